From an optimization exercise on the open Yosys and OpenROAD flow, aimed at small area; shortcuts taken in it are not production practice. RTL that was checked went through simulation tests only; none was proved equivalent to the original. Order is by start time. A run may have started before the one above it ended, and the first run may already hold edits. Not every run is shown, and edits may drop behaviour that the tests do not exercise. For run 8, only the layout was checked, not whether the RTL still works. No driver is modelled on the clock port, so clock power and skew are understated where the tree is cut down; a real chip needs a root buffer or a tree. Power figures rest on the tool's default switching activity, not on a simulated workload.

==> flow/design.v <==
`timescale 1ns/1ps
module Debouncer(in,brk,hids,ign,dd,pd,clk);
 output reg brk,hids,ign,dd,pd;
 input [4:0]in;
 input clk;
 always@(posedge clk)
 begin
   brk<=in[4];
   hids<=in[3];
   ign<=in[2];
   dd<=in[1];
   pd<=in[0];
 end
endmodule
module fuel_pump(ign,hids,brk,clk,power,reset);
 input ign,hids,clk,brk,reset;
 output reg power;
 reg state;
 always@(posedge clk)
 begin
   if(reset==1'b1)
   begin
     power<=1'b0;
     state<=1'b0;
   end
   else if(state == 1'b0)
   begin
     if((ign & hids & brk) == 1'b1)
     begin
       power<=1'b1;
       state<=1'b1;
     end
   end
   else if (state== 1'b1)
   begin
     if(ign==1'b0)
     begin
       power<=1'b0;
       state<=1'b0;
     end
   end
 end
endmodule
module anti_theft_fsm(ign,dd,pd,st,exp,stat,siren,clk,start,ck,reset);
 input ign,dd,pd,exp,clk,ck,reset;
 output reg siren,stat,start;
 output reg [1:0]st;
 reg [2:0]p_state;
 reg star;
 reg [1:0] k;
 reg [1:0] k_v;
 reg start_v;
 always@(negedge clk)
 begin
  if(reset==1'b1)
  begin
    k<=2'd0;
    start<=1'b0;
    star<=1'b0;
    p_state<=3'd0;
    st<=2'd0;
    siren<=1'b0;
    stat<=1'b0;
  end
  else
  begin
   k_v=k;
   start_v=start;
   if(star==1'b1)
   begin
     k_v=k_v+2'd1;
     if(k_v==2'd2)
     begin
       k_v=2'd0;
       start_v=1'b1;
     end
   end
   else
   begin
     k_v=2'd0;
     start_v=1'b0;
   end
   k<=k_v;
   start<=start_v;
   if(p_state==3'd0)
   begin
    stat<=ck;
   end
   if(p_state==3'd0)
    begin
     if((dd==1'b1 | pd==1'b1) & ign==1'b0)
     begin
       star<=1'b1;
       siren<=1'b0;
       if(dd==1'b1 & pd==1'b0)
       st<=2'd1;
       else if(pd==1'b1)
       st<=2'd2;
       p_state<= 3'd4;
     end
     else if(ign==1'b1)
     begin
       star<=1'b0;
       st<=2'd0;
       stat<=1'b0;
       siren<=1'b0;
       p_state<=3'd2;
     end
    end
    else if(p_state==3'd1)
    begin
      if(dd==1'b0 & pd==1'b0 & ign==1'b0 & siren==1'b1 & exp==1'b1)
      begin
       star<=1'b0;
       st<=2'd0;
       siren<=1'b0;
       stat<=ck;
       p_state<=3'd0;
      end
      else if(ign==1'b1)
      begin
       star<=1'b0;
       st<=2'd0;
       stat<=1'b0;
       siren<=1'b0;
       p_state<=3'd2;
      end
      else if((dd==1'b1 | pd==1'b1) & ign==1'b0 & siren==1'b1)
      begin
       star<=1'b0;
       st<=2'd0;
       stat<=1'b1;
       siren<=1'b1;
       p_state<=3'd5;
      end
    end
    else if(p_state==3'd2)
    begin
      if(dd==1'b0 & pd==1'b0 & ign==1'b0 & siren==1'b0)
      begin
       star<=1'b1;
       st<=2'd0;
       stat<=1'b1;
       siren<=1'b0;
       p_state<=3'd7;
      end
      else if((dd==1'b1 | pd==1'b1) & ign==1'b0 & siren==1'b0)
      begin
       star<=1'b0;
       st<=2'd0;
       stat<=1'b0;
       siren<=1'b0;
       p_state<=3'd4;
     end
    end
    else if(p_state==3'd4)
    begin
      if(ign==1'b1)
      begin
       star<=1'b0;
       st<=2'd0;
       stat<=1'b0;
       siren<=1'b0;
       p_state<=3'd2;
      end
      else if((dd==1'b1 | pd==1'b1) & ign==1'b0 & siren==1'b0 & exp==1'b1)
      begin
       star<=1'b0;
       st<=2'd0;
       stat<=1'b1;
       siren<=1'b1;
       p_state<=3'd5;
      end
      else if(dd==1'b0 & pd==1'b0 & ign==1'b0 & siren==1'b0  & start_v==1'b0)
      begin
       star<=1'b1;
       st<=2'd0;
       stat<=1'b1;
       siren<=1'b0;
       p_state<=3'd7;
      end
      else if(dd==1'b0 & pd==1'b0 & ign==1'b0 & siren==1'b0 & start_v==1'b1)
      begin
        star<=1'b0;
        siren<=1'b0;
        st<=2'd0;
        stat<=ck;
        p_state<=3'd0;
      end
    end
    else if(p_state==3'd5)
    begin
     if(ign==1'b1)
     begin
       star<=1'b0;
       st<=2'd0;
       stat<=1'b0;
       siren<=1'b0;
       p_state<=3'd2;
     end
      else if(dd==1'b0 & pd==1'b0 & ign==1'b0  & siren==1'b1)
      begin
       star<=1'b1;
       st<=2'd3;
       stat<=1'b1;
       siren<=1'b1;
       p_state<=3'd1;
      end
    end
    else if(p_state==3'd7)
    begin
      if(dd==1'b0 & pd==1'b0 & ign==1'b0 & siren==1'b0 & exp==1'b1)
      begin
       star<=1'b0;
       siren<=1'b0;
       st<=2'd0;
       stat<=ck;
       p_state<=3'd0;
      end
      else if((dd==1'b1 | pd==1'b1) & ign==1'b0 & siren==1'b0)
      begin
       star<=1'b0;
       stat<=1'b0;
       st<=2'd0;
       siren<=1'b0;
       p_state<=3'd4;
      end
      else if(ign==1'b1)
      begin
       star<=1'b0;
       stat<=1'b0;
       st<=2'd0;
       siren<=1'b0;
       p_state<=3'd2;
      end
    end
  end
 end
endmodule
module divider(clk,ck,reset);
 input reset,clk;
 output reg ck;
 localparam [9:0] HALF_PERIOD = 10'd1000;
 reg p_clk2;
 reg [9:0]cnt2;
 reg [9:0]cnt2_v;
 always@(posedge clk)
 begin
  if(reset==1'b1)
  begin
   p_clk2<=1'b0;
   ck<=1'b0;
   cnt2<=10'd0;
  end
  else
  begin
   cnt2_v=cnt2+10'd1;
   if(cnt2_v==HALF_PERIOD)
   begin
    ck<=~p_clk2;
    p_clk2<=~p_clk2;
    cnt2_v=10'd0;
   end
   cnt2<=cnt2_v;
  end
 end
endmodule
module Timer(exp,start,clk,st,reset);
 reg [3:0]val;
 reg [1:0]a;
 input [1:0]st;
 input start,clk,reset;
 reg clk_reset;
 output reg exp;
 reg [3:0]count;
 localparam [3:0] T_arm_delay=4'd10, T_driver_delay=4'd8, T_pass_delay=4'd15, T_alarm_delay=4'd3;
 localparam [8:0] TICK = 9'd500;
 reg [8:0] cnt;
 reg [8:0] cnt_v;
 reg exp_v, clk_reset_v;
 always@(negedge clk)
 begin
  if(reset==1'b1)
  begin
    val<=T_driver_delay;
    count<=T_driver_delay;
    a<=2'd0;
    cnt<=9'd0;
    exp<=1'b0;
    clk_reset<=1'b0;
  end
  else
  begin
   exp_v=exp;
   clk_reset_v=clk_reset;
   if(exp_v==1'b1)
   begin
     a<=a+2'd1;
     if(a==2'd3)
     begin
       a<=2'd0;
       exp_v=1'b0;
     end
   end
   case(st)
     2'd0 : begin val<=T_arm_delay; end
     2'd1 : begin val<=T_driver_delay; end
     2'd2 : begin val<=T_pass_delay; end
     2'd3 : begin val<=T_alarm_delay; end
   endcase
   if(start==1'b0)
   begin
     count<=val;
   end
   cnt_v=cnt+9'd1;
   if(cnt_v==TICK)
   begin
     if(start==1'b1)
     begin
       count<=count-4'd1;
       if(count==4'd0)
       begin
         exp_v=1'b1;
         clk_reset_v=1'b1;
        end
     end
     else begin clk_reset_v=1'b0; exp_v=1'b0; end
     if(clk_reset_v==1'b1) begin count<=val; end
     cnt_v=9'd0;
   end
   cnt<=cnt_v;
   exp<=exp_v;
   clk_reset<=clk_reset_v;
  end
 end
endmodule
module Car_alarm_system(in,reset,power,siren,stat,clk);
 input reset,clk;
 input [4:0]in;
 output power,siren,stat;
 wire [1:0] st;
 wire ck,dd,pd,brk,hids,ign,exp,start;
 Debouncer D1(in,brk,hids,ign,dd,pd,clk);
 fuel_pump f1(ign,hids,brk,clk,power,reset);
 anti_theft_fsm a1(ign,dd,pd,st,exp,stat,siren,clk,start,ck,reset);
 Timer tim(exp,start,clk,st,reset);
 divider d1(clk,ck,reset);
endmodule
==> flow/run.sh <==
#!/bin/bash
# synth_recipe.tcl (not shown) runs the flow's synth.tcl, then flattens the netlist and writes it again
# the make line also repeats each setting of config.mk as NAME=value (left out here)
make -C /OpenROAD-flow-scripts/flow DESIGN_CONFIG=/design/flow/config.mk WORK_HOME=/design/flow/orfs CLKGATE_MAP_FILE= SYNTH_SCRIPT=/design/flow/synth_recipe.tcl finish
==> flow/config.mk <==
export PLATFORM = sky130hd
export DESIGN_NAME = Car_alarm_system
export DESIGN_NICKNAME = Car_alarm_system
export VERILOG_FILES = /design/flow/design.v
export SDC_FILE = /design/flow/constraint.sdc
export NUM_CORES = 4
export LEC_CHECK = 0
export CAP_MARGIN = 20
export CORE_MARGIN = 2
export CORE_UTILIZATION = 40
export SLEW_MARGIN = 20
==> flow/constraint.sdc <==
create_clock -name core_clock -period 15.0 [get_ports {clk}]
set_input_delay 3.0000 -clock core_clock [delete_from_list [all_inputs] [get_ports {clk}]]
set_output_delay 3.0000 -clock core_clock [all_outputs]
set_load 0.01 [all_outputs]
==> run_results.csv, run 1 <==
group,metric,value,unit
worst_setup_path,crit_family,"buffers and inverters",
detailed_routing,avgRoutedWirePerCell,12.77,µm
clocking,insertion_delay,0.36,ns
worst_hold_path,hold_class,"flip-flop to flip-flop",
floorplan,ios,10,
floorplan,core-area,6719,µm²
sta,hold_viol,0,
worst_setup_path,endpoint_kind,"primary output",
logic_synthesis,ys_seq_area_share,36.36,%
floorplan,initial_core_util,40.97,%
worst_setup_path,cp_data_arrival_time,9.10,ns
sta,clock_skew,0.06291,ns
clocking,cts_hold_buffers,0,
power_and_ir_drop,p_per_area,133.9,nW/µm²
grt,grt_pass1_wl,9963,µm
worst_setup_path,r2r_cells,6,
placement,dpl.hpwl,3832,µm
logic_synthesis,synth_area,2753,µm²
detailed_routing,drt_iter0_drc,124,
clocking,path_clk_slew,0.04,ns
clocking,cts_buffers,5,
logic_synthesis,synth_area_per_cell,8.291,µm²
logic_synthesis,synth-main-ff-cell,"dfxtp_1",
clocking,cts_tree,"built",
sta,setup_violations,0,
sta,slew_headroom,36.67,%
sta,worst_pin_slew,0.9427,ns
clocking,postCtsResizedCells,0,
logic_synthesis,synth_fp_nets,346,
logic_synthesis,synth_edf_count,0,
placement,place_congestion,0.8756,
flow_run,drv_cap,0,
run_status,status,"complete, no violations",
clocking,htree_levels,2,
final_layout,nets,375,
grt,grt_max_degree,28,
worst_setup_path,worst_ep_required_time,12.00,ns
logic_synthesis,ys_warn_count,5,
worst_setup_path,worst-setup-path-type,"flip-flop to primary output",
logic_synthesis,syn_inst,332,
worst_setup_path,cp_slowest_stage_delay,0.63,ns
power_and_ir_drop,power_leakage,1.186,nW
final_layout,antenna_cells,0,
logic_synthesis,synth-seq-cells,50,
floorplan,die_y,86.96,µm
clocking,post_cts_buffers,0,
logic_synthesis,async_flop_share,0,%
grt,grt_pass1_vias,2255,
detailed_routing,num_vias,2415,
worst_hold_path,hold_depth,1,
sta,maxSlewViolCount,0,
worst_setup_path,reg2reg_setup_slack,5.19,ns
worst_setup_path,slowest_stage,"clkdlybuf4s50_1",
clocking,cts_max_path_buffers,2,
detailed_routing,ant_nets,0,
detailed_routing,via_per_inst,5.464,
final_layout,post_route_cells_drive_above_1_share,7.459,%
worst_hold_path,min_from,"a1.k[0]",
worst_setup_path,rr_startpoint,"D1.ign",
worst_setup_path,path_buf_inv,1,
placement,io_buffers,9,
power_and_ir_drop,vdd_drop_max,0.07227,mV
worst_setup_path,start_kind,"flip-flop",
worst_setup_path,cp_cell_sequence,"clkdlybuf4s50_1",
worst_hold_path,min_to,"a1.k[0]",
grt,antenna_found_initial,0,
logic_synthesis,synthDistinctLibCells,64,
grt,track_usage,16.13,%
floorplan,row_count,30,
sta,rsz0062_at_grt,"false",
floorplan,die-area,7561,µm²
worst_setup_path,worstReg2RegEnd,"a1.p_state[1]",
sta,setup_tns,0,ns
detailed_routing,remaining_drc_errors,0,
floorplan,die_w,86.96,µm
grt,grt-ovfl-total,0,
clocking,clock-sinks,50,
detailed_routing,wirelength,5643,µm
worst_setup_path,critPathMaxFanout,16,
clocking,clockRootBuffer,"clkbuf_8",
power_and_ir_drop,fin_total_pwr,0.0004077,W
final_layout,area_growth,10.59,%
detailed_routing,dr.pass1.iters,5,
==> synth_stat cells (8+ instances only) <==
library cell / n / share of area, %
inv_1: 12 / 1.6
clkbuf_1: 12 / 1.6
xor2_1: 10 / 3.2
xnor2_1: 8 / 2.5
a21oi_1: 13 / 2.4
nand3_1: 12 / 2.2
nand2_1: 26 / 3.5
nor3_1: 15 / 2.7
o21ai_0: 17 / 3.1
dfxtp_1: 50 / 36
nor2_1: 46 / 6.3
==> metrics by stage <==
stage                     area (µm²)  utilization, %  std cells  setup WS, ns  hold slack, ns
final                           3044           45.31        442         2.896          0.4188
after global routing            3044           45.31        442         2.807          0.4390
after global placement          2836           42.22        403         2.937          0.4073
after floorplan                 2753               -        332         3.783          0.3963
after detailed placement        2836           42.22        403         2.915          0.4198
after CTS                       3044           45.31        442         2.906          0.4276
==> placed cells by master, fill, tap and decap left out, types with 5 or more instances in the layout <==
cell             instances
a21oi_1                 13
nand4_1                  5
clkdlybuf4s50_1          9
inv_1                   43
a211oi_1                 5
clkbuf_8                 6
xor2_1                  10
mux2i_1                  7
xnor2_1                  8
nand2_1                 26
o22ai_1                  5
dfxtp_1                 50
ha_1                     7
o21ai_0                 17
nor3_1                  15
nor2_1                  46
a31oi_1                  6
nand3_1                 12
==> cell families after synthesis <==
| kind of cell | share of synthesized area [%] |
|---|---|
| mux | 2.955 |
| xor+xnor | 5.727 |
| compound gates | 19.18 |
| fa+ha+maj | 3.182 |
| buf+inv | 6.045 |
| flops | 36.36 |
| simple gates | 26.55 |
==> state kept, by name, summed over array words and instances (netlist names), 2 cells and up, named ones only <==
| signal | count |
|---|---|
| d1.cnt2 | 10 |
| tim.cnt | 9 |
| tim.val | 4 |
| a1.p_state | 3 |
| tim.count | 3 |
| a1.k | 2 |
| a1.st | 2 |
| tim.a | 2 |
==> layout make-up <==
type	instances	area [µm²]
multi-input combinational	250	1585
timing repair buffer	11	105.1
clock buffer	7	86.33
tap	80	100.1
inverter	11	41.29
sequential	50	1001
clock inverter	33	125.1
fill	694	3675
==> power by group <==
| part | switching (W) | internal (W) | total [W] |
|---|---|---|---|
| clock network | 0.0000642 | 0.0000483 | 0.000113 |
| logic | 0.0000565 | 0.0000520 | 0.000109 |
| registers | 0.0000377 | 0.000149 | 0.000187 |
| total | 0.000158 | 0.000249 | 0.000408 |
==> metal layers <==
| layer | track usage [%] | wire length, µm |
|---|---|---|
| met1 | 20.86 | 2748 |
| met2 | 25.95 | 2584 |
| met3 | 3.697 | 258 |
| met4 | 6.392 | 51 |
| met5 | 0 | 0 |
==> worst max path at each step <==
stage / startpoint / endpoint / slack, ns / cells after the start
after global routing: a1.siren / siren / 2.81 / 1
after detailed placement: reset / tim.cnt[1] / 2.91 / 4
after floorplan: reset / a1.k[0] / 3.78 / 3
after CTS: a1.siren / siren / 2.91 / 1
after global placement: reset / tim.cnt[1] / 2.94 / 4
final: a1.siren / siren / 2.90 / 1
==> run 2, diff against run 1 <==
==> flow/design.v (replaced) <==
`timescale 1ns/1ps
module Car_alarm_system(in,reset,power,siren,stat,clk);
 input reset,clk;
 input [4:0]in;
 output power,siren,stat;
 wire brk = in[4], hids = in[3], ign = in[2], dd = in[1], pd = in[0];
 wire door = dd | pd;
 reg pp, pw;
 always @(posedge clk) begin
   pp <= ign & ((pp & ~reset) | (hids & brk));
   pw <= pp & ~reset;
 end
 assign power = pw;
 localparam [8:0] D_RST = 9'd432;  
 reg [8:0] d;
 reg hh, ckk;
 wire g = (d[7:0] == 8'd236);
 wire tick = ~reset & g;
 always @(posedge clk) begin
   d <= reset ? D_RST : {d[7:0], d[8] ^ d[3] ^ g};
   hh <= ~reset & (hh ^ g);
   ckk <= ~reset & (ckk ^ (hh & g));
 end
 wire ck = ~reset & ckk;
 localparam [3:0] S_DR = 4'b0000, S_A0 = 4'b0001, S_EB = 4'b1000, S_AR = 4'b0100,
                  S_AL = 4'b1100, S_AC = 4'b1101;
 reg [3:0] q;
 wire [3:0] qs = reset ? S_A0 : q;
 wire is_a0 = (qs[3:2] != 2'b11) & ~qs[1] & qs[0];
 wire is_ea = qs[1];
 wire is_ar = qs == S_AR, is_eb = qs == S_EB, is_dr = qs == S_DR;
 wire is_al = qs == S_AL, is_ac = qs == S_AC;
 wire star = is_ar | is_ea | is_ac;
 wire [1:0] st = is_ea ? (qs[0] ? 2'd2 : 2'd1) : is_ac ? 2'd3 : 2'd0;
 reg k, start;
 wire start_v = star & (k | start);
 reg [3:0] count;
 reg [1:0] p;
 reg cr;
 wire cr_s = cr & ~reset;
 wire cz = (count == 4'd0);
 wire exp = cr_s & ~cz;
 wire [3:0] val = (p == 2'd0) ? 4'd10 : (p == 2'd1) ? 4'd8 : (p == 2'd2) ? 4'd15 : 4'd3;
 always @(posedge clk) begin
   k <= star & ~k;
   start <= start_v;
   p <= st;
   if (cr_s) begin
     if (tick & ~start) begin count <= val; cr <= 1'b0; end
     else begin count <= cz ? count : count - 4'd1; cr <= 1'b1; end
   end else begin
     cr <= tick & start & cz;
     if (~start) count <= val;
     else if (tick) count <= cz ? 4'd4 : count - 4'd1;
   end
 end
 wire [3:0] a0 = {1'b0, ck, 2'b01};
 reg [3:0] nq;
 always @* begin
   nq = qs;
   if (ign) nq = S_DR;
   else if (door) begin
     if (is_a0) nq = {1'b0, ck, 1'b1, pd};
     else if (is_dr | is_ar) nq = S_EB;
     else if (is_eb | is_ea) nq = exp ? S_AL : qs;
     else nq = S_AL;
   end else begin
     if (is_a0) nq = a0;
     else if (is_dr | is_eb) nq = S_AR;
     else if (is_ar | is_ac) nq = exp ? a0 : qs;
     else if (is_al) nq = S_AC;
     else nq = start_v ? a0 : S_AR;  
   end
 end
 always @(posedge clk) q <= nq;
 assign siren = ~reset & q[3] & q[2];
 assign stat = ~reset & q[2];
endmodule
--- a/flow/config.mk
+++ b/flow/config.mk
@@ -9,3 +9,4 @@
 export CORE_MARGIN = 2
 export CORE_UTILIZATION = 40
+export CTS_BUF_LIST = sky130_fd_sc_hd__clkbuf_8
 export SLEW_MARGIN = 20
==> run 2 against run 1 <==
Critical endpoint unchanged. Clock-buffer cell count fell by 4. Still clean on timing, DRC and antenna. First-iteration DRC count fell by 73%. Cell count fell by 62%. Wire length fell by 63%.
==> run_results.csv, run 2 <==
group,metric,value,unit
power_and_ir_drop,vdd_drop_max,0.05573,mV
floorplan,die_y,59.17,µm
final_layout,nets,143,
logic_synthesis,synth_area_leader_cell,"dfxtp_1",
floorplan,initial_core_util,40.88,%
logic_synthesis,synth_edf_count,4,
worst_setup_path,cp_cell_sequence,"clkdlybuf4s50_1 -> nor2b_1 -> and2_1 -> clkdlybuf4s50_1",
grt,antenna_found_initial,0,
worst_setup_path,reg2reg_setup_slack,13.11,ns
final_layout,reg.largest.list,"d (9), count (4), q (4)",
flow_run,drv_cap,0,
worst_setup_path,cp_slowest_stage_delay,0.84,ns
logic_synthesis,yosys-top-cells-count,"dfxtp_1, nor2_1, nor2b_1, a21oi_1, nand2b_1",
logic_synthesis,synth_area,1217,µm²
final_layout,largest_register_ffs,9,
clocking,insertion_delay,0.26,ns
worst_setup_path,endpoint_kind,"primary output",
logic_synthesis,synth_fp_nets,137,
worst_setup_path,rr_startpoint,"count[0]",
detailed_routing,via_per_inst,5.416,
detailed_routing,ant_nets,0,
floorplan,core-area,2978,µm²
sta,period_needed,7.831,ns
final_layout,fill_cells,278,
worst_setup_path,r2r_cells,6,
floorplan,ios,10,
sta,rsz0062_at_grt,"false",
worst_setup_path,critPathMostFrequentCell,"clkdlybuf4s50_1",
detailed_routing,wirelength,2110,µm
worst_setup_path,worst-setup-path-type,"input port to primary output",
grt,track_usage,13.70,%
final_layout,final_area,1376,µm²
worst_setup_path,worstReg2RegEnd,"count[1]",
sta,worst_pin_slew,0.8352,ns
logic_synthesis,ys_warn_count,1,
grt,grt_max_degree,28,
worst_hold_path,hold_class,"flip-flop to flip-flop",
run_status,status,"complete, no violations",
worst_hold_path,min_to,"k",
worst_setup_path,crit_family,"buffers and inverters",
logic_synthesis,yosysMostFrequentCell,"dfxtp_1",
sta,setup_violations,0,
sta,slew_headroom,44.14,%
power_and_ir_drop,p_per_area,106.3,nW/µm²
worst_setup_path,critPathMaxFanout,27,
placement,placed_area,1305,µm²
logic_synthesis,synth-seq-cells,26,
sta,hold_viol,0,
worst_setup_path,path_buf_inv,2,
detailed_routing,remaining_drc_errors,0,
grt,grt_pass1_vias,835,
worst_hold_path,min_from,"k",
worst_hold_path,hold_depth,1,
logic_synthesis,synth_top_cell_area_share,36.18,%
detailed_routing,avgRoutedWirePerCell,12.71,µm
sta,clock_skew,0.002695,ns
clocking,cts_max_path_buffers,2,
final_layout,antenna_cells,0,
final_layout,post_route_cells_drive_above_1_share,9.774,%
sta,maxSlewViolCount,0,
placement,dpl.hpwl,1544,µm
sta,finalCritPeriodShare,52.21,%
grt,grt-ovfl-total,0,
logic_synthesis,async_flop_share,0,%
floorplan,die_w,59.17,µm
clocking,path_clk_slew,0.09,ns
logic_synthesis,synthDistinctLibCells,40,
floorplan,row_count,20,
clocking,cts_buffers,3,
power_and_ir_drop,power_leakage,0.5012,nW
detailed_routing,num_vias,899,
detailed_routing,dr.pass1.iters,4,
worst_setup_path,slowest_stage,"clkdlybuf4s50_1",
logic_synthesis,synth-main-ff-cell,"dfxtp_1",
floorplan,die-area,3501,µm²
worst_setup_path,worst_ep_required_time,12.00,ns
final_layout,layout_common_cells,"dfxtp_1, nor2b_1, nor2_1",
clocking,post_cts_buffers,0,
logic_synthesis,syn_inst,128,
detailed_routing,drt_iter0_drc,34,
clocking,cts_tree,"built",
placement,io_buffers,9,
worst_setup_path,cp_data_arrival_time,4.83,ns
placement,place_congestion,0.8385,
clocking,cts_hold_buffers,0,
final_layout,regArea,560.5,µm²
final_layout,top_register,"d",
logic_synthesis,synth_area_per_cell,9.511,µm²
clocking,clock-sinks,26,
final_layout,final_common_cell,"dfxtp_1",
worst_setup_path,start_kind,"input port",
grt,grt_pass1_wl,3657,µm
final_layout,multi_input_area,601.8,µm²
clocking,htree_levels,1,
sta,setup_tns,0,ns
clocking,clockRootBuffer,"clkbuf_8",
clocking,postCtsResizedCells,0,
logic_synthesis,synth.area.top_cells,"dfxtp_1, edfxtp_1, nor2b_1",
sta,fmax,0.1277,GHz
logic_synthesis,ys_seq_area_share,46.04,%
final_layout,area_growth,13.05,%
[run 2: where the power goes]
group | total [W] | switching (W) | leakage [nW] | internal (W)
logic | 0.0000127 | 0.00000568 | 0.244 | 0.00000698
clock network | 0.0000568 | 0.0000211 | 0.0357 | 0.0000357
registers | 0.0000769 | 0.00000301 | 0.222 | 0.0000739
total | 0.000146 | 0.0000298 | 0.501 | 0.000117
[run 2: worst max path at each step]
stage	from	endpoint	slack (ns)	cells after the start
floorplan	reset	siren	8.59	2
global placement	reset	siren	7.23	4
detailed placement	reset	siren	7.16	4
CTS	reset	siren	7.17	4
global route	reset	siren	7.04	4
finish	reset	siren	7.17	4
[run 2: area by class of cell]
type | count | area share (%)
clock buffers | 3 | 3.000
clock inverters | 1 | 2.182
inverters | 3 | 0.8182
multi-input cells | 91 | 43.73
flip-flops and latches | 26 | 40.73
well taps | 33 | 3.000
repair buffers | 9 | 6.545
[run 2: cell families (layout without fill, tap and decap cells)]
family	count (synthesis)	after routing	share of synthesized area (%)
simple gates	54	54	26.93
compound gates	28	28	15.21
xor+xnor	5	5	3.597
fa+ha+maj	2	2	2.055
mux	2	2	1.644
flops	26	26	46.04
buf+inv	11	16	4.521
[run 2: routing by layer]
layer | vias up | share of wire, % | routed length [µm] | global-route usage, %
met5 | - | 0 | 0 | 0
li1 | 466 | - | - | -
met3 | 4 | 2.3 | 48 | 2.620
met4 | 0 | 1.5 | 31 | 7.792
met2 | 15 | 45 | 952 | 20.48
met1 | 414 | 51 | 1077 | 18.43
[run 2: worst reg2reg max path, cell delays in order (launching register included)]
cell	delay (ns)
edfxtp_1	0.42
inv_1	0.08
ha_1	0.19
nor3b_1	0.53
nand3_1	0.23
nand2b_1	0.13
mux2i_1	0.07
[run 2: through the flow]
step | cells | util (%) | total power (W) | hold slack [ns] | worst slack [ns]
final | 166 | 46.22 | 0.0001463 | 0.4313 | 7.169
after global routing | 166 | 46.22 | 0.0001527 | 0.4546 | 7.041
after CTS | 166 | 46.22 | 0.0001481 | 0.4342 | 7.168
after detailed placement | 162 | 43.82 | 0.00009111 | 0.4211 | 7.163
after global placement | 162 | 43.82 | 0.00009068 | 0.4093 | 7.233
after floorplan | 128 | - | 0.00008732 | 0.3982 | 8.591
==> run 3, diff against run 2 <==
==> flow/flow/run.sh (new file) <==
#!/bin/bash
# The standard layout (standard.sh, ORFS from synthesis to finish) with
# two changes: the port buffers that buffer_ports inserts are buf_1 cells, and
# clock tree synthesis inserts no dummy loads. The make output goes to
# standard.log; ORFS keeps each step's log under orfs/logs/.
set -euo pipefail
export BUFFER_PORTS_ARGS="-buffer_cell sky130_fd_sc_hd__buf_1"
export CTS_ARGS="-sink_clustering_enable -repair_clock_nets -dont_use_dummy_load -buf_list sky130_fd_sc_hd__clkbuf_8"
bash standard.sh > standard.log 2>&1
==> flow/standard.sh (new file) <==
#!/bin/bash
# synth_recipe.tcl (not shown) runs the flow's synth.tcl, then flattens the netlist and writes it again
# the make line also repeats each setting of config.mk as NAME=value (left out here)
make -C /OpenROAD-flow-scripts/flow DESIGN_CONFIG=/design/flow/config.mk WORK_HOME=/design/flow/orfs CLKGATE_MAP_FILE= SYNTH_SCRIPT=/design/flow/synth_recipe.tcl "${@:-finish}"
--- a/flow/config.mk
+++ b/flow/config.mk
@@ -9,4 +9,3 @@
 export CORE_MARGIN = 2
 export CORE_UTILIZATION = 40
-export CTS_BUF_LIST = sky130_fd_sc_hd__clkbuf_8
 export SLEW_MARGIN = 20
removed: flow/run.sh
==> run 3 against run 2 <==
Largest cell class unchanged. Power is 14% lower. Clock-buffer cell count stayed put. Synthesized area unchanged. Largest power group unchanged. Fmax is 9.0% higher. Core utilization down 2.9 points. Still clean. Synthesized cell count did not move. Register-to-register slack worse by 0.09 ns. Design area down 6.3%.
==> run_results.csv, run 3 <==
group,metric,value,unit
run_status,status,"complete, no violations",
worst_setup_path,rr_startpoint,"count[0]",
grt,grt-ovfl-total,0,
logic_synthesis,synth.area.top_cells,"dfxtp_1, edfxtp_1, nor2b_1",
floorplan,initial_core_util,40.88,%
logic_synthesis,synthDistinctLibCells,40,
clocking,cts_buffers,3,
placement,io_buffers,9,
power_and_ir_drop,power.internal,0.00009759,W
final_layout,post_route_cells_drive_above_1_share,9.091,%
logic_synthesis,yosys-top-cells-count,"dfxtp_1, nor2_1, nor2b_1, a21oi_1, nand2b_1",
floorplan,die-area,3501,µm²
floorplan,die_y,59.17,µm
sta,period_needed,7.187,ns
worst_hold_path,hold_depth,1,
logic_synthesis,synth_fp_nets,137,
final_layout,final_area,1290,µm²
worst_setup_path,worstReg2RegEnd,"count[1]",
logic_synthesis,synth_edf_count,4,
worst_setup_path,worst-setup-path-type,"input port to primary output",
logic_synthesis,synth_area,1217,µm²
floorplan,row_count,20,
logic_synthesis,yosysMostFrequentCell,"dfxtp_1",
power_and_ir_drop,p_clk_share,29.8,%
power_and_ir_drop,power_leakage,0.4639,nW
worst_setup_path,worst_ep_required_time,12.00,ns
grt,track_usage,14.20,%
logic_synthesis,synth-compound-area-share,15.21,%
power_and_ir_drop,fin_total_pwr,0.0001259,W
logic_synthesis,synth_area_leader_cell,"dfxtp_1",
floorplan,ios,10,
final_layout,fill_cells,293,
sta,clock_skew,0.01207,ns
power_and_ir_drop,vdd_drop_max,0.04537,mV
detailed_routing,via_per_inst,5.358,
placement,placed_area,1249,µm²
clocking,postCtsResizedCells,0,
power_and_ir_drop,p_per_area,97.56,nW/µm²
power_and_ir_drop,p_sw_share,22.46,%
worst_setup_path,start_kind,"input port",
final_layout,nets,143,
power_and_ir_drop,seqPwrFrac,61.1,%
clocking,cts_hold_buffers,0,
final_layout,top_register,"d",
worst_setup_path,endpoint_kind,"primary output",
floorplan,core-area,2978,µm²
detailed_routing,avgRoutedWirePerCell,12.95,µm
logic_synthesis,syn_inst,128,
power_and_ir_drop,power_switching,0.00002826,W
sta,rsz0062_at_grt,"false",
grt,grt_max_degree,28,
final_layout,antenna_cells,0,
placement,place_congestion,0.8255,
clocking,path_clk_slew,0.07,ns
worst_setup_path,cp_slowest_stage_delay,0.73,ns
worst_setup_path,r2r_cells,6,
detailed_routing,remaining_drc_errors,0,
sta,worst_pin_slew,1.015,ns
sta,hold-worst-slack,0.4225,ns
grt,grt_pass1_vias,857,
sta,hold_viol,0,
sta,setup_violations,0,
clocking,clock-sinks,26,
sta,finalCritPeriodShare,47.91,%
detailed_routing,ant_nets,0,
logic_synthesis,synth_top_cell_area_share,36.18,%
final_layout,finalNonFillerCells,165,
logic_synthesis,ys_seq_area_share,46.04,%
power_and_ir_drop,p_comb_share,9.1,%
placement,dp_cells,162,
final_layout,final_common_cell,"dfxtp_1",
sta,setup_tns,0,ns
logic_synthesis,synth_top_family_by_area,"simple AND/OR/NAND/NOR gates",
detailed_routing,drt_iter0_drc,20,
clocking,clockRootBuffer,"clkbuf_8",
final_layout,largest_register_ffs,9,
logic_synthesis,yosys.area_share.simple,26.93,%
final_layout,reg.largest.list,"d (9), count (4), q (4)",
placement,dpl.hpwl,1571,µm
flow_run,drv_cap,0,
detailed_routing,num_vias,884,
logic_synthesis,yosys-mux-area-fraction,1.644,%
clocking,insertion_delay,0.26,ns
logic_synthesis,synth_xor_area_share,3.597,%
worst_setup_path,reg2reg_setup_slack,13.02,ns
grt,antenna_found_initial,0,
worst_setup_path,crit_start,"reset",
sta,slew_headroom,32.32,%
logic_synthesis,synthAdderAreaFrac,2.055,%
worst_setup_path,critPathCapture,"siren",
clocking,htree_levels,1,
logic_synthesis,ys_warn_count,1,
logic_synthesis,synth-seq-cells,26,
grt,grt_pass1_wl,3739,µm
worst_setup_path,cp_data_arrival_time,4.19,ns
worst_setup_path,critPathMostFrequentCell,"buf_1",
floorplan,die_w,59.17,µm
worst_setup_path,slowest_stage,"buf_1",
final_layout,layout_common_cells,"dfxtp_1, nor2b_1, nor2_1",
worst_setup_path,cp_cell_sequence,"buf_1 -> nor2b_1 -> and2_1 -> buf_1",
clocking,cts_tree,"built",
logic_synthesis,async_flop_share,0,%
clocking,cts_max_path_buffers,2,
worst_setup_path,critPathMaxFanout,27,
sta,fmax,0.1391,GHz
worst_hold_path,hold_class,"flip-flop to flip-flop",
logic_synthesis,synth-main-ff-cell,"dfxtp_1",
detailed_routing,dr.pass1.iters,4,
detailed_routing,wirelength,2136,µm
clocking,post_cts_buffers,0,
final_layout,area_growth,5.961,%
logic_synthesis,synth_area_per_cell,9.511,µm²
sta,maxSlewViolCount,0,
run 3: cell counts after synthesis:
No cell type changed its count.
run 3: cell type report:
type	count	area (µm²)	share of cell area [%]
Clock buffer	3	41.29	3.201
Inverter	3	11.26	0.8729
Multi-Input combinational cell	91	601.8	46.65
Sequential cell	26	560.5	43.45
Tap cell	33	41.29	3.201
Timing Repair Buffer	9	33.78	2.619
run 3: critical path, delay by kind of cell:
family                 cells  cell delay [ns]
buffers and inverters      2             0.85
AND/OR/NAND/NOR            2             0.33
run 3: power groups by stage:
stage | clock network (W) | logic, W | registers [W]
floorplan | 0 | 0.0000108 | 0.0000765
detailed placement | 0 | 0.0000115 | 0.0000785
global placement | 0 | 0.0000111 | 0.0000784
global route | 0.0000425 | 0.0000131 | 0.0000775
CTS | 0.0000391 | 0.0000116 | 0.0000769
finish | 0.0000375 | 0.0000114 | 0.0000769
run 3: logic make-up after synthesis:
group           Yosys count
compound gates           28
simple gates             54
xor+xnor                  5
mux                       2
fa+ha+maj                 2
flops                    26
buf+inv                  11
run 3: how the worst min path moves through the flow:
stage | from | endpoint | slack [ns]
6_report | k | k | 0.42
5_1_grt | k | k | 0.46
4_1_cts | k | k | 0.42
3_5_place_dp | k | k | 0.41
3_3_place_gp | k | k | 0.41
2_1_floorplan | k | k | 0.40
run 3: layer usage:
metal	wire (µm)	track usage (%)
met5	0	0
met4	23	6.494
met3	70	2.620
met2	982	22.70
met1	1059	18.60
run 3: stage by stage:
step | setup WS (ns) | util, %
3_3_place_gp | 7.876 | 41.93
2_1_floorplan | 8.591 | -
3_5_place_dp | 7.828 | 41.93
4_1_cts | 7.827 | 43.32
5_1_grt | 7.705 | 43.32
6_report | 7.813 | 43.32
==> run 4, diff against run 3 <==
--- a/flow/flow/run.sh
+++ b/flow/flow/run.sh
@@ -6,4 +6,4 @@
 set -euo pipefail
 export BUFFER_PORTS_ARGS="-buffer_cell sky130_fd_sc_hd__buf_1"
-export CTS_ARGS="-sink_clustering_enable -repair_clock_nets -dont_use_dummy_load -buf_list sky130_fd_sc_hd__clkbuf_8"
+export CTS_ARGS="-repair_clock_nets -dont_use_dummy_load -buf_list sky130_fd_sc_hd__clkbuf_8 -root_buf sky130_fd_sc_hd__clkbuf_8"
 bash standard.sh > standard.log 2>&1
==> run 4 against run 3 <==
Still clean on timing, DRC and antenna. Cell count stayed put. Flip-flop and latch count did not move. Combinational power hardly changed. Worst hold slack stayed put. Synthesized area did not move. Register-to-register slack is essentially flat. Sequential power hardly changed. Clock power about the same. First-iteration DRC count is the same. Design area unchanged. Largest cell class unchanged.
==> run_results.csv, run 4 <==
group,metric,value,unit
floorplan,core-area,2978,µm²
worst_hold_path,hold_depth,1,
worst_setup_path,cp_cell_sequence,"buf_1 -> nor2b_1 -> and2_1 -> buf_1",
run_status,status,"complete, no violations",
sta,rsz0062_at_grt,"false",
clocking,htree_levels,1,
grt,grt-ovfl-total,0,
final_layout,post_route_cells_drive_above_1_share,9.091,%
flow_run,drv_cap,0,
worst_setup_path,cp_slowest_stage_delay,0.73,ns
logic_synthesis,synth.area.top_cells,"dfxtp_1, edfxtp_1, nor2b_1",
sta,setup_tns,0,ns
logic_synthesis,ys_warn_count,1,
final_layout,finalNonFillerCells,165,
detailed_routing,dr_wl_met3,70,µm
worst_hold_path,hold_class,"flip-flop to flip-flop",
worst_setup_path,crit_cells,4,
floorplan,die-area,3501,µm²
logic_synthesis,synthAdderAreaFrac,2.055,%
sta,worst_pin_slew,1.015,ns
logic_synthesis,yosys-mux-area-fraction,1.644,%
logic_synthesis,synthDistinctLibCells,40,
logic_synthesis,synth_edf_count,4,
placement,dpl.hpwl,1571,µm
sta,slew_headroom,32.32,%
sta,fmax,0.1391,GHz
logic_synthesis,synth_area_leader_cell,"dfxtp_1",
sta,period_needed,7.187,ns
floorplan,row_count,20,
clocking,post_cts_buffers,0,
clocking,insertion_delay,0.26,ns
grt,grt_max_degree,28,
floorplan,die_y,59.17,µm
logic_synthesis,synth-compound-area-share,15.21,%
final_layout,final_common_cell,"dfxtp_1",
logic_synthesis,synth_fp_nets,137,
floorplan,initial_core_util,40.88,%
logic_synthesis,yosys.area_share.simple,26.93,%
clocking,cts_buffers,3,
clocking,path_clk_slew,0.07,ns
final_layout,largest_register_ffs,9,
clocking,cts_max_path_buffers,2,
detailed_routing,dr_wl_met2,982,µm
final_layout,layout_common_cells,"dfxtp_1, nor2b_1, nor2_1",
sta,setup_violations,0,
power_and_ir_drop,vdd_drop_max,0.04537,mV
logic_synthesis,synth_xor_area_share,3.597,%
worst_setup_path,start_kind,"input port",
placement,place_congestion,0.8255,
clocking,postCtsResizedCells,0,
logic_synthesis,yosysMostFrequentCell,"dfxtp_1",
worst_setup_path,critPathMaxFanout,27,
detailed_routing,avgRoutedWirePerCell,12.95,µm
final_layout,reg.largest.list,"d (9), count (4), q (4)",
sta,hold_viol,0,
detailed_routing,drt_iter0_drc,20,
clocking,cts_hold_buffers,0,
detailed_routing,highest_layer,"met4",
grt,track_usage,14.20,%
logic_synthesis,synth_area_per_cell,9.511,µm²
power_and_ir_drop,p_per_area,97.56,nW/µm²
final_layout,nets,143,
final_layout,top_register,"d",
worst_setup_path,worst_ep_required_time,12.00,ns
logic_synthesis,syn_inst,128,
final_layout,area_growth,5.961,%
floorplan,ios,10,
worst_setup_path,critPathMostFrequentCell,"buf_1",
detailed_routing,num_vias,884,
floorplan,die_w,59.17,µm
detailed_routing,ant_nets,0,
detailed_routing,remaining_drc_errors,0,
worst_setup_path,r2r_cells,6,
worst_setup_path,slowest_stage,"buf_1",
detailed_routing,wirelength,2136,µm
logic_synthesis,async_flop_share,0,%
detailed_routing,dr.pass1.iters,4,
grt,grt_pass1_wl,3739,µm
detailed_routing,drt-met1-wl,1059,µm
worst_setup_path,crit_family,"buffers and inverters",
grt,grt_pass1_vias,857,
final_layout,antenna_cells,0,
worst_setup_path,reg2reg_setup_slack,13.02,ns
placement,io_buffers,9,
worst_setup_path,worst-setup-path-type,"input port to primary output",
logic_synthesis,synth_top_family_by_area,"simple AND/OR/NAND/NOR gates",
sta,finalCritPeriodShare,47.91,%
worst_setup_path,endpoint_kind,"primary output",
worst_setup_path,cp_data_arrival_time,4.19,ns
logic_synthesis,synth_area,1217,µm²
detailed_routing,via_per_inst,5.358,
logic_synthesis,synth_top_cell_area_share,36.18,%
logic_synthesis,synth-seq-cells,26,
clocking,clock-sinks,26,
logic_synthesis,ys_seq_area_share,46.04,%
sta,maxSlewViolCount,0,
worst_setup_path,path_buf_inv,2,
power_and_ir_drop,power_leakage,0.4639,nW
grt,antenna_found_initial,0,
sta,clock_skew,0.01207,ns
clocking,cts_tree,"built",
logic_synthesis,yosys-top-cells-count,"dfxtp_1, nor2_1, nor2b_1, a21oi_1, nand2b_1",
logic_synthesis,synth-main-ff-cell,"dfxtp_1",
clocking,clockRootBuffer,"clkbuf_8",
placement,dp_cells,162,
run 4: cell counts in the layout (fill, tap and decap cells not counted):
Identical to the previous run, type by type.
run 4: stage by stage:
| step | instance area, µm² | total power [W] | hold WS, ns | setup WS [ns] | utilization (%) |
|---|---|---|---|---|---|
| 4_1_cts | 1290 | 0.0001276 | 0.4239 | 7.827 | 43.32 |
| 5_1_grt | 1290 | 0.0001331 | 0.4554 | 7.705 | 43.32 |
| 3_5_place_dp | 1249 | 0.00008994 | 0.4113 | 7.828 | 41.93 |
| 3_3_place_gp | 1249 | 0.00008946 | 0.4092 | 7.876 | 41.93 |
| 2_1_floorplan | 1217 | 0.00008732 | 0.3982 | 8.591 | - |
| 6_report | 1290 | 0.0001259 | 0.4225 | 7.813 | 43.32 |
run 4: worst paths after layout:
kind / from / endpoint
worst min register to register: k / k
worst min-delay path: k / k
worst max register to register: count[0] / count[1]
worst max-delay path: reset / siren
run 4: per-layer routing:
metal  up-vias  GRT usage, %
li1        457             -
met1       407         18.60
met2        18         22.70
met3         2         2.620
met4         0         6.494
met5         -             0
run 4: final cells by class:
class	instances	area, µm²
Sequential cell	26	560.5
Timing Repair Buffer	9	33.78
Clock buffer	3	41.29
Tap cell	33	41.29
Inverter	3	11.26
Fill cell	293	1688
Multi-Input combinational cell	91	601.8
run 4: power by group:
| group | leakage, nW | switching, W | internal (W) |
|---|---|---|---|
| combinational | 0.221 | 0.00000566 | 0.00000578 |
| clock | 0.0216 | 0.0000196 | 0.0000179 |
| sequential | 0.222 | 0.00000302 | 0.0000739 |
run 4: logic make-up after synthesis:
| family | Yosys count |
|---|---|
| compound gates | 28 |
| xor+xnor | 5 |
| buf+inv | 11 |
| simple gates | 54 |
| mux | 2 |
| flops | 26 |
| fa+ha+maj | 2 |
==> run 5, diff against run 4 <==
--- a/flow/flow/run.sh
+++ b/flow/flow/run.sh
@@ -6,4 +6,4 @@
 set -euo pipefail
 export BUFFER_PORTS_ARGS="-buffer_cell sky130_fd_sc_hd__buf_1"
-export CTS_ARGS="-repair_clock_nets -dont_use_dummy_load -buf_list sky130_fd_sc_hd__clkbuf_8 -root_buf sky130_fd_sc_hd__clkbuf_8"
+export CTS_ARGS="-sink_clustering_enable -sink_clustering_size 40 -sink_clustering_max_diameter 500 -repair_clock_nets -dont_use_dummy_load -buf_list sky130_fd_sc_hd__clkbuf_8 -root_buf sky130_fd_sc_hd__clkbuf_8"
 bash standard.sh > standard.log 2>&1
==> run 5 against run 4 <==
Global-route usage unchanged. Largest cell class unchanged. Highest routed layer unchanged. Still clean on timing, DRC and antenna. Synthesized cell count unchanged. First-iteration DRC count unchanged. Wire length unchanged. Cell count unchanged. Worst setup slack unchanged.
==> run_results.csv, run 5 <==
group,metric,value,unit
run_status,status,"complete, no violations",
clocking,postCtsResizedCells,0,
floorplan,initial_core_util,40.88,%
worst_hold_path,hold_depth,1,
logic_synthesis,synth_area,1217,µm²
floorplan,core-area,2978,µm²
logic_synthesis,synth_area_leader_cell,"dfxtp_1",
detailed_routing,drt_iter0_drc,20,
sta,clock_skew,0.01207,ns
final_layout,top_register,"d",
placement,placed_area,1249,µm²
logic_synthesis,ys_warn_count,1,
final_layout,antenna_cells,0,
worst_setup_path,slowest_stage,"buf_1",
logic_synthesis,synth_fp_nets,137,
worst_hold_path,hold_class,"flip-flop to flip-flop",
sta,hold_viol,0,
final_layout,area_growth,5.961,%
grt,antenna_found_initial,0,
clocking,cts_tree,"built",
final_layout,fill_cells,293,
worst_setup_path,crit_cells,4,
power_and_ir_drop,p_per_area,97.56,nW/µm²
detailed_routing,remaining_drc_errors,0,
placement,io_buffers,9,
logic_synthesis,synth_area_per_cell,9.511,µm²
logic_synthesis,ys_seq_area_share,46.04,%
worst_setup_path,cp_cell_sequence,"buf_1 -> nor2b_1 -> and2_1 -> buf_1",
worst_setup_path,worst-setup-path-type,"input port to primary output",
final_layout,final_common_cell,"dfxtp_1",
sta,finalCritPeriodShare,47.91,%
logic_synthesis,synth.area.top_cells,"dfxtp_1, edfxtp_1, nor2b_1",
worst_setup_path,reg2reg_setup_slack,13.02,ns
placement,place_congestion,0.8255,
detailed_routing,num_vias,884,
worst_setup_path,cp_data_arrival_time,4.19,ns
detailed_routing,dr.pass1.iters,4,
sta,rsz0062_at_grt,"false",
clocking,cts_max_path_buffers,2,
worst_setup_path,r2r_cells,6,
detailed_routing,ant_nets,0,
worst_hold_path,min_to,"k",
placement,dpl.hpwl,1571,µm
detailed_routing,avgRoutedWirePerCell,12.95,µm
power_and_ir_drop,vdd_drop_max,0.04537,mV
sta,setup_tns,0,ns
worst_setup_path,critPathMostFrequentCell,"buf_1",
clocking,insertion_delay,0.26,ns
detailed_routing,via_per_inst,5.358,
logic_synthesis,yosysMostFrequentCell,"dfxtp_1",
final_layout,nets,143,
logic_synthesis,synth_top_cell_area_share,36.18,%
clocking,cts_buffers,3,
sta,maxSlewViolCount,0,
logic_synthesis,synth-seq-cells,26,
sta,fmax,0.1391,GHz
power_and_ir_drop,power_leakage,0.4639,nW
sta,period_needed,7.187,ns
final_layout,layout_common_cells,"dfxtp_1, nor2b_1, nor2_1",
clocking,clock-sinks,26,
grt,grt_max_degree,28,
floorplan,die_w,59.17,µm
worst_setup_path,worst_ep_required_time,12.00,ns
flow_run,drv_cap,0,
logic_synthesis,syn_inst,128,
final_layout,final_area,1290,µm²
grt,track_usage,14.20,%
logic_synthesis,synth_edf_count,4,
logic_synthesis,async_flop_share,0,%
logic_synthesis,yosys-top-cells-count,"dfxtp_1, nor2_1, nor2b_1, a21oi_1, nand2b_1",
clocking,path_clk_slew,0.07,ns
floorplan,die-area,3501,µm²
worst_setup_path,critPathMaxFanout,27,
logic_synthesis,synth-main-ff-cell,"dfxtp_1",
final_layout,post_route_cells_drive_above_1_share,9.091,%
grt,grt_pass1_vias,857,
floorplan,row_count,20,
worst_setup_path,crit_family,"buffers and inverters",
final_layout,finalNonFillerCells,165,
worst_setup_path,cp_slowest_stage_delay,0.73,ns
grt,grt-ovfl-total,0,
grt,grt_pass1_wl,3739,µm
clocking,cts_hold_buffers,0,
final_layout,largest_register_ffs,9,
clocking,htree_levels,1,
worst_setup_path,start_kind,"input port",
worst_setup_path,endpoint_kind,"primary output",
logic_synthesis,synthDistinctLibCells,40,
sta,slew_headroom,32.32,%
worst_setup_path,worstReg2RegEnd,"count[1]",
floorplan,ios,10,
clocking,clockRootBuffer,"clkbuf_8",
power_and_ir_drop,fin_total_pwr,0.0001259,W
worst_setup_path,rr_startpoint,"count[0]",
floorplan,die_y,59.17,µm
sta,worst_pin_slew,1.015,ns
worst_hold_path,min_from,"k",
detailed_routing,wirelength,2136,µm
worst_setup_path,path_buf_inv,2,
sta,setup_violations,0,
placement,dp_cells,162,
clocking,post_cts_buffers,0,
final_layout,reg.largest.list,"d (9), count (4), q (4)",
[run 5: cell counts in the layout (fill, tap and decap cells not counted)]
No cell type changed its count.
[run 5: worst max-delay path by stage]
stage                from     to  slack [ns]
detailed placement  reset  siren        7.83
CTS                 reset  siren        7.83
floorplan           reset  siren        8.59
global route        reset  siren        7.71
global placement    reset  siren        7.88
finish              reset  siren        7.81
[run 5: kinds of logic (layout without fill, tap and decap cells)]
kind of cell	after synthesis	count (layout)	share of synthesized area, %
simple gates	54	54	26.93
compound gates	28	28	15.21
flops	26	26	46.04
buf+inv	11	15	4.521
xor+xnor	5	5	3.597
fa+ha+maj	2	2	2.055
mux	2	2	1.644
[run 5: area by class of cell]
type	instances	area, µm²	share of cell area (%)
repair buffers	9	33.78	2.619
inverters	3	11.26	0.8729
multi-input cells	91	601.8	46.65
well taps	33	41.29	3.201
flip-flops and latches	26	560.5	43.45
clock buffers	3	41.29	3.201
[run 5: per-stage QoR]
stage          utilization [%]  setup slack [ns]  hold WS (ns)
6_report                 43.32             7.813        0.4225
5_1_grt                  43.32             7.705        0.4554
4_1_cts                  43.32             7.827        0.4239
3_5_place_dp             41.93             7.828        0.4113
3_3_place_gp             41.93             7.876        0.4092
2_1_floorplan                -             8.591        0.3982
[run 5: worst register-to-register path, stage by stage, from the launching register on]
cell and delay [ns]:
edfxtp_1 0.43, inv_1 0.08, ha_1 0.19, nor3b_1 0.59
nand3_1 0.23, nand2b_1 0.13, mux2i_1 0.07
[run 5: report_power, final]
| part | internal (W) | total [W] | switching, W |
|---|---|---|---|
| Clock | 0.0000179 | 0.0000375 | 0.0000196 |
| Combinational | 0.00000578 | 0.0000114 | 0.00000566 |
| Sequential | 0.0000739 | 0.0000769 | 0.00000302 |
[run 5: routing by layer]
metal / share of wire (%) / vias up / GRT usage [%]
met5: 0 / - / 0
met4: 1.1 / 0 / 6.494
met3: 3.3 / 2 / 2.620
met2: 46 / 18 / 22.70
met1: 50 / 407 / 18.60
li1: - / 457 / -
==> run 6, diff against run 5 <==
--- a/flow/flow/run.sh
+++ b/flow/flow/run.sh
@@ -6,4 +6,5 @@
 set -euo pipefail
 export BUFFER_PORTS_ARGS="-buffer_cell sky130_fd_sc_hd__buf_1"
-export CTS_ARGS="-sink_clustering_enable -sink_clustering_size 40 -sink_clustering_max_diameter 500 -repair_clock_nets -dont_use_dummy_load -buf_list sky130_fd_sc_hd__clkbuf_8 -root_buf sky130_fd_sc_hd__clkbuf_8"
+export CTS_ARGS="-sink_clustering_enable -repair_clock_nets -dont_use_dummy_load -buf_list sky130_fd_sc_hd__clkbuf_8 -root_buf sky130_fd_sc_hd__clkbuf_8"
+export POST_CTS_TCL="$PWD/flow/post_cts.tcl"
 bash standard.sh > standard.log 2>&1
==> flow/flow/post_cts.tcl (new file) <==
# Remove the clock tree's root buffer: the clock port then drives the leaf
# buffers directly (two of them for this design).
set block [ord::get_db_block]
set clk_net [$block findNet clk]
foreach it [$clk_net getITerms] {
  set root [$it getInst]
  set out_net [[$root findITerm X] getNet]
  set n 0
  foreach l [$out_net getITerms] { if {[$l getInst] != $root} { incr n } }
  if {$n > 4} { continue }
  foreach l [$out_net getITerms] {
    if {[$l getInst] != $root} { $l disconnect; $l connect $clk_net }
  }
  puts "post_cts: removed root buffer [$root getName] ($n loads moved to clk)"
  odb::dbInst_destroy $root
  odb::dbNet_destroy $out_net
  break
}
estimate_parasitics -placement
==> run 6 against run 5 <==
Still clean on timing, DRC and antenna. Power is 6.3% lower. Synthesized cell count did not move. Worst hold slack worse by 0.0029 ns. Sequential share of layout area increased by 0.47 points. Synthesized area did not move. Combinational power about the same. Critical path depth unchanged. Critical endpoint unchanged. Largest cell class unchanged. Largest power group unchanged.
==> run_results.csv, run 6 <==
group,metric,value,unit
grt,grt_pass1_vias,839,
worst_setup_path,cp_data_arrival_time,4.17,ns
worst_setup_path,critPathMaxFanout,27,
placement,io_buffers,9,
floorplan,die_y,59.17,µm
grt,track_usage,13.93,%
worst_setup_path,cp_slowest_stage_delay,0.72,ns
final_layout,largest_register_ffs,9,
logic_synthesis,yosysMostFrequentCell,"dfxtp_1",
sta,setup_tns,0,ns
logic_synthesis,synth_area,1217,µm²
worst_hold_path,hold_class,"flip-flop to flip-flop",
logic_synthesis,synth-main-ff-cell,"dfxtp_1",
final_layout,antenna_cells,0,
sta,slew_headroom,33.75,%
floorplan,die_w,59.17,µm
logic_synthesis,synth_top_cell_area_share,36.18,%
run_status,status,"complete, no violations",
floorplan,row_count,20,
logic_synthesis,async_flop_share,0,%
clocking,path_clk_slew,0.07,ns
grt,grt-ovfl-total,0,
placement,pre_cts_ws,7.828,ns
worst_setup_path,cp_cell_sequence,"buf_1 -> nor2b_1 -> and2_1 -> buf_1",
sta,clock_skew,0.01321,ns
detailed_routing,drt_iter0_drc,24,
floorplan,core-area,2978,µm²
logic_synthesis,synth.area.top_cells,"dfxtp_1, edfxtp_1, nor2b_1",
final_layout,area_growth,4.830,%
detailed_routing,via_per_inst,5.439,
sta,worst_slack,7.826,ns
detailed_routing,avgRoutedWirePerCell,12.96,µm
final_layout,post_route_cells_drive_above_1_share,8.397,%
worst_setup_path,critPathMostFrequentCell,"buf_1",
final_layout,reg.largest.list,"d (9), count (4), q (4)",
placement,dpl.hpwl,1571,µm
sta,finalCritPeriodShare,47.83,%
power_and_ir_drop,vdd_drop_max,0.04481,mV
worst_setup_path,worst_ep_required_time,12.00,ns
placement,place_congestion,0.8255,
sta,rsz0062_at_grt,"false",
floorplan,ios,10,
power_and_ir_drop,p_per_area,92.36,nW/µm²
detailed_routing,num_vias,892,
clocking,insertion_delay,0.15,ns
logic_synthesis,yosys-top-cells-count,"dfxtp_1, nor2_1, nor2b_1, a21oi_1, nand2b_1",
detailed_routing,remaining_drc_errors,0,
sta,maxSlewViolCount,0,
logic_synthesis,syn_inst,128,
logic_synthesis,ys_warn_count,1,
grt,antenna_found_initial,0,
final_layout,layout_common_cells,"dfxtp_1, nor2b_1, nor2_1",
logic_synthesis,ys_seq_area_share,46.04,%
sta,period_needed,7.174,ns
sta,hold_viol,0,
final_layout,final_common_cell,"dfxtp_1",
logic_synthesis,synth-seq-cells,26,
worst_setup_path,worst-setup-path-type,"input port to primary output",
clocking,clock-sinks,26,
sta,worst_pin_slew,0.9938,ns
grt,grt_pass1_wl,3705,µm
logic_synthesis,synth_edf_count,4,
worst_setup_path,start_kind,"input port",
logic_synthesis,synthDistinctLibCells,40,
logic_synthesis,synth_fp_nets,137,
sta,fmax,0.1394,GHz
power_and_ir_drop,power_leakage,0.4567,nW
worst_setup_path,endpoint_kind,"primary output",
grt,grt_max_degree,28,
worst_setup_path,slowest_stage,"buf_1",
flow_run,drv_cap,0,
sta,setup_violations,0,
detailed_routing,dr.pass1.iters,6,
worst_setup_path,path_buf_inv,2,
floorplan,initial_core_util,40.88,%
floorplan,die-area,3501,µm²
logic_synthesis,synth_area_per_cell,9.511,µm²
detailed_routing,ant_nets,0,
final_layout,finalNonFillerCells,164,
power_and_ir_drop,fin_total_pwr,0.0001179,W
detailed_routing,wirelength,2126,µm
final_layout,nets,142,
final_layout,top_register,"d",
placement,dp_cells,162,
worst_setup_path,crit_family,"buffers and inverters",
logic_synthesis,synth_area_leader_cell,"dfxtp_1",
run 6: logic make-up (layout without fill, tap and decap cells):
logic type	Yosys count	after routing	share of synthesized area, %
AOI/OAI and AO/OA	28	28	15.21
xor gates and xnor gates	5	5	3.597
adders and majority gates	2	2	2.055
buffers and inverters	11	14	4.521
DFF	26	26	46.04
muxes	2	2	1.644
and+or+nand+nor	54	54	26.93
run 6: path summary, 6_finish.rpt:
kind / startpoint / to / slack (ns) / depth (start not counted)
worst max-delay path: reset / siren / 7.83 / 4
worst min-delay path: k / k / 0.42 / 1
worst max register to register: count[0] / count[1] / 13.02 / 6
worst min register to register: k / k / 0.42 / 1
run 6: report_power, final:
part / leakage [nW] / total, W / switching, W / internal [W]
Combinational: 0.221 / 0.0000115 / 0.00000569 / 0.00000578
Clock: 0.0144 / 0.0000295 / 0.0000173 / 0.0000123
Sequential: 0.222 / 0.0000769 / 0.00000297 / 0.0000739
Total: 0.457 / 0.000118 / 0.0000259 / 0.0000919
run 6: metrics by stage:
stage | cell area (µm²) | hold WS (ns) | util [%]
global route | 1276 | 0.4554 | 42.86
finish | 1276 | 0.4196 | 42.86
detailed placement | 1249 | 0.4113 | 41.93
global placement | 1249 | 0.4092 | 41.93
floorplan | 1217 | 0.3982 | -
run 6: metal layers:
metal / GRT usage, % / wire [µm]
met4: 5.519 / 31
met1: 18.60 / 1019
met2: 22.70 / 998
met3: 1.965 / 77
met5: 0 / 0
run 6: layout make-up:
| class | count | area, µm² |
|---|---|---|
| fill | 294 | 1702 |
| tap | 33 | 41.29 |
| sequential | 26 | 560.5 |
| multi-input combinational | 91 | 601.8 |
| timing repair buffer | 9 | 33.78 |
| clock buffer | 2 | 27.53 |
| inverter | 3 | 11.26 |
==> run 7, diff against run 6 <==
==> flow/flow/run.sh (replaced) <==
#!/bin/bash
# Layout flow: the standard flow (standard.sh) with these changes.
#  1. After the standard synthesis, the combinational logic between the
#     registers is mapped again by ABC for area (remap.log); the registers,
#     their cells and names are the standard synthesis's.
#  2. buffer_ports inserts buf_1 cells as the port buffers.
#  3. Clock tree synthesis adds no dummy loads, and its root buffer is then
#     removed, so the clock port drives the (two) leaf buffers directly.
# Each tool's output goes to a log file in this folder; ORFS keeps each
# step's own log under orfs/logs/.
set -euo pipefail
export BUFFER_PORTS_ARGS="-buffer_cell sky130_fd_sc_hd__buf_1"
export CTS_ARGS="-sink_clustering_enable -repair_clock_nets -dont_use_dummy_load -buf_list sky130_fd_sc_hd__clkbuf_8 -root_buf sky130_fd_sc_hd__clkbuf_8"
export POST_CTS_TCL="$PWD/flow/post_cts.tcl"

bash standard.sh synth > standard_synth.log 2>&1

R=orfs/results/$FLOW_PLATFORM/Car_alarm_system/base
cp $R/1_2_yosys.v remap_in.v
bash flow/remap.sh remap_in.v remap_out.v > remap.log 2>&1
cp remap_out.v $R/1_2_yosys.v
rm -f $R/1_synth.odb $R/1_synth.sdc

bash standard.sh > standard.log 2>&1
==> flow/flow/cellmodels.py (new file) <==
#!/usr/bin/env python3
# Write Verilog models for the standard cells a netlist uses: combinational
# cells get their liberty function, sequential cells stay black boxes.
# usage: cellmodels.py LIBERTY NETLIST > models.v
import re, sys
lib = open(sys.argv[1]).read()
used = set(re.findall(r'^\s*(sky130_fd_sc_hd__\w+)\s', open(sys.argv[2]).read(), re.M))
starts = list(re.finditer(r'\n\s*cell\s*\(\s*"?(sky130_fd_sc_hd__\w+)"?\s*\)\s*\{', lib))
for i, m in enumerate(starts):
    name = m.group(1)
    if name not in used:
        continue
    used.discard(name)
    body = lib[m.end(): starts[i + 1].start() if i + 1 < len(starts) else len(lib)]
    seq = re.search(r'\n\s*(ff|latch|statetable)\s*\(', body) is not None
    ins, outs = [], []
    for pn, pb in re.findall(r'\n\s*pin\s*\(\s*"?(\w+)"?\s*\)\s*\{(.*?)\n\s{8}\}', body, re.S):
        d = re.search(r'direction\s*:\s*"?(\w+)"?', pb)
        if not d:
            continue
        f = re.search(r'function\s*:\s*"([^"]*)"', pb)
        if d.group(1) == 'input':
            ins.append(pn)
        elif d.group(1) == 'output':
            outs.append((pn, f.group(1) if f else None))
    ports = ', '.join([f'input {p}' for p in ins] + [f'output {p}' for p, _ in outs])
    if seq or any(f is None for _, f in outs):
        print(f'(* blackbox *) module {name}({ports}); endmodule')
        continue
    assigns = []
    for p, f in outs:
        e = f.replace('!', '~').replace('*', '&').replace('+', '|')
        e = re.sub(r'(\w)\s+(?=[\w(~])', r'\1 & ', e)
        e = re.sub(r'\)\s+(?=[\w(~])', ') & ', e)
        assigns.append(f'assign {p} = {e};')
    print(f'module {name}({ports}); ' + ' '.join(assigns) + ' endmodule')
if used:
    sys.exit(f'no liberty cell for {sorted(used)}')
==> flow/flow/dont_use.txt (new file) <==
sky130_fd_sc_hd__probe_p_8
sky130_fd_sc_hd__probec_p_8
sky130_fd_sc_hd__lpflow_bleeder_1
sky130_fd_sc_hd__lpflow_clkbufkapwr_1
sky130_fd_sc_hd__lpflow_clkbufkapwr_16
sky130_fd_sc_hd__lpflow_clkbufkapwr_2
sky130_fd_sc_hd__lpflow_clkbufkapwr_4
sky130_fd_sc_hd__lpflow_clkbufkapwr_8
sky130_fd_sc_hd__lpflow_clkinvkapwr_1
sky130_fd_sc_hd__lpflow_clkinvkapwr_16
sky130_fd_sc_hd__lpflow_clkinvkapwr_2
sky130_fd_sc_hd__lpflow_clkinvkapwr_4
sky130_fd_sc_hd__lpflow_clkinvkapwr_8
sky130_fd_sc_hd__lpflow_decapkapwr_12
sky130_fd_sc_hd__lpflow_decapkapwr_3
sky130_fd_sc_hd__lpflow_decapkapwr_4
sky130_fd_sc_hd__lpflow_decapkapwr_6
sky130_fd_sc_hd__lpflow_decapkapwr_8
sky130_fd_sc_hd__lpflow_inputiso0n_1
sky130_fd_sc_hd__lpflow_inputiso0p_1
sky130_fd_sc_hd__lpflow_inputiso1n_1
sky130_fd_sc_hd__lpflow_inputiso1p_1
sky130_fd_sc_hd__lpflow_inputisolatch_1
sky130_fd_sc_hd__lpflow_isobufsrc_1
sky130_fd_sc_hd__lpflow_isobufsrc_16
sky130_fd_sc_hd__lpflow_isobufsrc_2
sky130_fd_sc_hd__lpflow_isobufsrc_4
sky130_fd_sc_hd__lpflow_isobufsrc_8
sky130_fd_sc_hd__lpflow_isobufsrckapwr_16
sky130_fd_sc_hd__lpflow_lsbuf_lh_hl_isowell_tap_1
sky130_fd_sc_hd__lpflow_lsbuf_lh_hl_isowell_tap_2
sky130_fd_sc_hd__lpflow_lsbuf_lh_hl_isowell_tap_4
sky130_fd_sc_hd__lpflow_lsbuf_lh_isowell_4
sky130_fd_sc_hd__lpflow_lsbuf_lh_isowell_tap_1
sky130_fd_sc_hd__lpflow_lsbuf_lh_isowell_tap_2
sky130_fd_sc_hd__lpflow_lsbuf_lh_isowell_tap_4
sky130_fd_sc_hd__fill_1
sky130_fd_sc_hd__fill_2
sky130_fd_sc_hd__fill_4
sky130_fd_sc_hd__fill_8
sky130_fd_sc_hd__conb_1
==> flow/flow/remap.abc (new file) <==
&get -n
&deepsyn -T 30 -S @SEED@
&put
strash
dch -f
amap -A 20 -F 5
topo
==> flow/flow/remap.sh (new file) <==
#!/bin/bash
# Map the combinational logic of the standard synthesis' netlist again with
# ABC, for area. The registers (cells and names) are left as they are.
# usage: remap.sh IN.v OUT.v ; logs to remap_s<seed>.log
set -euo pipefail
IN=$1; OUT=$2
HERE=$(cd "$(dirname "$0")" && pwd)
LIB=$FLOW_HOME/platforms/$FLOW_PLATFORM/lib/sky130_fd_sc_hd__tt_025C_1v80.lib
YOSYS=$FLOW_HOME/../tools/install/yosys/bin/yosys
python3 $HERE/cellmodels.py $LIB $IN > remap_cells.v
DONT_USE=""
for c in $(cat $HERE/dont_use.txt); do DONT_USE="$DONT_USE -dont_use $c"; done
for s in 1 2 3 4; do
  sed "s/@SEED@/$s/" $HERE/remap.abc > remap_s$s.abc
  cat > remap_s$s.ys <<EOS
read_verilog remap_cells.v
read_verilog $IN
hierarchy -top $FLOW_TOP
flatten
techmap
opt -purge
abc -liberty $LIB $DONT_USE -script $PWD/remap_s$s.abc
opt_clean -purge
hierarchy -top $FLOW_TOP
tee -o remap_s$s.stat stat -liberty $LIB
write_verilog -noattr -noexpr -nohex -nodec remap_s$s.v
EOS
  $YOSYS -s remap_s$s.ys > remap_s$s.log 2>&1 &
done
wait
best=""; barea=""
for s in 1 2 3 4; do
  a=$(awk '/Chip area/ {print $NF}' remap_s$s.stat)
  echo "seed $s: area $a"
  if [[ -n "$a" ]] && { [[ -z "$barea" ]] || python3 -c "import sys; sys.exit(0 if $a < $barea else 1)"; }; then best=$s; barea=$a; fi
done
echo "using seed $best ($barea)"
cp remap_s$best.v $OUT
--- a/flow/config.mk
+++ b/flow/config.mk
@@ -8,4 +8,4 @@
 export CAP_MARGIN = 20
 export CORE_MARGIN = 2
-export CORE_UTILIZATION = 40
+export CORE_UTILIZATION = 25
 export SLEW_MARGIN = 20
==> run 7 against run 6 <==
Critical path type unchanged. Sequential share of layout area up 5.3 points. Critical endpoint unchanged. Worst hold slack got worse by 0.0070 ns. Clock-buffer cell count did not move. Core utilization is 14 points lower. Sequential power up 0.7%. Non-clock buffer count is the same. Highest routed layer unchanged. Largest cell class is now registers. Die area is 31% higher. Clock skew fell by 0.0023 ns. Cell count is 8.5% higher. Fmax increased by 6.9%. Critical path depth decreased by 1. Combinational power up 4%.
==> run_results.csv, run 7 <==
group,metric,value,unit
worst_setup_path,worst_ep_required_time,12.00,ns
worst_setup_path,r2r_cells,6,
logic_synthesis,synth_area,1016,µm²
worst_setup_path,reg2reg_setup_slack,12.34,ns
sta,hold_viol,0,
logic_synthesis,synth_fp_nets,124,
power_and_ir_drop,fin_total_pwr,0.0001182,W
worst_setup_path,endpoint_kind,"primary output",
sta,rsz0062_at_grt,"false",
power_and_ir_drop,p_per_area,103.7,nW/µm²
final_layout,largest_register_ffs,9,
final_layout,fill_cells,420,
logic_synthesis,synth_area_per_cell,8.684,µm²
sta,period_needed,6.710,ns
detailed_routing,dr_wl_met2,739,µm
logic_synthesis,ys_warn_count,1,
power_and_ir_drop,vdd_drop_max,0.04343,mV
grt,grt_max_degree,16,
detailed_routing,dr_wl_met3,27,µm
final_layout,final_util,28.91,%
clocking,insertion_delay,0.14,ns
flow_run,drv_cap,0,
detailed_routing,avgRoutedWirePerCell,9.551,µm
floorplan,core-area,3943,µm²
detailed_routing,dr.pass1.iters,4,
final_layout,multi_input_area,395.4,µm²
detailed_routing,drt-met1-wl,892,µm
floorplan,row_count,23,
sta,fmax,0.1490,GHz
detailed_routing,remaining_drc_errors,0,
clocking,clock-sinks,26,
worst_setup_path,cp_data_arrival_time,3.71,ns
logic_synthesis,syn_inst,117,
grt,grt_pass1_vias,690,
worst_hold_path,hold_class,"flip-flop to flip-flop",
sta,setup_violations,0,
sta,slew_headroom,38.04,%
sta,finalCritPeriodShare,44.73,%
final_layout,layout_common_cells,"nor2_1, dfxtp_1, clkinv_1",
placement,pre_cts_ws,8.308,ns
final_layout,nets,137,
sta,worst_slack,8.290,ns
detailed_routing,highest_layer,"met4",
floorplan,die-area,4590,µm²
floorplan,die_y,67.75,µm
power_and_ir_drop,power_leakage,0.3820,nW
run_status,status,"complete, no violations",
worst_setup_path,critPathCapture,"siren",
grt,antenna_found_initial,0,
worst_setup_path,worstReg2RegEnd,"count[3]",
detailed_routing,num_vias,799,
sta,setup_tns,0,ns
floorplan,ios,10,
sta,clock_skew,0.01093,ns
clocking,path_clk_slew,0.07,ns
placement,io_buffers,9,
final_layout,top_register,"d",
floorplan,initial_core_util,25.77,%
sta,worst_pin_slew,0.9209,ns
detailed_routing,ant_nets,0,
final_layout,area_growth,12.19,%
worst_setup_path,crit_start,"reset",
sta,maxSlewViolCount,0,
grt,grt_pass1_wl,2898,µm
grt,track_usage,8.104,%
worst_setup_path,start_kind,"input port",
final_layout,antenna_cells,0,
detailed_routing,wirelength,1700,µm
worst_setup_path,rr_startpoint,"d[3]",
detailed_routing,drt_iter0_drc,23,
placement,place_congestion,0.8187,
worst_setup_path,critPathMaxFanout,15,
final_layout,post_route_cells_drive_above_1_share,1.563,%
worst_setup_path,worst-setup-path-type,"input port to primary output",
placement,dpl.hpwl,1348,µm
final_layout,reg.largest.list,"d (9), count (4), q (4)",
grt,grt-ovfl-total,0,
final_layout,regArea,560.5,µm²
floorplan,die_w,67.75,µm
detailed_routing,via_per_inst,4.489,
[run 7: stage by stage]
stage                     instance area [µm²]  std cells  hold WS, ns
final                                    1140        178       0.4126
after global placement                   1112        176       0.4081
after floorplan                          1016        117       0.3921
after global routing                     1140        178       0.4379
after detailed placement                 1112        176       0.4103
[run 7: worst min path at each step]
stage,from,to,cells after the start
6_report,k,k,1
5_1_grt,k,k,1
3_5_place_dp,k,k,1
3_3_place_gp,k,k,1
2_1_floorplan,k,k,1
[run 7: worst max-delay path: stages]
cell and delay, ns:
buf_1 0.43, nor3_1 0.13, buf_1 0.15
[run 7: where the power goes]
group	leakage [nW]	internal (W)	switching, W
sequential	0.222	0.0000749	0.00000249
clock	0.0144	0.0000122	0.0000166
combinational	0.146	0.00000468	0.00000733
total	0.382	0.0000918	0.0000264
[run 7: final cells by class]
type | count | share of cell area (%)
Multi-Input combinational cell | 75 | 34.69
Inverter | 16 | 5.269
Clock buffer | 2 | 2.415
Timing Repair Buffer | 9 | 2.964
Sequential cell | 26 | 49.18
Tap cell | 50 | 5.488
[run 7: routing by layer]
layer  GRT usage (%)  vias to the layer above
met5               0                        -
met4           4.592                        0
met3          0.5000                        3
met2           12.75                        8
met1           10.94                      356
li1                -                      432
==> run 8, diff against run 7 <==
--- a/flow/design.v
+++ b/flow/design.v
@@ -36,22 +36,33 @@
  wire start_v = star & (k | start);
  reg [3:0] count;
- reg [1:0] p;
  reg cr;
  wire cr_s = cr & ~reset;
  wire cz = (count == 4'd0);
- wire exp = cr_s & ~cz;
- wire [3:0] val = (p == 2'd0) ? 4'd10 : (p == 2'd1) ? 4'd8 : (p == 2'd2) ? 4'd15 : 4'd3;
+ wire exp = cr_s & (count[3:2] == 2'b01);
+ wire last = exp & (count[1:0] == 2'b00);
+ wire load_ok = ~start & ~start_v;
+ wire [3:0] val = (st == 2'd0) ? 4'd10 : (st == 2'd1) ? 4'd8 : (st == 2'd2) ? 4'd15 : 4'd3;
+ reg [3:0] count_n;
+ reg cr_n;
+ always @* begin
+   count_n = count;
+   cr_n = cr_s;
+   if (cr_s) begin
+     if (tick & ~start) cr_n = 1'b0;
+     if (exp & ~last) count_n = count - 4'd1;
+     else if (load_ok) count_n = val;
+     else if (last) count_n = 4'd3;
+   end else if (start) begin
+     if (tick) begin
+       if (cz) begin count_n = 4'd7; cr_n = 1'b1; end
+       else count_n = count - 4'd1;
+     end
+   end else if (load_ok) count_n = val;
+ end
  always @(posedge clk) begin
    k <= star & ~k;
    start <= start_v;
-   p <= st;
-   if (cr_s) begin
-     if (tick & ~start) begin count <= val; cr <= 1'b0; end
-     else begin count <= cz ? count : count - 4'd1; cr <= 1'b1; end
-   end else begin
-     cr <= tick & start & cz;
-     if (~start) count <= val;
-     else if (tick) count <= cz ? 4'd4 : count - 4'd1;
-   end
+   cr <= cr_n;
+   count <= count ^ (count_n ^ count);
  end
  wire [3:0] a0 = {1'b0, ck, 2'b01};
==> run 8 against run 7 <==
Still clean. Clock power fell by 2%. Worst hold slack got worse by 0.00088 ns. Core utilization rose by 0.32 points. Highest routed layer unchanged. Power fell by 11%. Via count fell by 4.4%. Critical path type unchanged.
==> run_results.csv, run 8 <==
group,metric,value,unit
worst_setup_path,critPathCapture,"siren",
logic_synthesis,syn_inst,119,
power_and_ir_drop,p_comb_share,8.8,%
worst_setup_path,cp_data_arrival_time,4.15,ns
floorplan,ios,10,
worst_hold_path,hold_class,"flip-flop to flip-flop",
final_layout,layout_common_cells,"dfxtp_1, nor2_1, clkinv_1",
grt,grt_pass1_vias,728,
grt,grt-ovfl-total,0,
floorplan,core-area,3633,µm²
power_and_ir_drop,vdd_drop_max,0.04936,mV
clocking,insertion_delay,0.14,ns
final_layout,nets,139,
detailed_routing,dr.pass1.iters,4,
placement,io_buffers,9,
sta,fmax,0.1398,GHz
floorplan,initial_core_util,25.90,%
worst_setup_path,reg2reg_setup_slack,12.44,ns
worst_setup_path,worstReg2RegEnd,"count[0]",
final_layout,reg.largest.list,"d (9), count (4), q (4)",
clocking,path_clk_slew,0.07,ns
sta,setup_violations,0,
worst_setup_path,r2r_cells,10,
power_and_ir_drop,power.internal,0.00008221,W
worst_setup_path,crit_start,"reset",
power_and_ir_drop,seqPwrFrac,64.6,%
worst_setup_path,start_kind,"input port",
detailed_routing,drt_iter0_drc,8,
grt,antenna_found_initial,0,
detailed_routing,wirelength,1684,µm
logic_synthesis,synth_area_per_cell,7.907,µm²
logic_synthesis,ys_warn_count,1,
final_layout,top_register,"d",
grt,track_usage,8.927,%
detailed_routing,drt-met1-wl,897,µm
sta,clock_skew,0.01331,ns
logic_synthesis,synth_fp_nets,126,
power_and_ir_drop,p_clk_share,26.6,%
flow_run,drv_cap,0,
final_layout,fill_cells,409,
final_layout,multi_input_area,385.4,µm²
final_layout,antenna_cells,0,
worst_setup_path,rr_startpoint,"d[2]",
sta,setup_tns,0,ns
worst_setup_path,endpoint_kind,"primary output",
floorplan,die_w,65.35,µm
detailed_routing,dr_wl_met2,703,µm
grt,grt_max_degree,15,
sta,hold_viol,0,
floorplan,row_count,22,
detailed_routing,dr_wl_met3,38,µm
power_and_ir_drop,power_leakage,0.3634,nW
worst_setup_path,worst_ep_required_time,12.00,ns
detailed_routing,remaining_drc_errors,0,
worst_setup_path,critPathMaxFanout,13,
final_layout,largest_register_ffs,9,
detailed_routing,num_vias,764,
final_layout,post_route_cells_drive_above_1_share,1.538,%
detailed_routing,via_per_inst,4.292,
sta,worst_pin_slew,0.8321,ns
sta,finalCritPeriodShare,47.68,%
sta,period_needed,7.152,ns
run_status,status,"complete, no violations",
final_layout,regArea,480.5,µm²
power_and_ir_drop,power_switching,0.00002343,W
floorplan,die-area,4271,µm²
floorplan,die_y,65.35,µm
final_layout,area_growth,12.90,%
placement,dpl.hpwl,1327,µm
power_and_ir_drop,p_sw_share,22.18,%
final_layout,final_common_cell,"dfxtp_1",
worst_setup_path,worst-setup-path-type,"input port to primary output",
detailed_routing,ant_nets,0,
placement,place_congestion,0.8420,
power_and_ir_drop,fin_total_pwr,0.0001056,W
grt,grt_pass1_wl,3049,µm
sta,maxSlewViolCount,0,
clocking,clock-sinks,24,
sta,slew_headroom,44.01,%
logic_synthesis,synth_area,940.9,µm²
detailed_routing,avgRoutedWirePerCell,9.461,µm
sta,rsz0062_at_grt,"false",
detailed_routing,highest_layer,"met4",
power_and_ir_drop,p_per_area,99.44,nW/µm²
## run 8: area by class of cell
class / count / share of cell area, %
sequential: 24 / 45.23
multi-input combinational: 75 / 36.28
inverter: 20 / 7.067
tap: 48 / 5.654
timing repair buffer: 9 / 3.180
clock buffer: 2 / 2.591
## run 8: worst max-delay path, stage by stage
cell and delay, ns:
buf_1 0.39, clkinv_1 0.31, nand2_1 0.21, nor2_1 0.10, buf_1 0.15
## run 8: layer usage
layer / GRT usage (%) / vias up
met4: 4.427 / 0
met1: 11.88 / 322
li1: - / 423
met2: 14.29 / 14
met3: 1.027 / 5
met5: 0 / -
## run 8: per-stage QoR
step           hold slack (ns)  std cells  utilization (%)  setup slack (ns)  instance area (µm²)
3_5_place_dp            0.4052        176            28.48             7.851                 1035
5_1_grt                 0.4431        178            29.24             7.607                 1062
3_3_place_gp            0.4015        176            28.48             7.889                 1035
6_report                0.4117        178            29.24             7.848                 1062
2_1_floorplan           0.3916        119                -             8.566                940.9
## run 8: worst min-delay path by stage
stage	slack (ns)	end	depth (start not counted)	start
after floorplan	0.39	k	1	k
after global placement	0.40	k	1	k
after detailed placement	0.41	d[2]	2	d[1]
after global routing	0.44	d[2]	2	d[1]
final	0.41	k	1	k
## run 8: power by group through the flow
stage / clock network (W) / logic, W / registers, W
after floorplan: 0 / 0.00000649 / 0.0000693
after global placement: 0 / 0.00000932 / 0.0000697
after detailed placement: 0 / 0.00000927 / 0.0000697
after global routing: 0.0000310 / 0.0000110 / 0.0000686
final: 0.0000281 / 0.00000927 / 0.0000682
==> run 9, diff against run 8 <==
--- a/flow/design.v
+++ b/flow/design.v
@@ -13,10 +13,12 @@
  assign power = pw;
  localparam [8:0] D_RST = 9'd432;  
- reg [8:0] d;
+ localparam [8:0] D_POL = 9'b000001110;
+ reg [8:0] e;
+ wire [8:0] d = e ^ D_POL;
  reg hh, ckk;
  wire g = (d[7:0] == 8'd236);
  wire tick = ~reset & g;
  always @(posedge clk) begin
-   d <= reset ? D_RST : {d[7:0], d[8] ^ d[3] ^ g};
+   e <= (reset ? D_RST : {d[7:0], d[8] ^ d[3] ^ g}) ^ D_POL;
    hh <= ~reset & (hh ^ g);
    ckk <= ~reset & (ckk ^ (hh & g));
==> flow/flow/remap.abc (replaced) <==
&get -n
&deepsyn -J 300 -S @SEED@
&put
strash
dch -f
amap -A 20 -F 5
topo
--- a/flow/flow/remap.sh
+++ b/flow/flow/remap.sh
@@ -11,5 +11,7 @@
 DONT_USE=""
 for c in $(cat $HERE/dont_use.txt); do DONT_USE="$DONT_USE -dont_use $c"; done
-for s in 1 2 3 4; do
+SEEDS="1 2 3 4 5 6 7 8"
+run_seed() {
+  local s=$1
   sed "s/@SEED@/$s/" $HERE/remap.abc > remap_s$s.abc
   cat > remap_s$s.ys <<EOS
@@ -26,10 +28,14 @@
 write_verilog -noattr -noexpr -nohex -nodec remap_s$s.v
 EOS
-  $YOSYS -s remap_s$s.ys > remap_s$s.log 2>&1 &
+  $YOSYS -s remap_s$s.ys > remap_s$s.log 2>&1
+}
+for s in $SEEDS; do
+  run_seed $s &
+  while (( $(jobs -rp | wc -l) >= ${NUM_CORES:-4} )); do sleep 0.5; done
 done
 wait
 best=""; barea=""
-for s in 1 2 3 4; do
-  a=$(awk '/Chip area/ {print $NF}' remap_s$s.stat)
+for s in $SEEDS; do
+  a=$(awk '/Chip area/ {print $NF}' remap_s$s.stat 2>/dev/null || true)
   echo "seed $s: area $a"
   if [[ -n "$a" ]] && { [[ -z "$barea" ]] || python3 -c "import sys; sys.exit(0 if $a < $barea else 1)"; }; then best=$s; barea=$a; fi
==> run 9 against run 8 <==
Clock power is 2% lower. Cell count down 6.7%. Register-to-register slack better by 0.11 ns. Non-clock buffer count is the same. Core utilization rose by 1.1 points. Sequential power is 0.9% higher. Critical endpoint unchanged. Largest cell class unchanged.
==> run_results.csv, run 9 <==
group,metric,value,unit
worst_setup_path,worst_ep_required_time,12.00,ns
power_and_ir_drop,p_per_area,101.6,nW/µm²
final_layout,reg.largest.list,"e (9), count (4), q (4)",
placement,dpl.hpwl,1256,µm
detailed_routing,ant_nets,0,
detailed_routing,wirelength,1604,µm
clocking,insertion_delay,0.14,ns
worst_setup_path,worstReg2RegEnd,"count[2]",
worst_setup_path,critPathMaxFanout,15,
worst_setup_path,start_kind,"input port",
grt,grt_pass1_vias,707,
detailed_routing,remaining_drc_errors,0,
worst_hold_path,hold_depth,1,
detailed_routing,via_per_inst,4.482,
placement,placed_area,1007,µm²
detailed_routing,drt_iter0_drc,19,
placement,place_congestion,0.7347,
final_layout,final_area,1035,µm²
grt,grt_pass1_wl,2932,µm
floorplan,die_w,64.53,µm
flow_run,drv_cap,0,
sta,clock_skew,0.01294,ns
clocking,path_clk_slew,0.08,ns
floorplan,die_y,64.53,µm
worst_setup_path,cp_cell_sequence,"buf_1 -> nor2_1 -> clkinv_1 -> nor2_1 -> buf_1",
worst_setup_path,slowest_stage,"buf_1",
worst_hold_path,min_to,"e[1]",
grt,track_usage,8.838,%
sta,worst_slack,8.131,ns
worst_hold_path,hold_class,"flip-flop to flip-flop",
sta,setup_tns,0,ns
detailed_routing,dr_wl_met2,704,µm
worst_setup_path,reg2reg_setup_slack,12.55,ns
final_layout,top_register,"e",
sta,hold_viol,0,
sta,fmax,0.1456,GHz
detailed_routing,dr.pass1.iters,4,
final_layout,antenna_cells,0,
worst_setup_path,rr_startpoint,"e[0]",
grt,antenna_found_initial,0,
floorplan,initial_core_util,26.81,%
sta,worst_pin_slew,0.7756,ns
worst_setup_path,worst-setup-path-type,"input port to primary output",
worst_setup_path,endpoint_kind,"primary output",
detailed_routing,dr_wl_met3,39,µm
sta,setup_violations,0,
final_layout,layout_common_cells,"dfxtp_1, clkinv_1, nor2_1",
detailed_routing,drt-met1-wl,825,µm
detailed_routing,avgRoutedWirePerCell,9.663,µm
floorplan,row_count,21,
logic_synthesis,syn_inst,109,
power_and_ir_drop,vdd_drop_max,0.04509,mV
floorplan,ios,10,
detailed_routing,num_vias,744,
worst_setup_path,r2r_cells,10,
sta,finalCritPeriodShare,45.80,%
worst_hold_path,min_from,"e[0]",
final_layout,area_growth,12.98,%
detailed_routing,highest_layer,"met4",
final_layout,final_util,30.29,%
final_layout,post_route_cells_drive_above_1_share,1.667,%
clocking,clock-sinks,24,
floorplan,core-area,3416,µm²
sta,maxSlewViolCount,0,
sta,rsz0062_at_grt,"false",
run_status,status,"complete, no violations",
placement,pre_cts_ws,8.105,ns
power_and_ir_drop,power_leakage,0.3406,nW
final_layout,largest_register_ffs,9,
logic_synthesis,synth_area_per_cell,8.403,µm²
grt,grt_max_degree,16,
power_and_ir_drop,fin_total_pwr,0.0001052,W
sta,slew_headroom,47.82,%
grt,grt-ovfl-total,0,
logic_synthesis,synth_area,915.9,µm²
placement,io_buffers,9,
logic_synthesis,ys_warn_count,1,
final_layout,final_common_cell,"dfxtp_1",
worst_setup_path,cp_data_arrival_time,3.87,ns
logic_synthesis,synth_fp_nets,116,
worst_setup_path,cp_slowest_stage_delay,0.26,ns
final_layout,nets,129,
floorplan,die-area,4163,µm²
sta,period_needed,6.869,ns
## run 9: worst max-delay path, delay by kind of cell
family | cells | cell delay (ns)
buffers and inverters | 3 | 0.52
AND/OR/NAND/NOR | 2 | 0.34
## run 9: worst max path at each step
stage	startpoint	end	slack, ns	cells after the start
2_1_floorplan	reset	siren	8.46	3
3_3_place_gp	reset	siren	8.17	5
3_5_place_dp	reset	siren	8.10	5
5_1_grt	reset	siren	8.00	5
6_report	reset	siren	8.13	5
## run 9: final cells by class
cell class,instances,area (µm²)
fillers,377,2381
flip-flops and latches,24,480.5
multi-input cells,68,371.6
inverters,17,63.81
well taps,46,57.56
repair buffers,9,33.78
clock buffers,2,27.53
## run 9: metal layers
| layer | GRT usage, % | vias up |
|---|---|---|
| li1 | - | 399 |
| met1 | 11.44 | 333 |
| met2 | 13.54 | 8 |
| met3 | 2.604 | 4 |
| met4 | 3.989 | 0 |
| met5 | 0 | - |
## run 9: where the power goes
part	switching, W	internal [W]	total, W	leakage, nW
clock network	0.0000154	0.0000122	0.0000276	0.0144
logic	0.00000527	0.00000345	0.00000872	0.129
registers	0.00000203	0.0000668	0.0000688	0.197
total	0.0000227	0.0000825	0.000105	0.341
## run 9: per-stage QoR
stage	hold WS (ns)	std cells
floorplan	0.3667	109
global placement	0.3826	164
detailed placement	0.3837	164
global route	0.4165	166
finish	0.4057	166
==> run 10, diff against run 9 <==
==> flow/design.v (replaced) <==
`timescale 1ns/1ps
module Car_alarm_system(in,reset,power,siren,stat,clk);
 input reset,clk;
 input [4:0]in;
 output power,siren,stat;
 wire brk = in[4], hids = in[3], ign = in[2], dd = in[1], pd = in[0];
 wire door = dd | pd;
 reg pp, pw;
 always @(posedge clk) begin
   pp <= ign & ((pp & ~reset) | (hids & brk));
   pw <= pp & ~reset;
 end
 assign power = pw;
 localparam [8:0] D_RST = 9'd432;  
 localparam [8:0] D_POL = 9'b000001110;
 reg [8:0] e;
 wire [8:0] d = e ^ D_POL;
 reg hh_r, ckk_r;
 wire hh = hh_r ^ 1'b0, ckk = ckk_r ^ 1'b0;
 wire g = (d[7:0] == 8'd236);
 wire tick = ~reset & g;
 always @(posedge clk) begin
   e <= (reset ? D_RST : {d[7:0], d[8] ^ d[3] ^ g}) ^ D_POL;
   hh_r <= (~reset & (hh ^ g)) ^ 1'b0;
   ckk_r <= (~reset & (ckk ^ (hh & g))) ^ 1'b0;
 end
 wire ck = ~reset & ckk;
 reg [3:0] q;
 wire [3:0] qs = reset ? 4'd2 : q;
 reg k_r, start_r;
 wire k = k_r ^ 1'b0, start = start_r ^ 1'b0;
 wire d_a0 = (~qs[3] & qs[1] & ~qs[0]);
 wire d_drar = (~qs[1] & qs[0]) | (~qs[2] & ~qs[1]);
 wire d_ebea = (qs[1]);
 wire n_a0 = (~qs[3] & qs[1] & ~qs[0]);
 wire n_dreb = (~qs[2] & ~qs[1]) | (~qs[3] & qs[0]);
 wire n_arac = (qs[3] & ~qs[1]);
 wire n_al = (~qs[1]);
 wire star = (qs[3] & qs[1]) | (qs[3] & qs[2]);
 wire st1 = (qs[3] & qs[1] & ~qs[0]) | (qs[3] & qs[2] & ~qs[0]);
 wire st0 = (qs[3] & qs[1] & qs[0]) | (qs[3] & qs[2] & ~qs[1] & ~qs[0]);
 wire sir = (qs[2] & ~qs[1] & ~qs[0]);
 wire [1:0] st = {st1, st0};
 wire start_v = star & (k | start);
 reg [3:0] count_r;
 wire [3:0] count = count_r ^ 4'b0000;
 reg cr_r;
 wire cr = cr_r ^ 1'b1;
 wire cr_s = cr & ~reset;
 wire cz = (count == 4'd0);
 wire exp = cr_s & (count[3:2] == 2'b01);
 wire last = exp & (count[1:0] == 2'b00);
 wire load_ok = ~start & ~start_v;
 wire [3:0] val = (st == 2'd0) ? 4'd10 : (st == 2'd1) ? 4'd8 : (st == 2'd2) ? 4'd15 : 4'd3;
 reg [3:0] count_n;
 reg cr_n;
 always @* begin
   count_n = count;
   cr_n = cr_s;
   if (cr_s) begin
     if (tick & ~start) cr_n = 1'b0;
     if (exp & ~last) count_n = count - 4'd1;
     else if (load_ok) count_n = val;
     else if (last) count_n = 4'd3;
   end else if (start) begin
     if (tick) begin
       if (cz) begin count_n = 4'd7; cr_n = 1'b1; end
       else count_n = count - 4'd1;
     end
   end else if (load_ok) count_n = val;
 end
 always @(posedge clk) begin
   k_r <= (star & ~k) ^ 1'b0;
   start_r <= start_v ^ 1'b0;
   cr_r <= cr_n ^ 1'b1;
   count_r <= count_r ^ ((count_n ^ 4'b0000) ^ count_r);
 end
 reg [3:0] nq;
 always @* begin
   if (ign) nq = 4'd8;
   else if (door) begin
     if (d_a0) nq = (4'd11 ^ ({4{pd}} & 4'd1) | ({4{ck}} & 4'd4));
     else if (d_drar) nq = 4'd3;
     else if (d_ebea) nq = exp ? 4'd4 : qs;
     else nq = 4'd4;
   end else begin
     if (n_a0) nq = (4'd2 | {4{ck}} & 4'd4);
     else if (n_dreb) nq = 4'd13;
     else if (n_arac) nq = exp ? (4'd2 | {4{ck}} & 4'd4) : qs;
     else if (n_al) nq = 4'd12;
     else nq = start_v ? (4'd2 | {4{ck}} & 4'd4) : 4'd13;
   end
 end
 always @(posedge clk) q <= nq;
 assign siren = ~reset & ((q[2] & ~q[1] & ~q[0]));
 assign stat = ~reset & q[2];
endmodule
==> run 10 against run 9 <==
Global-route usage grew 0.23 points. Sequential share of layout area grew 0.34 points. Core utilization shrank 0.22 points. Critical path depth shrank 2. Clock skew shrank 0.0092 ns. Critical path type unchanged.
==> run_results.csv, run 10 <==
group,metric,value,unit
run_status,status,"complete, no violations",
detailed_routing,ant_nets,0,
clocking,path_clk_slew,0.08,ns
logic_synthesis,synth_fp_nets,112,
logic_synthesis,ys_warn_count,1,
placement,dpl.hpwl,1296,µm
floorplan,row_count,21,
power_and_ir_drop,vdd_drop_max,0.05187,mV
grt,track_usage,9.071,%
logic_synthesis,syn_inst,105,
worst_setup_path,endpoint_kind,"primary output",
grt,use_met3,2.113,%
logic_synthesis,synth_area,908.4,µm²
worst_setup_path,path_buf_inv,2,
final_layout,area_growth,13.09,%
grt,grt_pass1_vias,710,
detailed_routing,num_vias,755,
grt,grt_max_degree,14,
detailed_routing,avgRoutedWirePerCell,10.35,µm
power_and_ir_drop,p_per_area,105.6,nW/µm²
placement,place_congestion,0.8122,
grt,grtUsageMet2,15.89,%
worst_hold_path,hold_class,"flip-flop to flip-flop",
power_and_ir_drop,power_leakage,0.3485,nW
worst_setup_path,cp_slowest_stage_delay,0.39,ns
floorplan,initial_core_util,26.59,%
detailed_routing,remaining_drc_errors,0,
grt,grt-ovfl-total,0,
final_layout,regArea,480.5,µm²
placement,io_buffers,9,
sta,rsz0062_at_grt,"false",
floorplan,core-area,3416,µm²
sta,slew_headroom,58.97,%
final_layout,multi_input_area,379.1,µm²
final_layout,layout_common_cells,"dfxtp_1, nor2_1, clkinv_1",
final_layout,antenna_cells,0,
worst_setup_path,worst_ep_required_time,12.00,ns
grt,met1_usage,10.45,%
worst_setup_path,crit_start,"reset",
sta,hold_viol,0,
logic_synthesis,synth_area_per_cell,8.651,µm²
clocking,insertion_delay,0.14,ns
detailed_routing,drt_iter0_drc,17,
detailed_routing,dr.pass1.iters,4,
final_layout,largest_register_ffs,9,
worst_setup_path,start_kind,"input port",
worst_hold_path,min_from,"e[0]",
final_layout,final_common_cell,"dfxtp_1",
sta,maxSlewViolCount,0,
flow_run,drv_cap,0,
grt,antenna_found_initial,0,
worst_setup_path,critPathMostFrequentCell,"buf_1",
clocking,clock-sinks,24,
final_layout,post_route_cells_drive_above_1_share,1.724,%
sta,period_needed,6.642,ns
sta,clock_skew,0.003777,ns
worst_setup_path,critPathMaxFanout,13,
placement,dp_cells,160,
floorplan,die_y,64.28,µm
detailed_routing,wirelength,1676,µm
final_layout,reg.largest.list,"e (9), count_r (4), q (4)",
final_layout,top_register,"e",
sta,finalCritPeriodShare,44.28,%
worst_setup_path,cp_data_arrival_time,3.64,ns
sta,setup_violations,0,
worst_setup_path,slowest_stage,"buf_1",
final_layout,finalNonFillerCells,162,
final_layout,nets,125,
worst_setup_path,crit_family,"buffers and inverters",
worst_setup_path,worst-setup-path-type,"input port to primary output",
final_layout,fill_cells,389,
worst_setup_path,rr_startpoint,"e[3]",
sta,fmax,0.1506,GHz
floorplan,ios,10,
detailed_routing,via_per_inst,4.660,
floorplan,die-area,4132,µm²
sta,worst_pin_slew,0.6072,ns
grt,grt_pass1_wl,2953,µm
power_and_ir_drop,fin_total_pwr,0.0001085,W
grt,busiest_layer,"met2",
worst_setup_path,cp_cell_sequence,"buf_1 -> nor2_1 -> buf_1",
sta,setup_tns,0,ns
floorplan,die_w,64.28,µm
## run 10: cell types whose count changed in the layout (fill, tap and decap cells not counted), sizes merged, moves of 3 or more
cell / previous run / this run
a21oi: 4 / 7
clkinv: 17 / 13
nand2: 7 / 4
nor2b: 3 / 6
o21a: 4 / 0
o21ai: 11 / 7
## run 10: per-stage QoR
step / area, µm² / hold slack [ns] / utilization, % / setup slack (ns)
after floorplan: 908.4 / 0.3667 / - / 8.822
after global placement: 999.7 / 0.3814 / 29.27 / 8.353
after global routing: 1027 / 0.4242 / 30.07 / 8.292
after detailed placement: 999.7 / 0.3874 / 29.27 / 8.341
final: 1027 / 0.4062 / 30.07 / 8.358
## run 10: power breakdown
group	switching [W]	internal [W]	leakage [nW]	total [W]
combinational	0.00000679	0.00000425	0.136	0.0000110
clock	0.0000153	0.0000122	0.0144	0.0000275
sequential	0.00000239	0.0000676	0.198	0.0000700
total	0.0000245	0.0000840	0.349	0.000108
## run 10: worst paths after layout
kind	endpoint	slack (ns)	depth (start not counted)
min reg2reg	e[1]	0.41	1
max	stat	8.36	3
max reg2reg	count_r[1]	12.68	10
min	e[1]	0.41	1
## run 10: cell type report
cell class	instances	share of cell area (%)
Clock buffer	2	2.680
Inverter	13	4.750
Multi-Input combinational cell	68	36.91
Sequential cell	24	46.77
Tap cell	46	5.603
Timing Repair Buffer	9	3.289
## run 10: routing by layer
layer	vias to the layer above	share of wire, %
li1	392	-
met1	348	49
met2	13	46
met3	2	3.0
met4	0	1.7
met5	-	0
==> run 11, diff against run 10 <==
--- a/flow/design.v
+++ b/flow/design.v
@@ -27,20 +27,21 @@
  wire ck = ~reset & ckk;
  reg [3:0] q;
- wire [3:0] qs = reset ? 4'd2 : q;
- reg k_r, start_r;
- wire k = k_r ^ 1'b0, start = start_r ^ 1'b0;
- wire d_a0 = (~qs[3] & qs[1] & ~qs[0]);
- wire d_drar = (~qs[1] & qs[0]) | (~qs[2] & ~qs[1]);
- wire d_ebea = (qs[1]);
- wire n_a0 = (~qs[3] & qs[1] & ~qs[0]);
- wire n_dreb = (~qs[2] & ~qs[1]) | (~qs[3] & qs[0]);
- wire n_arac = (qs[3] & ~qs[1]);
- wire n_al = (~qs[1]);
- wire star = (qs[3] & qs[1]) | (qs[3] & qs[2]);
- wire st1 = (qs[3] & qs[1] & ~qs[0]) | (qs[3] & qs[2] & ~qs[0]);
- wire st0 = (qs[3] & qs[1] & qs[0]) | (qs[3] & qs[2] & ~qs[1] & ~qs[0]);
- wire sir = (qs[2] & ~qs[1] & ~qs[0]);
+ wire [3:0] qs = reset ? 4'd10 : q;
+ reg ps_r, ps2_r;
+ wire ps = ps_r ^ 1'b0, ps2 = ps2_r ^ 1'b0;
+ wire start = ps & ps2;
+ wire d_a0 = (qs[3] & qs[1]);
+ wire d_drar = (~qs[2] & qs[1]) | (~qs[3] & ~qs[1] & ~qs[0]);
+ wire d_ebea = (~qs[1]);
+ wire n_a0 = (qs[3] & qs[1]);
+ wire n_dreb = (~qs[3] & ~qs[2]);
+ wire n_arac = (~qs[3] & ~qs[0]);
+ wire n_al = (qs[1]);
+ wire star = (qs[3] & ~qs[1]) | (~qs[3] & qs[2] & ~qs[0]);
+ wire st1 = (qs[3] & ~qs[1] & ~qs[0]) | (~qs[3] & qs[2] & qs[1] & ~qs[0]);
+ wire st0 = (qs[3] & qs[0]) | (~qs[3] & qs[2] & qs[1] & ~qs[0]);
+ wire sir = (~qs[3] & qs[2] & qs[1]);
  wire [1:0] st = {st1, st0};
- wire start_v = star & (k | start);
+ wire start_v = star & ps;
  reg [3:0] count_r;
  wire [3:0] count = count_r ^ 4'b0000;
@@ -71,6 +72,6 @@
  end
  always @(posedge clk) begin
-   k_r <= (star & ~k) ^ 1'b0;
-   start_r <= start_v ^ 1'b0;
+   ps_r <= star ^ 1'b0;
+   ps2_r <= ps ^ 1'b0;
    cr_r <= cr_n ^ 1'b1;
    count_r <= count_r ^ ((count_n ^ 4'b0000) ^ count_r);
@@ -78,20 +79,20 @@
  reg [3:0] nq;
  always @* begin
-   if (ign) nq = 4'd8;
+   if (ign) nq = 4'd2;
    else if (door) begin
-     if (d_a0) nq = (4'd11 ^ ({4{pd}} & 4'd1) | ({4{ck}} & 4'd4));
-     else if (d_drar) nq = 4'd3;
-     else if (d_ebea) nq = exp ? 4'd4 : qs;
-     else nq = 4'd4;
+     if (d_a0) nq = (4'd9 ^ ({4{pd}} & 4'd1) | ({4{ck}} & 4'd4));
+     else if (d_drar) nq = 4'd1;
+     else if (d_ebea) nq = exp ? 4'd7 : qs;
+     else nq = 4'd7;
    end else begin
-     if (n_a0) nq = (4'd2 | {4{ck}} & 4'd4);
-     else if (n_dreb) nq = 4'd13;
-     else if (n_arac) nq = exp ? (4'd2 | {4{ck}} & 4'd4) : qs;
-     else if (n_al) nq = 4'd12;
-     else nq = start_v ? (4'd2 | {4{ck}} & 4'd4) : 4'd13;
+     if (n_a0) nq = (4'd10 | {4{ck}} & 4'd4);
+     else if (n_dreb) nq = 4'd4;
+     else if (n_arac) nq = exp ? (4'd10 | {4{ck}} & 4'd4) : qs;
+     else if (n_al) nq = 4'd6;
+     else nq = start_v ? (4'd10 | {4{ck}} & 4'd4) : 4'd4;
    end
  end
  always @(posedge clk) q <= nq;
- assign siren = ~reset & ((q[2] & ~q[1] & ~q[0]));
+ assign siren = ~reset & ((~q[3] & q[2] & q[1]));
  assign stat = ~reset & q[2];
 endmodule
==> run 11 against run 10 <==
Clock skew grew 0.0014 ns. Wire length fell by 7.4%. Worst setup slack worse by 0.25 ns. Combinational power is 25% lower. Flip-flop and latch count unchanged. Power down 1.9%. Fmax fell by 3.6%. First-iteration DRC count fell by 12%. Global-route usage shrank 0.21 points. Die area is 1.5% lower.
==> run_results.csv, run 11 <==
group,metric,value,unit
sta,rsz0062_at_grt,"false",
power_and_ir_drop,power_leakage,0.3324,nW
logic_synthesis,synth_area,893.4,µm²
grt,grt_max_degree,16,
final_layout,area_growth,13.31,%
sta,setup_violations,0,
floorplan,core-area,3390,µm²
final_layout,final_util,29.86,%
detailed_routing,wirelength,1552,µm
placement,place_congestion,0.8071,
floorplan,die_y,63.78,µm
power_and_ir_drop,p_per_area,105.2,nW/µm²
logic_synthesis,ys_warn_count,1,
clocking,insertion_delay,0.14,ns
sta,finalCritPeriodShare,45.95,%
grt,grt-ovfl-total,0,
detailed_routing,avgRoutedWirePerCell,9.580,µm
sta,hold-worst-slack,0.4056,ns
grt,grt_pass1_wl,2884,µm
detailed_routing,via_per_inst,4.525,
floorplan,die-area,4068,µm²
final_layout,finalNonFillerCells,162,
sta,fmax,0.1451,GHz
final_layout,antenna_cells,0,
detailed_routing,remaining_drc_errors,0,
final_layout,reg.largest.list,"e (9), count_r (4), q (4)",
worst_setup_path,start_kind,"input port",
sta,clock_skew,0.005131,ns
worst_setup_path,endpoint_kind,"primary output",
worst_hold_path,hold_class,"flip-flop to flip-flop",
power_and_ir_drop,vdd_drop_max,0.04219,mV
final_layout,largest_register_ffs,9,
detailed_routing,dr.pass1.iters,4,
worst_setup_path,cp_data_arrival_time,3.89,ns
grt,grt_pass1_vias,676,
sta,hold_viol,0,
worst_setup_path,r2r_cells,11,
detailed_routing,drt_iter0_drc,15,
grt,antenna_found_initial,0,
grt,track_usage,8.861,%
final_layout,layout_common_cells,"dfxtp_1, nor2_1, clkinv_1",
detailed_routing,num_vias,733,
run_status,status,"complete, no violations",
worst_hold_path,hold_depth,1,
sta,period_needed,6.892,ns
final_layout,post_route_cells_drive_above_1_share,1.724,%
logic_synthesis,synth_fp_nets,112,
sta,maxSlewViolCount,0,
sta,worst_pin_slew,0.7791,ns
final_layout,final_common_cell,"dfxtp_1",
worst_setup_path,worst-setup-path-type,"input port to primary output",
flow_run,drv_cap,0,
placement,dpl.hpwl,1202,µm
logic_synthesis,syn_inst,105,
floorplan,ios,10,
clocking,path_clk_slew,0.07,ns
sta,setup_tns,0,ns
final_layout,top_register,"e",
clocking,clock-sinks,24,
final_layout,nets,125,
worst_setup_path,worst_ep_required_time,12.00,ns
floorplan,initial_core_util,26.36,%
detailed_routing,ant_nets,0,
placement,io_buffers,9,
placement,dp_cells,160,
logic_synthesis,synth_area_per_cell,8.508,µm²
floorplan,row_count,21,
floorplan,die_w,63.78,µm
worst_setup_path,critPathMaxFanout,15,
sta,slew_headroom,47.58,%
## run 11: stage by stage
| step | setup WS, ns | instance area [µm²] | total power, W |
|---|---|---|---|
| floorplan | 8.499 | 893.4 | 0.00007660 |
| global placement | 8.131 | 984.7 | 0.00007955 |
| detailed placement | 8.064 | 984.7 | 0.00007975 |
| global route | 7.995 | 1012 | 0.0001119 |
| finish | 8.108 | 1012 | 0.0001064 |
## run 11: cell type report
cell class	count	area (µm²)
inverters	13	48.80
multi-input cells	68	364.1
well taps	46	57.56
flip-flops and latches	24	480.5
fillers	359	2377
repair buffers	9	33.78
clock buffers	2	27.53
## run 11: worst max-delay path: stages
cell	delay [ns]
buf_1	0.25
nor4_1	0.44
buf_1	0.19
## run 11: path summary, 6_finish.rpt
path	start	end	slack [ns]
hold / removal	e[0]	e[1]	0.41
setup / recovery	reset	siren	8.11
setup reg to reg	e[2]	count_r[1]	12.53
hold reg to reg	e[0]	e[1]	0.41
## run 11: metal layers
layer / GRT usage, % / vias to the layer above / share of wire (%)
li1: - / 389 / -
met1: 11.54 / 322 / 49
met2: 14.19 / 19 / 45
met3: 1.585 / 3 / 4.4
met4: 4.076 / 0 / 2.1
met5: 0 / - / 0
## run 11: power by group
part           leakage, nW  internal (W)  switching [W]    total, W
clock               0.0144     0.0000122      0.0000160   0.0000282
sequential           0.198     0.0000673     0.00000271   0.0000700
combinational        0.120    0.00000319     0.00000505  0.00000823
total                0.332     0.0000827      0.0000237    0.000106
==> run 12, diff against run 11 <==
--- a/flow/design.v
+++ b/flow/design.v
@@ -17,5 +17,5 @@
  wire [8:0] d = e ^ D_POL;
  reg hh_r, ckk_r;
- wire hh = hh_r ^ 1'b0, ckk = ckk_r ^ 1'b0;
+ wire hh = hh_r ^ 1'b0, ckk = ckk_r ^ 1'b1;
  wire g = (d[7:0] == 8'd236);
  wire tick = ~reset & g;
@@ -23,5 +23,5 @@
    e <= (reset ? D_RST : {d[7:0], d[8] ^ d[3] ^ g}) ^ D_POL;
    hh_r <= (~reset & (hh ^ g)) ^ 1'b0;
-   ckk_r <= (~reset & (ckk ^ (hh & g))) ^ 1'b0;
+   ckk_r <= (~reset & (ckk ^ (hh & g))) ^ 1'b1;
  end
  wire ck = ~reset & ckk;
==> run 12 against run 11 <==
Still clean. Sequential share of layout area rose by 0.35 points. Power down 2.4%. Sequential power down 1%. Die area decreased by 0.80%. Largest cell class unchanged. Largest power group unchanged.
==> run_results.csv, run 12 <==
group,metric,value,unit
final_layout,final_util,29.87,%
final_layout,largest_register_ffs,9,
final_layout,antenna_cells,0,
grt,grt_max_degree,15,
detailed_routing,drt_iter0_drc,27,
logic_synthesis,syn_inst,106,
floorplan,die_w,63.53,µm
sta,slew_headroom,41.66,%
clocking,insertion_delay,0.14,ns
power_and_ir_drop,fin_total_pwr,0.0001039,W
final_layout,top_register,"e",
detailed_routing,via_per_inst,4.479,
sta,worst_pin_slew,0.8671,ns
clocking,path_clk_slew,0.08,ns
sta,period_needed,7.157,ns
placement,place_congestion,0.7341,
worst_setup_path,endpoint_kind,"primary output",
grt,grt_pass1_vias,721,
sta,fmax,0.1397,GHz
final_layout,layout_common_cells,"dfxtp_1, clkinv_1, nor2_1",
sta,finalCritPeriodShare,47.71,%
final_layout,nets,126,
power_and_ir_drop,power_switching,0.00002190,W
placement,placed_area,977.2,µm²
detailed_routing,wirelength,1628,µm
worst_setup_path,worst-setup-path-type,"input port to primary output",
detailed_routing,remaining_drc_errors,0,
final_layout,final_area,1005,µm²
sta,setup_violations,0,
detailed_routing,ant_nets,0,
worst_hold_path,hold_class,"flip-flop to flip-flop",
detailed_routing,num_vias,730,
floorplan,core-area,3363,µm²
detailed_routing,dr.pass1.iters,4,
sta,setup_tns,0,ns
run_status,status,"complete, no violations",
power_and_ir_drop,seqPwrFrac,66.5,%
logic_synthesis,synth_area_per_cell,8.357,µm²
final_layout,area_growth,13.42,%
worst_setup_path,critPathMaxFanout,14,
worst_setup_path,worst_ep_required_time,12.00,ns
sta,hold_viol,0,
logic_synthesis,synth_area,885.9,µm²
floorplan,ios,10,
clocking,clock-sinks,24,
grt,antenna_found_initial,0,
final_layout,final_common_cell,"dfxtp_1",
power_and_ir_drop,p_per_area,103.4,nW/µm²
sta,clock_skew,0.01148,ns
power_and_ir_drop,power_leakage,0.3378,nW
logic_synthesis,ys_warn_count,1,
detailed_routing,avgRoutedWirePerCell,9.988,µm
flow_run,drv_cap,0,
power_and_ir_drop,p_clk_share,26.2,%
floorplan,row_count,21,
worst_setup_path,start_kind,"input port",
grt,track_usage,8.836,%
sta,rsz0062_at_grt,"false",
logic_synthesis,synth_fp_nets,113,
grt,grt-ovfl-total,0,
worst_setup_path,cp_data_arrival_time,4.16,ns
final_layout,post_route_cells_drive_above_1_share,1.709,%
power_and_ir_drop,p_comb_share,7.3,%
power_and_ir_drop,power.internal,0.00008195,W
power_and_ir_drop,vdd_drop_max,0.06982,mV
floorplan,die_y,63.53,µm
final_layout,reg.largest.list,"e (9), count_r (4), q (4)",
final_layout,fill_cells,401,
placement,dpl.hpwl,1298,µm
grt,grt_pass1_wl,2939,µm
sta,maxSlewViolCount,0,
floorplan,die-area,4035,µm²
floorplan,initial_core_util,26.34,%
placement,io_buffers,9,
power_and_ir_drop,p_sw_share,21.09,%
run 12: cell types whose count changed in the layout (fill, tap and decap cells not counted), sizes merged, moves of 2 or more:
cell | previous run | this run
nor3 | 4 | 7
nand4 | 0 | 2
nor2 | 18 | 13
or2 | 7 | 5
a21oi | 8 | 11
o21ai | 4 | 7
nand2 | 7 | 9
run 12: final cells by class:
| class | instances | area [µm²] | share of cell area [%] |
|---|---|---|---|
| Tap cell | 46 | 57.56 | 5.729 |
| Inverter | 13 | 48.80 | 4.857 |
| Clock buffer | 2 | 27.53 | 2.740 |
| Sequential cell | 24 | 480.5 | 47.82 |
| Multi-Input combinational cell | 69 | 356.6 | 35.49 |
| Timing Repair Buffer | 9 | 33.78 | 3.362 |
run 12: final timing paths:
kind | cells past startpoint | end | slack [ns] | start
worst max-delay path | 5 | stat | 7.84 | reset
worst max register to register | 8 | count_r[1] | 12.79 | e[2]
worst min register to register | 1 | e[1] | 0.39 | e[0]
worst min-delay path | 1 | e[1] | 0.39 | e[0]
run 12: through the flow:
| stage | hold slack [ns] | std cells | worst slack [ns] |
|---|---|---|---|
| floorplan | 0.3663 | 106 | 8.469 |
| global placement | 0.3869 | 161 | 7.879 |
| detailed placement | 0.3810 | 161 | 7.790 |
| global route | 0.4036 | 163 | 7.690 |
| finish | 0.3906 | 163 | 7.843 |
run 12: metal layers:
metal	track usage [%]	share of wire, %	wire (µm)	up-vias
met3	2.857	4.0	65	0
met4	0.8152	0	0	0
met2	15.00	46	741	12
li1	-	-	-	393
met5	0	0	0	-
met1	11.31	50	821	325
run 12: critical path: stages:
cell and delay, ns:
buf_1 0.40, clkinv_1 0.37, nand2_1 0.17, clkinv_1 0.08, buf_1 0.13
run 12: power groups by stage:
stage / sequential [W] / combinational (W) / clock, W
after floorplan: 0.0000699 / 0.00000520 / 0
after global placement: 0.0000704 / 0.00000756 / 0
after detailed placement: 0.0000705 / 0.00000762 / 0
after global routing: 0.0000694 / 0.00000882 / 0.0000299
final: 0.0000690 / 0.00000758 / 0.0000272
==> run 13, diff against run 12 <==
--- a/flow/design.v
+++ b/flow/design.v
@@ -13,5 +13,5 @@
  assign power = pw;
  localparam [8:0] D_RST = 9'd432;  
- localparam [8:0] D_POL = 9'b000001110;
+ localparam [8:0] D_POL = 9'b000001010;
  reg [8:0] e;
  wire [8:0] d = e ^ D_POL;
@@ -31,15 +31,15 @@
  wire ps = ps_r ^ 1'b0, ps2 = ps2_r ^ 1'b0;
  wire start = ps & ps2;
- wire d_a0 = (qs[3] & qs[1]);
- wire d_drar = (~qs[2] & qs[1]) | (~qs[3] & ~qs[1] & ~qs[0]);
+ wire d_a0 = (qs[3] & qs[1] & ~qs[0]);
+ wire d_drar = (qs[1] & ~qs[0]);
  wire d_ebea = (~qs[1]);
- wire n_a0 = (qs[3] & qs[1]);
+ wire n_a0 = (qs[3] & qs[1] & ~qs[0]);
  wire n_dreb = (~qs[3] & ~qs[2]);
- wire n_arac = (~qs[3] & ~qs[0]);
+ wire n_arac = (~qs[3]);
  wire n_al = (qs[1]);
- wire star = (qs[3] & ~qs[1]) | (~qs[3] & qs[2] & ~qs[0]);
- wire st1 = (qs[3] & ~qs[1] & ~qs[0]) | (~qs[3] & qs[2] & qs[1] & ~qs[0]);
- wire st0 = (qs[3] & qs[0]) | (~qs[3] & qs[2] & qs[1] & ~qs[0]);
- wire sir = (~qs[3] & qs[2] & qs[1]);
+ wire star = (qs[3] & ~qs[1]) | (~qs[3] & qs[2]);
+ wire st1 = (~qs[3] & qs[0]) | (qs[3] & ~qs[1] & ~qs[0]);
+ wire st0 = (~qs[1] & qs[0]) | (~qs[3] & qs[0]);
+ wire sir = (qs[1] & qs[0]);
  wire [1:0] st = {st1, st0};
  wire start_v = star & ps;
@@ -82,17 +82,17 @@
    else if (door) begin
      if (d_a0) nq = (4'd9 ^ ({4{pd}} & 4'd1) | ({4{ck}} & 4'd4));
-     else if (d_drar) nq = 4'd1;
-     else if (d_ebea) nq = exp ? 4'd7 : qs;
-     else nq = 4'd7;
+     else if (d_drar) nq = 4'd0;
+     else if (d_ebea) nq = exp ? 4'd15 : qs;
+     else nq = 4'd15;
    end else begin
      if (n_a0) nq = (4'd10 | {4{ck}} & 4'd4);
-     else if (n_dreb) nq = 4'd4;
+     else if (n_dreb) nq = 4'd6;
      else if (n_arac) nq = exp ? (4'd10 | {4{ck}} & 4'd4) : qs;
-     else if (n_al) nq = 4'd6;
-     else nq = start_v ? (4'd10 | {4{ck}} & 4'd4) : 4'd4;
+     else if (n_al) nq = 4'd7;
+     else nq = start_v ? (4'd10 | {4{ck}} & 4'd4) : 4'd6;
    end
  end
  always @(posedge clk) q <= nq;
- assign siren = ~reset & ((~q[3] & q[2] & q[1]));
+ assign siren = ~reset & ((q[1] & q[0]));
  assign stat = ~reset & q[2];
 endmodule
==> run 13 against run 12 <==
Synthesized area shrank 0.42%. Synthesized cell count is the same. Die area shrank 0.39%. Via count grew 2.6%. Clock-buffer cell count is the same. Global-route usage shrank 0.31 points. Cell count is the same. Worst hold slack gained 0.0083 ns. Sequential share of layout area grew 0.18 points. Flip-flop and latch count is the same. Critical path type unchanged. Critical endpoint is now siren.
==> run_results.csv, run 13 <==
group,metric,value,unit
detailed_routing,via_per_inst,4.595,
worst_setup_path,start_kind,"input port",
floorplan,ios,10,
placement,place_congestion,0.8021,
clocking,clock-sinks,24,
worst_setup_path,r2r_cells,6,
worst_setup_path,path_buf_inv,3,
placement,dpl.hpwl,1244,µm
final_layout,finalNonFillerCells,163,
final_layout,reg.largest.list,"e (9), count_r (4), q (4)",
worst_setup_path,crit_family,"buffers and inverters",
worst_setup_path,critPathMostFrequentCell,"buf_1",
detailed_routing,dr.pass1.iters,4,
sta,worst_pin_slew,0.7849,ns
worst_setup_path,cp_slowest_stage_delay,0.35,ns
sta,period_needed,7.065,ns
worst_setup_path,worst-setup-path-type,"input port to primary output",
detailed_routing,num_vias,749,
logic_synthesis,synth_fp_nets,113,
worst_setup_path,worst_ep_required_time,12.00,ns
logic_synthesis,syn_inst,106,
final_layout,post_route_cells_drive_above_1_share,1.709,%
sta,setup_violations,0,
sta,rsz0062_at_grt,"false",
placement,placed_area,973.4,µm²
grt,track_usage,8.521,%
grt,grt_pass1_wl,2801,µm
final_layout,fill_cells,385,
power_and_ir_drop,power_leakage,0.3561,nW
clocking,insertion_delay,0.14,ns
worst_setup_path,cp_data_arrival_time,4.07,ns
grt,antenna_found_initial,0,
worst_setup_path,reg2reg_setup_slack,12.74,ns
final_layout,largest_register_ffs,9,
detailed_routing,avgRoutedWirePerCell,9.994,µm
floorplan,die_y,63.40,µm
final_layout,final_common_cell,"dfxtp_1",
detailed_routing,wirelength,1629,µm
worst_setup_path,crit_start,"reset",
worst_setup_path,slowest_stage,"clkinv_1",
sta,hold_viol,0,
logic_synthesis,ys_warn_count,1,
floorplan,die-area,4020,µm²
floorplan,row_count,21,
logic_synthesis,synth_area,882.1,µm²
flow_run,drv_cap,0,
power_and_ir_drop,vdd_drop_max,0.05717,mV
worst_hold_path,hold_depth,1,
floorplan,initial_core_util,26.23,%
worst_setup_path,worstReg2RegEnd,"count_r[3]",
final_layout,antenna_cells,0,
grt,grt-ovfl-total,0,
sta,clock_skew,0.004200,ns
clocking,path_clk_slew,0.08,ns
sta,finalCritPeriodShare,47.10,%
worst_setup_path,cp_cell_sequence,"buf_1 -> clkinv_1 -> nand2_1 -> nor2_1 -> buf_1",
placement,io_buffers,9,
detailed_routing,drt_iter0_drc,28,
worst_setup_path,critPathMaxFanout,11,
final_layout,nets,126,
detailed_routing,ant_nets,0,
worst_hold_path,hold_class,"flip-flop to flip-flop",
worst_setup_path,critPathCapture,"siren",
placement,dp_cells,161,
worst_setup_path,crit_cells,5,
floorplan,die_w,63.40,µm
final_layout,top_register,"e",
worst_setup_path,endpoint_kind,"primary output",
grt,grt_max_degree,14,
detailed_routing,remaining_drc_errors,0,
sta,maxSlewViolCount,0,
worst_setup_path,rr_startpoint,"e[0]",
sta,slew_headroom,47.19,%
final_layout,final_area,1001,µm²
floorplan,core-area,3363,µm²
final_layout,layout_common_cells,"dfxtp_1, nor2_1, nand2_1",
run_status,status,"complete, no violations",
sta,setup_tns,0,ns
final_layout,area_growth,13.48,%
sta,fmax,0.1415,GHz
logic_synthesis,synth_area_per_cell,8.322,µm²
grt,grt_pass1_vias,678,
power_and_ir_drop,p_per_area,107.8,nW/µm²
[run 13: changes by cell type in the layout (fill, tap and decap cells not counted), sizes merged, moves of 3 or more]
cell	change
nand2	+4
nand3	-3
clkinv	-5
o21ai	+3
a31oi	+3
[run 13: final cells by class]
class | count | area, µm² | area share, %
sequential | 24 | 480.5 | 48.00
multi-input combinational | 74 | 371.6 | 37.12
tap | 46 | 57.56 | 5.750
timing repair buffer | 9 | 33.78 | 3.375
inverter | 8 | 30.03 | 3.000
clock buffer | 2 | 27.53 | 2.750
[run 13: layer usage]
layer / vias up / wire, µm / GRT usage [%]
li1: 390 / - / -
met1: 337 / 815 / 11.28
met2: 20 / 720 / 13.68
met3: 2 / 81 / 2.143
met4: 0 / 11 / 2.446
met5: - / 0 / 0
[run 13: report_power, final]
part	switching [W]	internal, W	total, W
clock	0.0000156	0.0000122	0.0000278
combinational	0.00000565	0.00000385	0.00000950
sequential	0.00000291	0.0000677	0.0000706
total	0.0000241	0.0000837	0.000108
[run 13: worst min-delay path by stage]
stage,to,startpoint
after floorplan,e[1],e[0]
after global placement,e[3],e[2]
after detailed placement,e[3],e[2]
after global routing,e[1],e[0]
final,e[3],e[2]
[run 13: through the flow]
stage / util [%] / setup slack (ns) / hold WS, ns / power [W]
5_1_grt: 29.76 / 7.796 / 0.4151 / 0.0001130
6_report: 29.76 / 7.935 / 0.3990 / 0.0001079
3_3_place_gp: 28.94 / 7.978 / 0.3810 / 0.00008115
3_5_place_dp: 28.94 / 7.923 / 0.3795 / 0.00008140
2_1_floorplan: - / 8.590 / 0.3611 / 0.00007812

re-timing with driven ports:
Ports are ideal in the flow. The routed layouts listed here were re-timed in OpenROAD.
Step 1: set_driving_cell puts a clkbuf_16 on clk and a buf_2 on each other input, an assumption about the parent block.
Step 2 adds t to the input delays and takes it off the output delays; t is the mean of the earliest and latest rising clock arrival at the registers after step 1. Input paths then give back, and output paths get back, about the clock's delay inside the block.
Three values: ideal ports, drivers, drivers and shift; two values: the first two.
run	t, ns	setup WS [ns]	slew at the worst register clock pin (ns)
run 2	0.286	7.169 / 7.141 / 7.141	0.09 / 0.09
run 3	0.283	7.813 / 7.784 / 7.784	0.09 / 0.09
run 4	0.283	7.813 / 7.784 / 7.784	0.09 / 0.09
run 5	0.283	7.813 / 7.784 / 7.784	0.09 / 0.09
run 6	0.173	7.826 / 7.797 / 7.797	0.09 / 0.09
run 7	0.170	8.290 / 8.268 / 8.268	0.09 / 0.09
run 8	0.168	7.848 / 7.826 / 7.826	0.09 / 0.09
run 9	0.170	8.131 / 8.107 / 8.107	0.08 / 0.08
run 10	0.168	8.358 / 8.333 / 8.333	0.08 / 0.08
run 11	0.170	8.108 / 8.088 / 8.088	0.08 / 0.08
run 12	0.165	7.843 / 7.819 / 7.819	0.08 / 0.08
run 13	0.168	7.935 / 7.913 / 7.913	0.08 / 0.08
After both steps setup and hold are still met in every run listed.
